Background: an optimization exercise with open tools, aiming at small area. Do not read the settings as production practice. The RTL was checked by simulation tests, not by an equivalence proof against the original design. Runs are listed by start time; runs that overlapped did not see each other's results, and the first one shown may already differ from the original design. Some runs may be left out. An edit can pass the tests and still lose a function that they never use. In runs 5 to 10 the design's own scripts or RTL, not TritonCTS, make the clock network. The clock port is modelled as an ideal driver, which makes a skipped or thinned clock tree look cheaper than it is; a real chip needs a root buffer or a tree.

==> design.v <==
`timescale 1ns / 1ps
module digital_clock_clk_gen(
    input fpga_clk,
    input rstn,
    output sec_tick,   
    output min_tick,   
    output hour_tick,  
    output scan_tick   
    );
reg sec_clk;
reg min_clk;
reg hour_clk;
reg clk_5k;
reg [4:0] Dividing_to_1Hz_count;
reg [4:0] sec_count;
reg [4:0] min_count;
reg [2:0] count10k;
wire sec_toggle  = (Dividing_to_1Hz_count == 5'd24);
wire scan_toggle = (count10k == 3'd4);
assign sec_tick  = sec_toggle & ~sec_clk;
assign min_tick  = sec_tick & (sec_count == 5'd29) & ~min_clk;
assign hour_tick = min_tick & (min_count == 5'd29) & ~hour_clk;
assign scan_tick = scan_toggle & ~clk_5k;
always@(posedge fpga_clk, negedge rstn) begin
    if(!rstn) begin
        count10k<=3'd0;
        clk_5k<=1'b0;
    end
    else begin
        if(scan_toggle)begin
          count10k<=3'b0;
          clk_5k<=~clk_5k;
        end
        else begin
            count10k<=count10k+1;
        end
    end
end
always@(posedge fpga_clk, negedge rstn) begin  
    if(!rstn) begin
        Dividing_to_1Hz_count <= 0;
        sec_clk <= 1;
    end
    else if(sec_toggle) begin
        Dividing_to_1Hz_count <= 5'd0;
        sec_clk <= ~sec_clk;
    end
    else begin
        Dividing_to_1Hz_count <= Dividing_to_1Hz_count + 1;
    end
end
always@(posedge fpga_clk, negedge rstn) begin  
    if(!rstn) begin
        min_clk <= 1;
        sec_count <= 0;
    end
    else if(sec_tick) begin
        if(sec_count == 5'd29) begin
            min_clk <= ~min_clk;
            sec_count <= 0;
        end
        else begin
            sec_count <= sec_count + 5'd1;
        end
    end
end
always@(posedge fpga_clk, negedge rstn) begin  
    if(!rstn) begin
        hour_clk <= 1;
        min_count <= 0;
    end
    else if(min_tick) begin
        if(min_count == 5'd29) begin
            hour_clk <= ~hour_clk;
            min_count <= 0;
        end
        else begin
            min_count <= min_count + 5'd1;
        end
    end
end
endmodule
`timescale 1ns / 1ps
module Digital_Clock(
    input clk,
    input rstn,
    input sec_tick,  
    input min_tick,
    input hour_tick,
    input scan_tick,
    output reg [7:0] digit,
    output reg [6:0] seg
    );
    reg  [ 6:0] seg0, seg1, seg3, seg4, seg6, seg7;
    wire [ 6:0] seg2 = 7'b1111110;  
    wire [ 6:0] seg5 = 7'b1111110;  
    reg  [ 5:0] SEC;
    reg  [ 5:0] MIN;
    reg  [ 4:0] HOUR;   
    wire [ 3:0] SEC_ONES  = SEC%10;
    wire [ 3:0] SEC_TENS  = SEC/10;
    wire [ 3:0] MIN_ONES  = MIN%10;
    wire [ 3:0] MIN_TENS  = MIN/10;
    wire [ 3:0] HOUR_ONES = HOUR%10;
    wire [ 3:0] HOUR_TENS = HOUR/10;
    always @(posedge clk, negedge rstn) begin
        if(!rstn) begin
            SEC <= 0;
        end    
        else if(sec_tick && SEC == 6'd59) begin
            SEC <= 6'd0;
        end     
        else if(sec_tick) begin
            SEC <= SEC + 1;
        end
    end
    always @(posedge clk, negedge rstn) begin
        if(!rstn) begin
            MIN <= 0;
        end    
        else if(min_tick && MIN == 6'd59) begin
            MIN <= 6'd0;
        end     
        else if(min_tick) begin
            MIN <= MIN + 1;
        end
    end
    always @(posedge clk, negedge rstn) begin
        if(!rstn) begin
            HOUR <= 0;
        end    
        else if(hour_tick && HOUR == 5'd23) begin
            HOUR <= 5'd0;
        end     
        else if(hour_tick) begin
            HOUR <= HOUR + 1;
        end
    end
    always@(posedge clk, negedge rstn) begin  
        if(!rstn) begin
            digit <= 8'b11111110;
        end
        else if(scan_tick) begin
            digit <= {digit[6:0], digit[7]};
        end
    end
    always@(digit or seg0 or seg1 or seg2 or seg3 or seg4 or seg5 or seg6 or seg7) begin
        case(digit)
        8'b11111110 : seg = seg0;
        8'b11111101 : seg = seg1;
        8'b11111011 : seg = seg2; 
        8'b11110111 : seg = seg3;
        8'b11101111 : seg = seg4;
        8'b11011111 : seg = seg5; 
        8'b10111111 : seg = seg6;
        8'b01111111 : seg = seg7;
        default:seg = 7'b0;
        endcase 
    end
    always@(SEC_ONES) begin
        case(SEC_ONES)
        4'd0 : seg0 = 7'b0000001;
        4'd1 : seg0 = 7'b1001111;
        4'd2 : seg0 = 7'b0010010;
        4'd3 : seg0 = 7'b0000110;
        4'd4 : seg0 = 7'b1001100;
        4'd5 : seg0 = 7'b0100100;
        4'd6 : seg0 = 7'b0100000;
        4'd7 : seg0 = 7'b0001111;
        4'd8 : seg0 = 7'b0000000;
        4'd9 : seg0 = 7'b0000100;
        default:seg0 = 7'b0;
        endcase        
    end
    always@(SEC_TENS) begin
        case(SEC_TENS)
        4'd0 : seg1 = 7'b0000001;
        4'd1 : seg1 = 7'b1001111;
        4'd2 : seg1 = 7'b0010010;
        4'd3 : seg1 = 7'b0000110;
        4'd4 : seg1 = 7'b1001100;
        4'd5 : seg1 = 7'b0100100;
        default:seg1 = 7'b0;
        endcase        
    end
    always@(MIN_ONES) begin
        case(MIN_ONES)
        4'd0 : seg3 = 7'b0000001;
        4'd1 : seg3 = 7'b1001111;
        4'd2 : seg3 = 7'b0010010;
        4'd3 : seg3 = 7'b0000110;
        4'd4 : seg3 = 7'b1001100;
        4'd5 : seg3 = 7'b0100100;
        4'd6 : seg3 = 7'b0100000;
        4'd7 : seg3 = 7'b0001111;
        4'd8 : seg3 = 7'b0000000;
        4'd9 : seg3 = 7'b0000100;
        default:seg3 = 7'b0;
        endcase        
    end
    always@(MIN_TENS) begin
        case(MIN_TENS)
        4'd0 : seg4 = 7'b0000001;
        4'd1 : seg4 = 7'b1001111;
        4'd2 : seg4 = 7'b0010010;
        4'd3 : seg4 = 7'b0000110;
        4'd4 : seg4 = 7'b1001100;
        4'd5 : seg4 = 7'b0100100;
        default:seg4 = 7'b0;
        endcase        
    end
    always@(HOUR_ONES) begin
        case(HOUR_ONES)
        4'd0 : seg6 = 7'b0000001;
        4'd1 : seg6 = 7'b1001111;
        4'd2 : seg6 = 7'b0010010;
        4'd3 : seg6 = 7'b0000110;
        4'd4 : seg6 = 7'b1001100;
        4'd5 : seg6 = 7'b0100100;
        4'd6 : seg6 = 7'b0100000;
        4'd7 : seg6 = 7'b0001111;
        4'd8 : seg6 = 7'b0000000;
        4'd9 : seg6 = 7'b0000100;
        default:seg6 = 7'b0;
        endcase        
    end
    always@(HOUR_TENS) begin
        case(HOUR_TENS)
        4'd0 : seg7 = 7'b0000001;
        4'd1 : seg7 = 7'b1001111;
        4'd2 : seg7 = 7'b0010010;
        default:seg7 = 7'b0;
        endcase        
    end    
endmodule
`timescale 1ns / 1ps
module TOP_Digital_Clock(
    input fpga_clk,
    input rstn,
    output wire [7:0] digit,
    output wire [6:0] seg
);
wire sec_tick;
wire min_tick;
wire hour_tick;
wire scan_tick;
digital_clock_clk_gen inst_clk_gen(
    .fpga_clk(fpga_clk),
    .rstn(rstn),
    .sec_tick(sec_tick),
    .min_tick(min_tick),
    .hour_tick(hour_tick),
    .scan_tick(scan_tick)
);
Digital_Clock inst_Digital_Clock(
    .clk(fpga_clk),
    .rstn(rstn),
    .sec_tick(sec_tick),
    .min_tick(min_tick),
    .hour_tick(hour_tick),
    .scan_tick(scan_tick),
    .digit(digit),
    .seg(seg)
);
endmodule
==> run.sh <==
#!/bin/bash
# synth_recipe.tcl (not shown) runs the flow's synth.tcl, then flattens the netlist and writes it again
# the make line also repeats each setting of config.mk as NAME=value (left out here)
make -C /OpenROAD-flow-scripts/flow DESIGN_CONFIG=/design/flow/config.mk WORK_HOME=/design/flow/orfs CLKGATE_MAP_FILE= SYNTH_SCRIPT=/design/flow/synth_recipe.tcl finish
==> config.mk <==
export PLATFORM = sky130hd
export DESIGN_NAME = TOP_Digital_Clock
export DESIGN_NICKNAME = TOP_Digital_Clock
export VERILOG_FILES = /design/flow/design.v
export SDC_FILE = /design/flow/constraint.sdc
export NUM_CORES = 4
export LEC_CHECK = 0
export CAP_MARGIN = 20
export CORE_MARGIN = 2
export CORE_UTILIZATION = 40
export SLEW_MARGIN = 20
==> constraint.sdc <==
create_clock -name core_clock -period 10.0 [get_ports {fpga_clk}]
set_input_delay 2.0000 -clock core_clock [delete_from_list [all_inputs] [get_ports {fpga_clk}]]
set_output_delay 2.0000 -clock core_clock [all_outputs]
set_load 0.01 [all_outputs]
==> flow_summary.rst, run 1 <==
.. list-table::
   :header-rows: 1

   * - Metric
     - Value
   * - Seq cells post-synth
     - 47
   * - Max frequency
     - about 0.15 GHz
   * - Number of detailed-routing iterations run before antenna repair
     - 5
   * - Number of enable-type register cells in the synthesized netlist
     - 0
   * - Overall Global Routing Usage
     - 0.167
   * - Total number of yosys warnings
     - 2
   * - Area of the mapped netlist
     - around 4200 µm²
   * - CP max stage cell
     - sky130_fd_sc_hd__dfrtp_1
   * - Flip-flop cell with the highest count after synthesis
     - sky130_fd_sc_hd__dfrtp_1
   * - Hold slack
     - roughly 0.47 ns
   * - Combinational family with the most area after synthesis
     - simple AND/OR/NAND/NOR gates
   * - CTS Buffer Depth
     - 2
   * - CTS H-tree depth
     - 2
   * - Proportion of synthesized area in mux cells
     - 0.0539
   * - Number of port buffers
     - 16
   * - Gate Count Post-Synth
     - roughly 500
   * - Placed wire-length estimate after detailed placement
     - between 6000 and 7000 µm
   * - Required time at the endpoint of the critical path
     - about 8 ns
   * - Setup repair after global routing missed its margin
     - false
   * - Final weighted congestion of routability-driven global placement
     - 0.844
   * - Summed negative setup slack over all endpoints
     - 0 ns
   * - Average wire per standard cell
     - 13.8 µm
   * - Number of max-slew violations in the final report
     - 0
   * - Largest area contributor in the netlist
     - sky130_fd_sc_hd__dfrtp_1
   * - Sequential cell area fraction in the yosys report
     - 0.281
   * - Drt drc
     - 0
   * - Arithmetic-cell share of the synthesized area counting full adders, half adders and majority gates
     - 0.148
   * - Area overhead of the layout relative to synthesis
     - 7.79%
   * - Type of the worst min-delay path
     - reg -> reg
   * - Final-layout fill cell count
     - just over 1,000
   * - Count of buffers added by post-CTS timing repair for setup
     - 0
   * - Vias after detailed routing
     - between 3,000 and 4,000
   * - Relative slew slack
     - 0.511
   * - Most frequent cells after synthesis
     - sky130_fd_sc_hd__nand2_1 (54), sky130_fd_sc_hd__ha_1 (49), sky130_fd_sc_hd__o21ai_0 (49), sky130_fd_sc_hd__dfrtp_1 (37), sky130_fd_sc_hd__inv_1 (34)
   * - Area share of the largest cell type after synthesis
     - 0.219
   * - First-pass GRT wire length
     - around 16,000 µm
   * - Arrival time worst endpoint
     - approximately 4.6 ns
   * - Number of hold buffers added after CTS
     - 0
   * - Final critical delay including setup and external delays
     - between 6 and 7 ns
   * - Total Wirelength
     - 8870 µm
   * - Clock Root Buffer
     - sky130_fd_sc_hd__clkbuf_8
   * - Status
     - timing/DRC/antenna clean
   * - Pin count of the biggest net entering global routing
     - 48
   * - Setup Skew
     - 0.0112 ns
   * - I/O pin total
     - 17
   * - Post-synthesis xor/xnor area fraction
     - 0.0270
   * - Final global-route overflow total
     - 0
   * - Overall die height
     - about 110 µm
   * - Final hold violation count
     - 0
   * - Peak per-stage delay on the critical path
     - between 0.6 and 0.7 ns
   * - Origin of the worst setup path
     - inst_Digital_Clock.MIN[3]
   * - Final setup vio count
     - 0
   * - Source of the worst register-to-register timing path
     - inst_clk_gen.Dividing_to_1Hz_count[0]
   * - Basic-gate share of the synthesized area counting and, or, nand and nor cells
     - 0.218
   * - Core ar.
     - 10,300 µm²
   * - Launch point of the worst hold path
     - inst_clk_gen.sec_clk
   * - Final #Nets
     - roughly 560
   * - Biggest area contributors in the synthesized netlist
     - sky130_fd_sc_hd__dfrtp_1 (22%), sky130_fd_sc_hd__ha_1 (15%), sky130_fd_sc_hd__dfstp_2 (6.2%)
   * - Async S/R FF share, synth
     - 1.00
   * - Number of global-route vias before repair
     - roughly 3,400
   * - Most frequently used cell type in the post-synthesis netlist
     - sky130_fd_sc_hd__nand2_1
   * - Initial antenna violation count
     - 0
   * - Effective utilization at floorplan
     - 0.411
   * - Startpoint Class
     - flop
   * - Cells along the critical path
     - or2_2 > ha_1 > nor2b_1 > nand2_1 > a22oi_1 > xnor2_1 > ha_1 > inv_1 > o31ai_1 > xor2_1 > nand2_1 > o32a_1 > nand3_1 > clkdlybuf4s50_1
   * - Share of the core filled with cells in the final layout
     - 0.443
   * - Number of diodes
     - 0
   * - Post-Synthesis Mean Instance Area
     - roughly 8.4 µm²
   * - Source-to-sink clock delay at the later pin of the worst-skew pair
     - just over 0.3 ns
   * - Sink count of the clock tree
     - 47
   * - Final cycle utilization of the critical path
     - 0.658
   * - Total clock buffers created by CTS
     - 5
   * - CP max FO
     - 21
   * - Area used by sequential logic in the layout
     - 1190 µm²
   * - Ratio of cells with drive above 1 in the final layout
     - 0.0868
   * - Post-synth cell types
     - between 60 and 70
   * - Share of the synthesized area in compound gates (AO/OA/AOI/OAI)
     - 0.215
   * - CTS tree
     - done
   * - Transition time of the tightest slew-check pin
     - ~0.73 ns
   * - Category of the critical setup timing path
     - reg -> out
   * - Width of the die
     - approximately 110 µm
   * - CTS resizes
     - 0
   * - Number of violations of the max-capacitance limit
     - 0
   * - Via/cell ratio
     - about 5.5
   * - Type of element capturing the critical path
     - output pin
   * - Iteration-0 DRC Markers
     - around 170
   * - Total number of placement rows
     - 37
   * - Die Footprint
     - between 10,000 and 15,000 µm²
   * - Syn Nets
     - around 550
   * - Routed Antenna Nets
     - 0
   * - Multi-input logic area
     - 2800 µm²
   * - Clock transition at the register clock pins on the worst setup and hold paths after CTS
     - approximately 0.1 ns
area by class of cell:
| class | count | share of cell area |
|---|---|---|
| clock buffers | 5 | 0.0151 |
| clock inverters | 3 | 0.00605 |
| inverters | 36 | 0.0297 |
| multi-input cells | 399 | 0.614 |
| flip-flops and latches | 47 | 0.261 |
| well taps | 136 | 0.0374 |
| repair buffers | 17 | 0.0363 |
sequential cells by signal, summed over array words and instances, names as in the netlist:
register and flops:
inst_Digital_Clock.HOUR 5, inst_clk_gen.min_clk 1, inst_clk_gen.clk_5k 1, inst_Digital_Clock.SEC 6
inst_clk_gen.sec_count 5, inst_clk_gen.min_count 5, inst_clk_gen.count10k 3, inst_Digital_Clock.MIN 6
inst_clk_gen.sec_clk 1, inst_Digital_Clock.digit 8, inst_clk_gen.hour_clk 1, inst_clk_gen.Dividing_to_1Hz_count 5
path summary, 6_finish.rpt:
kind                                                    to  slack [ns]  cells after the start
worst max-delay path                                seg[2]        3.42                     14
worst min-delay path                  inst_clk_gen.sec_clk        0.47                      2
max in group asynchronous       inst_Digital_Clock.HOUR[0]        7.92                      1
worst min register to register        inst_clk_gen.sec_clk        0.47                      2
worst max register to register  inst_Digital_Clock.HOUR[3]        7.32                      9
min in group asynchronous         inst_clk_gen.count10k[2]        1.69                      1
critical path, delay by kind of cell (launching register included):
kind            cells  cell delay [ns]
compound gates      3             0.91
xor+xnor            2             0.53
fa+ha+maj           2             0.56
buf+inv             2             0.58
flops               1             0.61
simple gates        5             1.07
logic make-up (layout without fill, tap and decap cells):
family	after synthesis	after routing
xor+xnor	13	13
fa+ha+maj	50	50
simple gates	179	179
buf+inv	56	61
compound gates	137	137
mux	20	20
flops	47	47
cell usage in the layout, fill, tap and decap left out, types with 10 or more instances in the layout:
master and count:
sky130_fd_sc_hd__a21oi_1 22, sky130_fd_sc_hd__dfrtp_1 37, sky130_fd_sc_hd__o21ai_0 49, sky130_fd_sc_hd__ha_1 49
sky130_fd_sc_hd__clkdlybuf4s50_1 15, sky130_fd_sc_hd__nor2b_1 10, sky130_fd_sc_hd__nand3_1 18, sky130_fd_sc_hd__nand2_1 54
sky130_fd_sc_hd__dfstp_2 10, sky130_fd_sc_hd__nor2_1 32, sky130_fd_sc_hd__mux2_2 12, sky130_fd_sc_hd__nand4_1 11
sky130_fd_sc_hd__inv_1 34, sky130_fd_sc_hd__nand2b_1 10
metal layers:
metal / GRT usage / wire length (µm)
met1: 0.227 / 4420
met2: 0.276 / 4030
met3: 0.0225 / 263
met4: 0.0510 / 159
met5: 0 / 0
through the flow:
stage,instance area [µm²],instances,setup slack (ns)
3_5_place_dp,4450,635,3.80
3_3_place_gp,4450,635,3.88
6_report,4550,643,3.42
5_1_grt,4550,643,3.10
4_1_cts,4550,643,3.43
2_1_floorplan,4220,502,4.79
Power of run 1 is not shown: the default activity estimate is doubtful for this run.
==> run 2, diff against run 1 <==
==> design.v (replaced) <==
`timescale 1ns / 1ps
module digital_clock_clk_gen(
    input fpga_clk,
    input rstn,
    output sec_tick,
    output scan_tick
    );
reg [3:0] cyc;     
reg [2:0] tenth;   
wire cyc_last   = (cyc == 4'd9);
assign scan_tick = (cyc == 4'd4);
assign sec_tick  = cyc_last & (tenth == 3'd4);
always @(posedge fpga_clk, negedge rstn) begin
    if (!rstn) begin
        cyc   <= 4'd0;
        tenth <= 3'd0;
    end
    else begin
        cyc <= cyc_last ? 4'd0 : cyc + 4'd1;
        if (cyc_last)
            tenth <= (tenth == 3'd4) ? 3'd0 : tenth + 3'd1;
    end
end
endmodule
`timescale 1ns / 1ps
module Digital_Clock(
    input clk,
    input rstn,
    input sec_tick,
    input scan_tick,
    output wire [7:0] digit,
    output reg  [6:0] seg
    );
reg [3:0] sec_ones;
reg [2:0] sec_tens;
reg [3:0] min_ones;
reg [2:0] min_tens;
reg [3:0] hour_ones;
reg [1:0] hour_tens;
reg [2:0] pos;         
wire sec_ones_last  = (sec_ones == 4'd9);
wire sec_tens_last  = (sec_tens == 3'd5);
wire min_ones_last  = (min_ones == 4'd9);
wire min_tens_last  = (min_tens == 3'd5);
wire hour_ones_last = (hour_ones == 4'd9);
wire day_last       = (hour_tens == 2'd2) && (hour_ones == 4'd3);
wire t1 = sec_tick;
wire t2 = t1 & sec_ones_last;
wire t3 = t2 & sec_tens_last;
wire t4 = t3 & min_ones_last;
wire t5 = t4 & min_tens_last;
always @(posedge clk, negedge rstn) begin
    if (!rstn) begin
        sec_ones  <= 4'd0;
        sec_tens  <= 3'd0;
        min_ones  <= 4'd0;
        min_tens  <= 3'd0;
        hour_ones <= 4'd0;
        hour_tens <= 2'd0;
        pos       <= 3'd0;
    end
    else begin
        if (t1) sec_ones <= sec_ones_last ? 4'd0 : sec_ones + 4'd1;
        if (t2) sec_tens <= sec_tens_last ? 3'd0 : sec_tens + 3'd1;
        if (t3) min_ones <= min_ones_last ? 4'd0 : min_ones + 4'd1;
        if (t4) min_tens <= min_tens_last ? 3'd0 : min_tens + 3'd1;
        if (t5) begin
            if (day_last) begin
                hour_ones <= 4'd0;
                hour_tens <= 2'd0;
            end
            else if (hour_ones_last) begin
                hour_ones <= 4'd0;
                hour_tens <= hour_tens + 2'd1;
            end
            else begin
                hour_ones <= hour_ones + 4'd1;
            end
        end
        if (scan_tick) pos <= pos + 3'd1;
    end
end
assign digit = ~(8'd1 << pos);
reg [3:0] val;
always @(*) begin
    case (pos)
    3'd0: val = sec_ones;
    3'd1: val = {1'b0, sec_tens};
    3'd2: val = 4'd10;
    3'd3: val = min_ones;
    3'd4: val = {1'b0, min_tens};
    3'd5: val = 4'd10;
    3'd6: val = hour_ones;
    default: val = {2'b00, hour_tens};
    endcase
end
always @(*) begin
    case (val)
    4'd0: seg = 7'b0000001;
    4'd1: seg = 7'b1001111;
    4'd2: seg = 7'b0010010;
    4'd3: seg = 7'b0000110;
    4'd4: seg = 7'b1001100;
    4'd5: seg = 7'b0100100;
    4'd6: seg = 7'b0100000;
    4'd7: seg = 7'b0001111;
    4'd8: seg = 7'b0000000;
    4'd9: seg = 7'b0000100;
    default: seg = 7'b1111110;
    endcase
end
endmodule
`timescale 1ns / 1ps
module TOP_Digital_Clock(
    input fpga_clk,
    input rstn,
    output wire [7:0] digit,
    output wire [6:0] seg
);
wire sec_tick;
wire scan_tick;
digital_clock_clk_gen inst_clk_gen(
    .fpga_clk(fpga_clk),
    .rstn(rstn),
    .sec_tick(sec_tick),
    .scan_tick(scan_tick)
);
Digital_Clock inst_Digital_Clock(
    .clk(fpga_clk),
    .rstn(rstn),
    .sec_tick(sec_tick),
    .scan_tick(scan_tick),
    .digit(digit),
    .seg(seg)
);
endmodule
==> flow_summary.rst, run 2 <==
.. list-table::
   :header-rows: 1

   * - Metric
     - Value
   * - Status
     - timing/DRC/antenna clean
   * - Largest area contributor in the netlist
     - sky130_fd_sc_hd__dfrtp_1
   * - Area overhead of the layout relative to synthesis
     - 14.8%
   * - Share of the core filled with cells in the final layout
     - 0.467
   * - Type of the worst min-delay path
     - reg -> reg
   * - Category of the critical setup timing path
     - reg -> out
   * - Average wire per standard cell
     - about 13 µm
   * - CTS resizes
     - 0
   * - Pin count of the biggest net entering global routing
     - 31
   * - Drt drc
     - 0
   * - Summed negative setup slack over all endpoints
     - 0 ns
   * - CTS Buffer Depth
     - 2
   * - Clock Root Buffer
     - sky130_fd_sc_hd__clkbuf_8
   * - Peak per-stage delay on the critical path
     - about 0.7 ns
   * - Ratio of cells with drive above 1 in the final layout
     - 0.0844
   * - Setup repair after global routing missed its margin
     - false
   * - Most frequently used cell type in the post-synthesis netlist
     - sky130_fd_sc_hd__dfrtp_1
   * - Most frequent cells after synthesis
     - sky130_fd_sc_hd__dfrtp_1 (30), sky130_fd_sc_hd__nand2_1 (29), sky130_fd_sc_hd__inv_1 (21), sky130_fd_sc_hd__ha_1 (17), sky130_fd_sc_hd__o21ai_0 (17)
   * - Type of element capturing the critical path
     - output pin
   * - Final critical delay including setup and external delays
     - ~5.4 ns
   * - Sequential cell area fraction in the yosys report
     - 0.366
   * - Most common cell after layout, fill and taps aside
     - sky130_fd_sc_hd__dfrtp_1
   * - Post-Synthesis Mean Instance Area
     - 9.41 µm²
   * - Required time at the endpoint of the critical path
     - 8.00 ns
   * - Width of the die
     - around 76 µm
   * - Commonest non-fill, non-tap cells in the layout
     - sky130_fd_sc_hd__dfrtp_1 (30), sky130_fd_sc_hd__nand2_1 (29), sky130_fd_sc_hd__inv_1 (21)
   * - Total clock buffers created by CTS
     - 5
   * - First-pass GRT wire length
     - ~7000 µm
   * - Via/cell ratio
     - ~5.1
   * - Number of detailed-routing iterations run before antenna repair
     - 4
   * - Max frequency
     - between 0.15 and 0.2 GHz
   * - Startpoint Class
     - flop
   * - Number of global-route vias before repair
     - between 1,000 and 1,500
   * - Relative slew slack
     - 0.369
   * - Number of port buffers
     - 16
   * - Iteration-0 DRC Markers
     - 85
   * - Placed wire-length estimate after detailed placement
     - around 3000 µm
   * - Async S/R FF share, synth
     - 1.00
   * - Count of buffers added by post-CTS timing repair for setup
     - 0
   * - Number of violations of the max-capacitance limit
     - 0
   * - Number of max-slew violations in the final report
     - 0
   * - Final weighted congestion of routability-driven global placement
     - approximately 0.76
   * - Final #Nets
     - 256
   * - Routed Antenna Nets
     - 0
   * - Post-synth cell types
     - 51
   * - Final global-route overflow total
     - 0
   * - CTS H-tree depth
     - 2
   * - CP max stage cell
     - sky130_fd_sc_hd__dfrtp_1
   * - Core ar.
     - 5040 µm²
   * - Number of enable-type register cells in the synthesized netlist
     - 0
   * - Initial antenna violation count
     - 0
   * - Transition time of the tightest slew-check pin
     - 0.938 ns
   * - Total Wirelength
     - around 4100 µm
   * - Total number of yosys warnings
     - 2
   * - Final hold violation count
     - 0
   * - Number of diodes
     - 0
   * - CP max FO
     - 18
   * - Source-to-sink clock delay at the later pin of the worst-skew pair
     - between 0.2 and 0.3 ns
   * - Seq cells post-synth
     - 30
   * - Die Footprint
     - 5720 µm²
   * - Clock transition at the register clock pins on the worst setup and hold paths after CTS
     - approximately 0.060 ns
   * - I/O pin total
     - 17
   * - Setup Skew
     - ~0.0047 ns
   * - Overall Global Routing Usage
     - 0.162
   * - CTS tree
     - done
   * - Final cycle utilization of the critical path
     - 0.541
   * - Number of hold buffers added after CTS
     - 0
   * - Arrival time worst endpoint
     - 3.41 ns
   * - Syn Nets
     - 237
   * - Area share of the largest cell type after synthesis
     - 0.366
   * - Area of the mapped netlist
     - 2050 µm²
   * - Gate Count Post-Synth
     - approximately 220
   * - Biggest area contributors in the synthesized netlist
     - sky130_fd_sc_hd__dfrtp_1 (37%), sky130_fd_sc_hd__ha_1 (10%), sky130_fd_sc_hd__nand2_1 (5.3%)
   * - Total number of placement rows
     - 26
   * - Effective utilization at floorplan
     - 0.407
   * - Vias after detailed routing
     - roughly 1,600
   * - Sink count of the clock tree
     - 30
   * - Flip-flop cell with the highest count after synthesis
     - sky130_fd_sc_hd__dfrtp_1
   * - Worst-case setup margin in the final layout
     - approximately 4.6 ns
   * - Final setup vio count
     - 0
   * - Worst-case setup slack after placement
     - 4.90 ns
   * - Cells along the critical path
     - inv_1 > ha_1 > nor4b_2 > a21oi_2 > and4bb_2 > nor2_1 > inv_1 > ha_1 > nor2_1 > o22a_1 > clkdlybuf4s50_1
   * - Overall die height
     - ~76 µm
[run 2: cell types whose count changed after synthesis, moves of 7 or more]
cell / before / now
sky130_fd_sc_hd__mux2_2: 12 / 1
sky130_fd_sc_hd__nand4_1: 11 / 0
sky130_fd_sc_hd__dfrtp_1: 37 / 30
sky130_fd_sc_hd__ha_1: 49 / 17
sky130_fd_sc_hd__nor2_1: 32 / 9
sky130_fd_sc_hd__nand3_1: 18 / 9
sky130_fd_sc_hd__a21oi_1: 22 / 7
sky130_fd_sc_hd__dfstp_2: 10 / 0
sky130_fd_sc_hd__inv_1: 34 / 21
sky130_fd_sc_hd__o21ai_0: 49 / 17
sky130_fd_sc_hd__nor2b_1: 10 / 2
sky130_fd_sc_hd__clkbuf_1: 13 / 2
sky130_fd_sc_hd__nand2_1: 54 / 29
[run 2: cell families after synthesis]
| family | after synthesis | synth area share |
|---|---|---|
| AO/OA/AOI/OAI | 51 | 0.176 |
| XOR/XNOR | 9 | 0.0384 |
| adder cells (fa/ha/maj) | 17 | 0.104 |
| buffers and inverters | 26 | 0.0524 |
| flip-flops | 30 | 0.366 |
| multiplexers | 5 | 0.0250 |
| AND/OR/NAND/NOR | 80 | 0.238 |
[run 2: layout make-up]
| class | instances | area, µm² |
|---|---|---|
| Multi-Input combinational cell | 162 | 1190 |
| Inverter | 21 | 78.8 |
| Timing Repair Buffer | 17 | 168 |
| Sequential cell | 30 | 751 |
| Clock buffer | 7 | 76.3 |
| Tap cell | 70 | 87.6 |
| Fill cell | 501 | 2690 |
[run 2: worst max-delay path: cells and delay by family (launching register included)]
family                     cells  cell delay, ns
and+or+nand+nor                4            0.85
buffers and inverters          3            0.80
DFF                            1            0.70
adders and majority gates      2            0.53
AOI/OAI and AO/OA              2            0.25
[run 2: routing by layer]
metal	vias up	track usage	wire length, µm
met5	-	0	0
met4	0	0.0585	40
met3	4	0.0437	100
met2	15	0.250	1940
met1	760	0.219	2040
li1	795	-	-
[run 2: final timing paths]
check | start | endpoint | cells after the start | slack (ns)
worst max register to register | inst_clk_gen.tenth[0] | inst_Digital_Clock.hour_ones[2] | 7 | 7.84
worst min-delay path | inst_clk_gen.tenth[2] | inst_clk_gen.tenth[2] | 1 | 0.51
worst min register to register | inst_clk_gen.tenth[2] | inst_clk_gen.tenth[2] | 1 | 0.51
min in group asynchronous | rstn | inst_Digital_Clock.min_ones[0] | 2 | 2.10
max in group asynchronous | rstn | inst_Digital_Clock.sec_ones[1] | 2 | 7.60
worst max-delay path | inst_Digital_Clock.pos[2] | seg[1] | 11 | 4.59
[run 2: through the flow]
stage	cell area, µm²	instances	hold slack (ns)
floorplan	2050	218	0.451
global placement	2280	300	0.474
detailed placement	2280	300	0.496
CTS	2350	307	0.505
global route	2350	307	0.524
finish	2350	307	0.506
Power of run 2 is not shown: the default activity estimate is doubtful for this run.
==> run 3, diff against run 2 <==
==> design.v (replaced) <==
`timescale 1ns / 1ps
module digital_clock_clk_gen(
    input fpga_clk,
    input rstn,
    output sec_tick,
    output scan_tick
    );
reg [3:0] cyc;     
reg [2:0] tenth;   
wire cyc_last = cyc[3] & cyc[0];                 
assign scan_tick = cyc[2] & ~cyc[1] & ~cyc[0];   
assign sec_tick  = cyc_last & tenth[2];          
always @(posedge fpga_clk, negedge rstn) begin
    if (!rstn) begin
        cyc   <= 4'd0;
        tenth <= 3'd0;
    end
    else begin
        cyc[0] <= ~cyc[0];
        cyc[1] <= ~cyc[3] & (cyc[1] ^ cyc[0]);
        cyc[2] <= cyc[2] ^ (cyc[1] & cyc[0]);
        cyc[3] <= cyc[3] ? ~cyc[0] : (cyc[2] & cyc[1] & cyc[0]);
        if (cyc_last) begin
            tenth[0] <= ~tenth[0] & ~tenth[2];
            tenth[1] <= tenth[1] ^ tenth[0];
            tenth[2] <= tenth[1] & tenth[0];
        end
    end
end
endmodule
`timescale 1ns / 1ps
module Digital_Clock(
    input clk,
    input rstn,
    input sec_tick,
    input scan_tick,
    output wire [7:0] digit,
    output wire [6:0] seg
    );
reg [3:0] so;
reg [2:0] st;
reg [3:0] mo;
reg [2:0] mt;
reg [3:0] ho;
reg [1:0] ht;
reg [2:0] pos;
wire so_n0 = (~so[0]);
wire so_n1 = (so[0] & ~so[1] & ~so[3]) | (~so[0] & so[1]);
wire so_n2 = (so[0] & so[1] & ~so[2]) | (~so[1] & so[2]) | (~so[0] & so[2]);
wire so_n3 = (~so[0] & so[3]) | (so[0] & so[1] & so[2]);
wire so_last = (so[0] & so[3]);
wire t2 = sec_tick & so_last;
wire st_n0 = (~st[0]);
wire st_n1 = (st[0] & ~st[1] & ~st[2]) | (~st[0] & st[1]);
wire st_n2 = (st[0] & st[1]) | (~st[0] & st[2]);
wire st_last = (st[0] & st[2]);
wire t3 = t2 & st_last;
wire mo_n0 = (~mo[0]);
wire mo_n1 = (mo[0] & ~mo[1] & ~mo[3]) | (~mo[0] & mo[1]);
wire mo_n2 = (mo[0] & mo[1] & ~mo[2]) | (~mo[1] & mo[2]) | (~mo[0] & mo[2]);
wire mo_n3 = (~mo[0] & mo[3]) | (mo[0] & mo[1] & mo[2]);
wire mo_last = (mo[0] & mo[3]);
wire t4 = t3 & mo_last;
wire mt_n0 = (~mt[0]);
wire mt_n1 = (mt[0] & ~mt[1] & ~mt[2]) | (~mt[0] & mt[1]);
wire mt_n2 = (mt[0] & mt[1]) | (~mt[0] & mt[2]);
wire mt_last = (mt[0] & mt[2]);
wire t5 = t4 & mt_last;
wire h_n0 = (~ho[0]);
wire h_n1 = (ho[0] & ~ho[1] & ~ho[3]) | (~ho[0] & ho[1]);
wire h_n2 = (ho[0] & ho[1] & ~ho[2] & ~ht[1]) | (~ho[1] & ho[2]) | (~ho[0] & ho[2]);
wire h_n3 = (~ho[0] & ho[3]) | (ho[0] & ho[1] & ho[2]);
wire h_n4 = (ho[0] & ho[3] & ~ht[0]) | (~ho[3] & ht[0]) | (~ho[0] & ht[0]);
wire h_n5 = (ho[0] & ho[3] & ht[0]) | (~ho[0] & ht[1]) | (~ho[1] & ht[1]);
wire [7:0] sel = 8'd1 << pos;
assign digit = ~sel;
wire val0 = (sel[0] & so[0]) | (sel[1] & st[0]) | (sel[3] & mo[0]) | (sel[4] & mt[0]) | (sel[6] & ho[0]) | (sel[7] & ht[0]);
wire val1 = (sel[0] & so[1]) | (sel[1] & st[1]) | sel[2] | (sel[3] & mo[1]) | (sel[4] & mt[1]) | sel[5] | (sel[6] & ho[1]) | (sel[7] & ht[1]);
wire val2 = (sel[0] & so[2]) | (sel[1] & st[2]) | (sel[3] & mo[2]) | (sel[4] & mt[2]) | (sel[6] & ho[2]);
wire val3 = (sel[0] & so[3]) | sel[2] | (sel[3] & mo[3]) | sel[5] | (sel[6] & ho[3]);
assign seg[0] = (~val1 & ~val2 & ~val3) | (val0 & val1 & val2);
assign seg[1] = (val0 & ~val2 & ~val3) | (val1 & ~val2) | (val0 & val1);
assign seg[2] = (val0) | (~val1 & val2) | (val1 & val3);
assign seg[3] = (val0 & ~val1 & ~val2 & ~val3) | (val1 & val3) | (~val0 & ~val1 & val2) | (val0 & val1 & val2);
assign seg[4] = (~val0 & val1 & ~val2);
assign seg[5] = (val1 & val3) | (val0 & ~val1 & val2) | (~val0 & val1 & val2);
assign seg[6] = (val0 & ~val1 & ~val2 & ~val3) | (val1 & val3) | (~val0 & ~val1 & val2);
always @(posedge clk, negedge rstn) begin
    if (!rstn) begin
        so <= 4'd0;
        st <= 3'd0;
        mo <= 4'd0;
        mt <= 3'd0;
        ho <= 4'd0;
        ht <= 2'd0;
        pos <= 3'd0;
    end
    else begin
        if (sec_tick) so <= {so_n3, so_n2, so_n1, so_n0};
        if (t2) st <= {st_n2, st_n1, st_n0};
        if (t3) mo <= {mo_n3, mo_n2, mo_n1, mo_n0};
        if (t4) mt <= {mt_n2, mt_n1, mt_n0};
        if (t5) begin ho <= {h_n3, h_n2, h_n1, h_n0}; ht <= {h_n5, h_n4}; end
        if (scan_tick) pos <= pos + 3'd1;
    end
end
endmodule
`timescale 1ns / 1ps
module TOP_Digital_Clock(
    input fpga_clk,
    input rstn,
    output wire [7:0] digit,
    output wire [6:0] seg
);
wire sec_tick;
wire scan_tick;
digital_clock_clk_gen inst_clk_gen(
    .fpga_clk(fpga_clk),
    .rstn(rstn),
    .sec_tick(sec_tick),
    .scan_tick(scan_tick)
);
Digital_Clock inst_Digital_Clock(
    .clk(fpga_clk),
    .rstn(rstn),
    .sec_tick(sec_tick),
    .scan_tick(scan_tick),
    .digit(digit),
    .seg(seg)
);
endmodule
==> flow/run.sh (new file) <==
#!/bin/bash
# Own layout flow: the standard synthesis, then the combinational logic is
# re-mapped for area with ABC (flip-flops untouched), then the standard ORFS
# flow from floorplan to finish with smaller port buffers and a lighter clock tree.
set -euo pipefail
W=$(pwd)
F=$W/flow
R=$W/orfs/results/sky130hd/TOP_Digital_Clock/base
LIB=$FLOW_HOME/platforms/sky130hd/lib/sky130_fd_sc_hd__tt_025C_1v80.lib
YOSYS=$(command -v yosys || echo $FLOW_HOME/../tools/install/yosys/bin/yosys)

bash standard.sh synth > std_synth.log 2>&1
cp $R/1_2_yosys.v $W/std_netlist.v

best=""; bestarea=""
for s in $F/abc*.abc; do
  n=$(basename $s .abc)
  sed -e "s#@LIB@#$LIB#g" -e "s#@IN@#$W/std_netlist.v#" -e "s#@OUT@#$W/reopt_$n.v#" \
      -e "s#@ABC@#$s#" -e "s#@TOP@#$FLOW_TOP#" $F/reopt.ys.in > $W/reopt_$n.ys
  if $YOSYS -l $W/reopt_$n.log -q $W/reopt_$n.ys > /dev/null 2>&1; then
    a=$(grep "Chip area for module" $W/reopt_$n.log | tail -1 | awk '{print $NF}')
    if [[ -n "$a" ]] && { [[ -z "$bestarea" ]] || python3 -c "import sys; sys.exit(0 if $a < $bestarea else 1)"; }; then
      best=$n; bestarea=$a
    fi
  fi
done
echo "re-mapped netlist: $best ($bestarea um2)" | tee $W/reopt_choice.txt
if [[ -n "$best" ]]; then
  cp $W/reopt_$best.v $R/1_2_yosys.v
  touch $R/1_2_yosys.v
  rm -f $R/1_synth.odb $R/1_synth.sdc
fi

export BUFFER_PORTS_ARGS="-buffer_cell sky130_fd_sc_hd__buf_1"
export CTS_ARGS="-sink_clustering_enable -repair_clock_nets -dont_use_dummy_load -buf_list sky130_fd_sc_hd__clkbuf_4 -root_buf sky130_fd_sc_hd__clkbuf_4"
bash standard.sh finish > std_finish.log 2>&1
==> flow/abc1.abc (new file) <==
strash
dch -f
amap
==> flow/abc2.abc (new file) <==
strash
balance -l; resub -K 6 -l; rewrite -l; resub -K 6 -N 2 -l; refactor -l; resub -K 8 -l; balance -l; resub -K 8 -N 2 -l; rewrite -l; resub -K 10 -l; rewrite -z -l; resub -K 10 -N 2 -l; balance -l; resub -K 12 -l; refactor -z -l; resub -K 12 -N 2 -l; rewrite -z -l; balance -l
dch -f
amap
==> flow/abc3.abc (new file) <==
strash
dc2
dch -f
amap
==> flow/abc4.abc (new file) <==
strash
dch -f
&get -n
&nf -p -a -R 1000
&put
==> flow/reopt.ys.in (new file) <==
# Re-map the combinational logic of the standard synthesis netlist; the
# flip-flop instances (names, cell types, connections) are kept as they are.
read_liberty -ignore_miss_func @LIB@
blackbox sky130_fd_sc_hd__df*
read_verilog @IN@
hierarchy -top @TOP@
flatten
opt_clean -purge
abc -script @ABC@ -liberty @LIB@ -dont_use *probe* -dont_use *lpflow* -D 10000
opt_clean -purge
hilomap -singleton -hicell sky130_fd_sc_hd__conb_1 HI -locell sky130_fd_sc_hd__conb_1 LO
splitnets
opt_clean -purge
stat -liberty @LIB@
write_verilog -noattr -nohex -nodec @OUT@
==> standard.sh (new file) <==
#!/bin/bash
# synth_recipe.tcl (not shown) runs the flow's synth.tcl, then flattens the netlist and writes it again
# the make line also repeats each setting of config.mk as NAME=value (left out here)
make -C /OpenROAD-flow-scripts/flow DESIGN_CONFIG=/design/flow/config.mk WORK_HOME=/design/flow/orfs CLKGATE_MAP_FILE= SYNTH_SCRIPT=/design/flow/synth_recipe.tcl "${@:-finish}"
removed: run.sh
==> flow_summary.rst, run 3 <==
.. list-table::
   :header-rows: 1

   * - Metric
     - Value
   * - CTS resizes
     - 0
   * - Post-route insts no fill
     - 240
   * - Final global-route overflow total
     - 0
   * - Arrival time worst endpoint
     - a little under 3 ns
   * - Number of violations of the max-capacitance limit
     - 0
   * - Number of max-slew violations in the final report
     - 0
   * - Relative slew slack
     - 0.457
   * - Number of global-route vias before repair
     - ~1,200
   * - Width of the die
     - 63.3 µm
   * - Required time at the endpoint of the critical path
     - approximately 8.0 ns
   * - Initial antenna violation count
     - 0
   * - Vias after detailed routing
     - around 1,200
   * - Pin count of the biggest net entering global routing
     - 31
   * - Number of diodes
     - 0
   * - CTS tree
     - done
   * - Type of element capturing the critical path
     - output pin
   * - Final #Nets
     - 198
   * - Number of hold buffers added after CTS
     - 0
   * - CTS Buffer Depth
     - 2
   * - Total number of yosys warnings
     - 2
   * - Core ar.
     - 3360 µm²
   * - Drt drc
     - 0
   * - Transition time of the tightest slew-check pin
     - a little under 0.8 ns
   * - Startpoint Class
     - flop
   * - Number of port buffers
     - 16
   * - Setup Skew
     - 0.0225 ns
   * - Placed wire-length estimate after detailed placement
     - 2310 µm
   * - Iteration-0 DRC Markers
     - slightly below 50
   * - I/O pin total
     - 17
   * - Setup repair after global routing missed its margin
     - false
   * - Area of the mapped netlist
     - between 1000 and 1500 µm²
   * - Count of buffers added by post-CTS timing repair for setup
     - 0
   * - Sink count of the clock tree
     - 30
   * - Number of detailed-routing iterations run before antenna repair
     - 4
   * - Max frequency
     - around 0.2 GHz
   * - Commonest non-fill, non-tap cells in the layout
     - sky130_fd_sc_hd__clkinv_1 (42), sky130_fd_sc_hd__nor2_1 (35), sky130_fd_sc_hd__dfrtp_1 (30)
   * - Status
     - timing/DRC/antenna clean
   * - Clock Root Buffer
     - sky130_fd_sc_hd__clkbuf_4
   * - Area overhead of the layout relative to synthesis
     - 11.6%
   * - Ratio of cells with drive above 1 in the final layout
     - 0.0309
   * - Total number of placement rows
     - 21
   * - Post-Synthesis Mean Instance Area
     - around 8.2 µm²
   * - Total Wirelength
     - ~3000 µm
   * - Gate Count Post-Synth
     - around 170
   * - Average wire per standard cell
     - 12.4 µm
   * - Clock transition at the register clock pins on the worst setup and hold paths after CTS
     - 0.09 ns
   * - Source-to-sink clock delay at the later pin of the worst-skew pair
     - approximately 0.32 ns
   * - Syn Nets
     - about 170
   * - Final setup vio count
     - 0
   * - Most common cell after layout, fill and taps aside
     - sky130_fd_sc_hd__clkinv_1
   * - CTS H-tree depth
     - 2
   * - Final critical delay including setup and external delays
     - ~4.9 ns
   * - First-pass GRT wire length
     - slightly above 5000 µm
   * - Via/cell ratio
     - 5.14
   * - Type of the worst min-delay path
     - reg -> reg
   * - CP max FO
     - 6
   * - Effective utilization at floorplan
     - 0.419
   * - Total clock buffers created by CTS
     - 5
   * - Final cycle utilization of the critical path
     - 0.495
   * - Final weighted congestion of routability-driven global placement
     - between 0.8 and 0.9
   * - Summed negative setup slack over all endpoints
     - 0 ns
   * - Routed Antenna Nets
     - 0
   * - Die Footprint
     - 4010 µm²
   * - Placed instance count
     - about 240
   * - Category of the critical setup timing path
     - reg -> out
   * - Overall die height
     - around 63 µm
   * - Final hold violation count
     - 0
   * - Overall Global Routing Usage
     - 0.166
run 3: routing by layer:
metal	vias to the layer above	GRT usage	share of wire
met1	576	0.190	0.45
met4	0	0.0815	0.022
met5	-	0	0
met2	27	0.288	0.49
li1	623	-	-
met3	7	0.0393	0.030
run 3: worst max-delay path, cell delays in order (launching register included):
cell	delay, ns
sky130_fd_sc_hd__dfrtp_1	0.44
sky130_fd_sc_hd__clkinv_1	0.20
sky130_fd_sc_hd__nand3_1	0.27
sky130_fd_sc_hd__o22ai_1	0.12
sky130_fd_sc_hd__a2111oi_0	0.71
sky130_fd_sc_hd__clkinv_1	0.26
sky130_fd_sc_hd__nor2_1	0.24
sky130_fd_sc_hd__nor2_1	0.10
sky130_fd_sc_hd__o22ai_1	0.12
sky130_fd_sc_hd__buf_1	0.17
run 3: per-stage QoR:
stage	setup slack [ns]	area, µm²	hold WS (ns)	util
final	5.05	1570	0.473	0.467
after global routing	4.76	1570	0.488	0.467
after CTS	5.08	1570	0.478	0.467
after detailed placement	5.46	1530	0.467	0.456
after global placement	5.76	1530	0.453	0.456
after floorplan	5.90	1410	0.434	-
run 3: cell type report:
class / instances / area (µm²)
Inverter: 42 / 158
Tap cell: 46 / 57.6
Timing Repair Buffer: 17 / 67.6
Sequential cell: 30 / 751
Clock buffer: 5 / 37.5
Fill cell: 358 / 1790
Multi-Input combinational cell: 100 / 499
run 3: worst paths after layout:
path                                            from                        to  slack, ns  depth (start not counted)
max                        inst_Digital_Clock.pos[2]                    seg[3]       5.05                          9
min                         inst_Digital_Clock.ht[0]  inst_Digital_Clock.ht[0]       0.47                          1
max reg2reg                      inst_clk_gen.cyc[0]  inst_Digital_Clock.ho[2]       7.15                         16
min reg2reg                 inst_Digital_Clock.ht[0]  inst_Digital_Clock.ht[0]       0.47                          1
max in group asynchronous                       rstn  inst_Digital_Clock.so[1]       8.02                          2
min in group asynchronous                       rstn  inst_Digital_Clock.so[3]       1.68                          2
Power of run 3 is not shown: the default activity estimate is doubtful for this run.
==> run 4, diff against run 3 <==
--- a/design.v
+++ b/design.v
@@ -5,26 +5,20 @@
     output sec_tick,
     output scan_tick
     );
-reg [3:0] cyc;     
-reg [2:0] tenth;   
-wire cyc_last = cyc[3] & cyc[0];                 
-assign scan_tick = cyc[2] & ~cyc[1] & ~cyc[0];   
-assign sec_tick  = cyc_last & tenth[2];          
+reg [3:0] c;
+reg [2:0] tenth;
+wire c_fb = (c[0] & ~c[3]) | (c[0] & ~c[1]) | (~c[0] & c[1] & c[3]) | (~c[0] & ~c[2]);
+wire c_last = (~c[0] & ~c[2]);    
+assign scan_tick = (~c[0] & c[1] & c[3]);    
+assign sec_tick = c_last & ((~tenth[0] & tenth[1]));    
 always @(posedge fpga_clk, negedge rstn) begin
     if (!rstn) begin
-        cyc   <= 4'd0;
+        c <= 4'd1;
         tenth <= 3'd0;
     end
     else begin
-        cyc[0] <= ~cyc[0];
-        cyc[1] <= ~cyc[3] & (cyc[1] ^ cyc[0]);
-        cyc[2] <= cyc[2] ^ (cyc[1] & cyc[0]);
-        cyc[3] <= cyc[3] ? ~cyc[0] : (cyc[2] & cyc[1] & cyc[0]);
-        if (cyc_last) begin
-            tenth[0] <= ~tenth[0] & ~tenth[2];
-            tenth[1] <= tenth[1] ^ tenth[0];
-            tenth[2] <= tenth[1] & tenth[0];
-        end
+        c <= {c[2:0], c_fb};
+        if (c_last) tenth <= {(tenth[0] & tenth[1]), (tenth[0]), (~tenth[2])};
     end
 end
 endmodule
@@ -41,8 +35,7 @@
 reg [2:0] st;
 reg [3:0] mo;
 reg [2:0] mt;
-reg [3:0] ho;
-reg [1:0] ht;
+reg [4:0] hr;
 reg [2:0] pos;
 wire so_n0 = (~so[0]);
 wire so_n1 = (so[0] & ~so[1] & ~so[3]) | (~so[0] & so[1]);
@@ -66,18 +59,23 @@
 wire mt_n2 = (mt[0] & mt[1]) | (~mt[0] & mt[2]);
 wire mt_last = (mt[0] & mt[2]);
 wire t5 = t4 & mt_last;
-wire h_n0 = (~ho[0]);
-wire h_n1 = (ho[0] & ~ho[1] & ~ho[3]) | (~ho[0] & ho[1]);
-wire h_n2 = (ho[0] & ho[1] & ~ho[2] & ~ht[1]) | (~ho[1] & ho[2]) | (~ho[0] & ho[2]);
-wire h_n3 = (~ho[0] & ho[3]) | (ho[0] & ho[1] & ho[2]);
-wire h_n4 = (ho[0] & ho[3] & ~ht[0]) | (~ho[3] & ht[0]) | (~ho[0] & ht[0]);
-wire h_n5 = (ho[0] & ho[3] & ht[0]) | (~ho[0] & ht[1]) | (~ho[1] & ht[1]);
+wire h_n0 = (~hr[0]);
+wire h_n1 = (hr[0] & ~hr[1] & ~hr[3]) | (~hr[0] & hr[1]) | (hr[0] & ~hr[1] & hr[2]);
+wire h_n2 = (hr[0] & hr[1] & ~hr[2]) | (~hr[1] & hr[2]) | (~hr[0] & hr[2]) | (hr[0] & hr[3] & hr[4]);
+wire h_n3 = (hr[0] & hr[1] & hr[2] & ~hr[3]) | (~hr[0] & hr[3]) | (~hr[1] & hr[2] & hr[3]) | (hr[3] & hr[4]);
+wire h_n4 = (hr[0] & ~hr[2] & hr[3] & ~hr[4]) | (~hr[3] & hr[4]) | (~hr[0] & hr[4]);
+wire hod0 = (hr[0]);
+wire htd0 = (hr[4]);
+wire hod1 = (hr[1]);
+wire htd1 = (hr[2] & hr[3]);
+wire hod2 = (hr[2] & ~hr[3]);
+wire hod3 = (~hr[2] & hr[3]);
 wire [7:0] sel = 8'd1 << pos;
 assign digit = ~sel;
-wire val0 = (sel[0] & so[0]) | (sel[1] & st[0]) | (sel[3] & mo[0]) | (sel[4] & mt[0]) | (sel[6] & ho[0]) | (sel[7] & ht[0]);
-wire val1 = (sel[0] & so[1]) | (sel[1] & st[1]) | sel[2] | (sel[3] & mo[1]) | (sel[4] & mt[1]) | sel[5] | (sel[6] & ho[1]) | (sel[7] & ht[1]);
-wire val2 = (sel[0] & so[2]) | (sel[1] & st[2]) | (sel[3] & mo[2]) | (sel[4] & mt[2]) | (sel[6] & ho[2]);
-wire val3 = (sel[0] & so[3]) | sel[2] | (sel[3] & mo[3]) | sel[5] | (sel[6] & ho[3]);
+wire val0 = (sel[0] & so[0]) | (sel[1] & st[0]) | (sel[3] & mo[0]) | (sel[4] & mt[0]) | (sel[6] & hod0) | (sel[7] & htd0);
+wire val1 = (sel[0] & so[1]) | (sel[1] & st[1]) | sel[2] | (sel[3] & mo[1]) | (sel[4] & mt[1]) | sel[5] | (sel[6] & hod1) | (sel[7] & htd1);
+wire val2 = (sel[0] & so[2]) | (sel[1] & st[2]) | (sel[3] & mo[2]) | (sel[4] & mt[2]) | (sel[6] & hod2);
+wire val3 = (sel[0] & so[3]) | sel[2] | (sel[3] & mo[3]) | sel[5] | (sel[6] & hod3);
 assign seg[0] = (~val1 & ~val2 & ~val3) | (val0 & val1 & val2);
 assign seg[1] = (val0 & ~val2 & ~val3) | (val1 & ~val2) | (val0 & val1);
 assign seg[2] = (val0) | (~val1 & val2) | (val1 & val3);
@@ -91,8 +89,7 @@
         st <= 3'd0;
         mo <= 4'd0;
         mt <= 3'd0;
-        ho <= 4'd0;
-        ht <= 2'd0;
+        hr <= 5'd0;
         pos <= 3'd0;
     end
     else begin
@@ -100,7 +97,7 @@
         if (t2) st <= {st_n2, st_n1, st_n0};
         if (t3) mo <= {mo_n3, mo_n2, mo_n1, mo_n0};
         if (t4) mt <= {mt_n2, mt_n1, mt_n0};
-        if (t5) begin ho <= {h_n3, h_n2, h_n1, h_n0}; ht <= {h_n5, h_n4}; end
+        if (t5) hr <= {h_n4, h_n3, h_n2, h_n1, h_n0};
         if (scan_tick) pos <= pos + 3'd1;
     end
 end
==> flow_summary.rst, run 4 <==
.. list-table::
   :header-rows: 1

   * - Metric
     - Value
   * - Commonest non-fill, non-tap cells in the layout
     - sky130_fd_sc_hd__clkinv_1 (36), sky130_fd_sc_hd__nor2_1 (29), sky130_fd_sc_hd__dfrtp_1 (28)
   * - Relative slew slack
     - 0.470
   * - Arrival time worst endpoint
     - 2.86 ns
   * - Sink count of the clock tree
     - 29
   * - Initial antenna violation count
     - 0
   * - Number of port buffers
     - 16
   * - Final hold violation count
     - 0
   * - Critical path's top delay family
     - compound AO/OA/AOI/OAI gates
   * - Total number of placement rows
     - 21
   * - Core ar.
     - 3310 µm²
   * - CTS resizes
     - 0
   * - Type of element capturing the critical path
     - output pin
   * - Final cycle utilization of the critical path
     - 0.486
   * - Max frequency
     - ~0.21 GHz
   * - Final #Nets
     - 185
   * - Number of violations of the max-capacitance limit
     - 0
   * - Die Footprint
     - between 3000 and 4000 µm²
   * - Count of buffers added by post-CTS timing repair for setup
     - 0
   * - Number of global-route vias before repair
     - between 1,000 and 1,500
   * - Peak per-stage delay on the critical path
     - between 0.6 and 0.7 ns
   * - Gate Count Post-Synth
     - 159
   * - Final weighted congestion of routability-driven global placement
     - between 0.8 and 0.9
   * - Overall Global Routing Usage
     - 0.158
   * - Bufs and invs on worst path
     - 3
   * - Ratio of cells with drive above 1 in the final layout
     - 0.0387
   * - Worst-case setup margin in the final layout
     - between 5 and 6 ns
   * - Number of flip-flops under the largest register name
     - 5
   * - Final critical delay including setup and external delays
     - slightly below 5 ns
   * - Summed negative setup slack over all endpoints
     - 0 ns
   * - CTS H-tree depth
     - 2
   * - I/O pin total
     - 17
   * - Setup Skew
     - roughly 0.017 ns
   * - Clock Root Buffer
     - sky130_fd_sc_hd__clkbuf_4
   * - Routed Antenna Nets
     - 0
   * - Worst-case setup slack after placement
     - ~5.6 ns
   * - Number of diodes
     - 0
   * - Area of the mapped netlist
     - roughly 1400 µm²
   * - CP max stage cell
     - sky130_fd_sc_hd__a2111oi_0
   * - Source-to-sink clock delay at the later pin of the worst-skew pair
     - approximately 0.33 ns
   * - Type of the worst min-delay path
     - reg -> reg
   * - Required time at the endpoint of the critical path
     - 8.00 ns
   * - Overall die height
     - 62.3 µm
   * - Clock transition at the register clock pins on the worst setup and hold paths after CTS
     - ~0.09 ns
   * - Total number of yosys warnings
     - 2
   * - Transition time of the tightest slew-check pin
     - slightly below 0.8 ns
   * - Total clock buffers created by CTS
     - 5
   * - First-pass GRT wire length
     - 4730 µm
   * - Startpoint Class
     - flop
   * - Drt drc
     - 0
   * - Syn Nets
     - 161
   * - Number of hold buffers added after CTS
     - 0
   * - Number of max-slew violations in the final report
     - 0
   * - CTS tree
     - done
   * - Average wire per standard cell
     - roughly 12 µm
   * - Placed wire-length estimate after detailed placement
     - between 2000 and 2500 µm
   * - Final global-route overflow total
     - 0
   * - Width of the die
     - ~62 µm
   * - Iteration-0 DRC Markers
     - 78
   * - Number of detailed-routing iterations run before antenna repair
     - 4
   * - Setup repair after global routing missed its margin
     - false
   * - CP max FO
     - 7
   * - Status
     - timing/DRC/antenna clean
   * - CTS Buffer Depth
     - 2
   * - Area overhead of the layout relative to synthesis
     - 12.0%
   * - Category of the critical setup timing path
     - reg -> out
   * - Biggest register
     - inst_Digital_Clock.hr
   * - Most common cell after layout, fill and taps aside
     - sky130_fd_sc_hd__clkinv_1
   * - Vias after detailed routing
     - ~1,200
   * - Final standard cell area without fillers
     - ~1500 µm²
   * - Post-Synthesis Mean Instance Area
     - about 8.6 µm²
   * - Final setup vio count
     - 0
   * - DP Area
     - 1490 µm²
   * - Cells along the critical path
     - clkinv_1 > nand3_1 > nor2b_1 > a2111oi_0 > clkinv_1 > nor2_1 > nor2_1 > o22ai_1 > buf_1
   * - Total Wirelength
     - ~2700 µm
   * - Via/cell ratio
     - 5.24
   * - Pin count of the biggest net entering global routing
     - 30
   * - Effective utilization at floorplan
     - 0.411
-- run 4: cell count changes in the layout (fill, tap and decap cells not counted), sizes merged, moves of 2 or more --
| cell | previous run | this run |
|---|---|---|
| nor2 | 35 | 29 |
| o32ai | 0 | 2 |
| a211oi | 3 | 5 |
| a21oi | 8 | 5 |
| clkinv | 42 | 36 |
| nand2 | 14 | 10 |
| nand3 | 4 | 7 |
| dfrtp | 30 | 28 |
| o22ai | 16 | 12 |
-- run 4: worst paths after layout --
| kind | from | to | slack, ns | cells after the start |
|---|---|---|---|---|
| max | inst_Digital_Clock.pos[2] | seg[3] | 5.14 | 9 |
| min | inst_clk_gen.c[2] | inst_clk_gen.c[3] | 0.39 | 0 |
| max reg2reg | inst_clk_gen.c[0] | inst_Digital_Clock.hr[2] | 6.77 | 16 |
| min reg2reg | inst_clk_gen.c[2] | inst_clk_gen.c[3] | 0.39 | 0 |
| max in group asynchronous | rstn | inst_clk_gen.c[0] | 8.04 | 2 |
| min in group asynchronous | rstn | inst_Digital_Clock.so[2] | 1.66 | 2 |
-- run 4: layout make-up --
cell class | instances | area (µm²)
fill | 343 | 1790
tap | 46 | 57.6
inverter | 36 | 135
multi-input combinational | 94 | 498
clock buffer | 5 | 37.5
sequential | 29 | 727
timing repair buffer | 17 | 67.6
-- run 4: stage by stage --
| stage | instances | hold slack [ns] | utilization |
|---|---|---|---|
| 2_1_floorplan | 159 | 0.354 | - |
| 3_3_place_gp | 222 | 0.363 | 0.449 |
| 3_5_place_dp | 222 | 0.370 | 0.449 |
| 4_1_cts | 227 | 0.398 | 0.460 |
| 5_1_grt | 227 | 0.410 | 0.460 |
| 6_report | 227 | 0.392 | 0.460 |
-- run 4: metal layers --
metal  wire length, µm  track usage
met1              1200        0.182
met2              1330        0.270
met4                51       0.0667
met3               133       0.0507
met5                 0            0
-- run 4: worst reg2reg max path: cells and delay by family (launching register included) --
family	cells	cell delay, ns
AOI/OAI and AO/OA	2	0.22
and+or+nand+nor	12	2.16
buffers and inverters	2	0.31
DFF	1	0.39
Power of run 4 is not shown: the default activity estimate is doubtful for this run.
==> run 5, diff against run 4 <==
--- a/flow/run.sh
+++ b/flow/run.sh
@@ -33,4 +33,5 @@
 
 export BUFFER_PORTS_ARGS="-buffer_cell sky130_fd_sc_hd__buf_1"
 export CTS_ARGS="-sink_clustering_enable -repair_clock_nets -dont_use_dummy_load -buf_list sky130_fd_sc_hd__clkbuf_4 -root_buf sky130_fd_sc_hd__clkbuf_4"
+export POST_CTS_TCL=$F/post_cts.tcl
 bash standard.sh finish > std_finish.log 2>&1
==> flow/post_cts.tcl (new file) <==
# Replace the clock tree that CTS built by NBUF clock buffers, each driving a
# cluster of nearby flip-flops; the clock port drives the buffers directly.
set nbuf [expr {[info exists ::env(MY_CLK_NBUF)] ? $::env(MY_CLK_NBUF) : 3}]
set bufm [expr {[info exists ::env(MY_CLK_BUF)] ? $::env(MY_CLK_BUF) : "sky130_fd_sc_hd__clkbuf_4"}]
set block [ord::get_db_block]
set port_net [[$block findBTerm fpga_clk] getNet]
# collect sinks (register clock pins) reachable through the CTS tree
set ::pc_sinks {}
set ::pc_old_insts {}
set ::pc_old_nets {}
proc walk {net} {
  upvar #0 pc_sinks sinks pc_old_insts old_insts pc_old_nets old_nets
  foreach it [$net getITerms] {
    if {[$it getIoType] ne "INPUT"} { continue }
    set inst [$it getInst]
    set m [[$inst getMaster] getName]
    if {[string match "*clkbuf*" $m] || [string match "*clkinv*" $m] || [string match "clkload*" [$inst getName]]} {
      lappend old_insts $inst
      foreach o [$inst getITerms] {
        if {[$o getIoType] eq "OUTPUT" && [$o getNet] ne "NULL"} { lappend old_nets [$o getNet]; walk [$o getNet] }
      }
    } else {
      lappend sinks $it
    }
  }
}
walk $port_net
set sinks $::pc_sinks
set old_insts $::pc_old_insts
set old_nets $::pc_old_nets
puts "post_cts: [llength $sinks] sinks, [llength $old_insts] old clock cells"
# disconnect sinks and remove the old tree
foreach s $sinks { $s disconnect }
foreach inst $old_insts { odb::dbInst_destroy $inst }
foreach n $old_nets { if {[llength [$n getITerms]] == 0} { odb::dbNet_destroy $n } }
# k-means clustering of sink locations
set pts {}
foreach s $sinks { set b [[$s getInst] getBBox]; lappend pts [list [expr {([$b xMin]+[$b xMax])/2}] [expr {([$b yMin]+[$b yMax])/2}]] }
set n [llength $pts]
set sorted [lsort -integer -index 0 [lmap p $pts {lindex $p 0}]]
set cent {}
for {set k 0} {$k < $nbuf} {incr k} {
  set p [lindex [lsort -integer -index 0 $pts] [expr {int(($k + 0.5) * $n / $nbuf)}]]
  lappend cent $p
}
for {set iter 0} {$iter < 30} {incr iter} {
  set assign {}
  foreach p $pts {
    set best 0; set bd 1e18
    for {set k 0} {$k < $nbuf} {incr k} {
      set c [lindex $cent $k]
      set d [expr {pow([lindex $p 0]-[lindex $c 0],2)+pow([lindex $p 1]-[lindex $c 1],2)}]
      if {$d < $bd} { set bd $d; set best $k }
    }
    lappend assign $best
  }
  set newcent {}
  for {set k 0} {$k < $nbuf} {incr k} {
    set sx 0; set sy 0; set c 0
    foreach p $pts a $assign { if {$a == $k} { set sx [expr {$sx+[lindex $p 0]}]; set sy [expr {$sy+[lindex $p 1]}]; incr c } }
    if {$c > 0} { lappend newcent [list [expr {int($sx/$c)}] [expr {int($sy/$c)}]] } else { lappend newcent [lindex $cent $k] }
  }
  set cent $newcent
}
set master [[ord::get_db] findMaster $bufm]
for {set k 0} {$k < $nbuf} {incr k} {
  set net [odb::dbNet_create $block "clknet_my_$k"]
  $net setSigType CLOCK
  set inst [odb::dbInst_create $block $master "clkbuf_my_$k"]
  set c [lindex $cent $k]
  $inst setLocation [expr {[lindex $c 0] - [$master getWidth]/2}] [expr {[lindex $c 1]}]
  $inst setPlacementStatus PLACED
  [$inst findITerm A] connect $port_net
  [$inst findITerm X] connect $net
  set cnt 0
  foreach s $sinks a $assign { if {$a == $k} { $s connect $net; incr cnt } }
  puts "post_cts: clkbuf_my_$k drives $cnt sinks"
}
detailed_placement
check_placement -verbose
estimate_parasitics -placement
report_clock_skew
==> flow_summary.rst, run 5 <==
.. list-table::
   :header-rows: 1

   * - Metric
     - Value
   * - Status
     - timing/DRC/antenna clean
   * - Arrival time worst endpoint
     - approximately 2.7 ns
   * - Drt drc
     - 0
   * - Vias after detailed routing
     - about 1,200
   * - Worst R2R End
     - inst_Digital_Clock.hr[2]
   * - Source-to-sink clock delay at the later pin of the worst-skew pair
     - 0.18 ns
   * - Final global-route overflow total
     - 0
   * - Hold slack
     - roughly 0.40 ns
   * - Source of the worst register-to-register timing path
     - inst_clk_gen.c[0]
   * - Number of diodes
     - 0
   * - Total Wirelength
     - approximately 2700 µm
   * - Routed Antenna Nets
     - 0
   * - Max frequency
     - around 0.21 GHz
   * - R2r setup slk
     - 6.70 ns
   * - Total number of yosys warnings
     - 2
   * - Final critical delay including setup and external delays
     - 4.72 ns
   * - Area of the mapped netlist
     - 1360 µm²
   * - I/O pin total
     - 17
   * - Number of flip-flops under the largest register name
     - 5
   * - Via/cell ratio
     - 5.24
   * - Syn Nets
     - 161
   * - Overall Global Routing Usage
     - 0.155
   * - Launch point of the worst hold path
     - inst_clk_gen.c[2]
   * - Total number of placement rows
     - 21
   * - Final #Nets
     - roughly 180
   * - Type of the worst min-delay path
     - reg -> reg
   * - Post-Synthesis Mean Instance Area
     - 8.55 µm²
   * - Effective utilization at floorplan
     - 0.411
   * - Setup repair after global routing missed its margin
     - false
   * - Final cycle utilization of the critical path
     - 0.472
   * - Summed negative setup slack over all endpoints
     - 0 ns
   * - Transition time of the tightest slew-check pin
     - around 0.78 ns
   * - Width of the die
     - approximately 62 µm
   * - Origin of the worst setup path
     - inst_Digital_Clock.pos[2]
   * - Placed wire-length estimate after detailed placement
     - ~2100 µm
   * - Core ar.
     - roughly 3300 µm²
   * - Final setup vio count
     - 0
   * - Clock transition at the register clock pins on the worst setup and hold paths after CTS
     - roughly 0.12 ns
   * - Biggest register
     - inst_Digital_Clock.hr
   * - Final hold violation count
     - 0
   * - Pin count of the biggest net entering global routing
     - 30
   * - Number of max-slew violations in the final report
     - 0
   * - Iteration-0 DRC Markers
     - slightly above 60
   * - Commonest non-fill, non-tap cells in the layout
     - sky130_fd_sc_hd__clkinv_1 (36), sky130_fd_sc_hd__nor2_1 (29), sky130_fd_sc_hd__dfrtp_1 (28)
   * - Number of port buffers
     - 16
   * - Area overhead of the layout relative to synthesis
     - 10.9%
   * - Category of the critical setup timing path
     - reg -> out
   * - Number of global-route vias before repair
     - roughly 1,100
   * - Relative slew slack
     - 0.463
   * - Most common cell after layout, fill and taps aside
     - sky130_fd_sc_hd__clkinv_1
   * - Sink count of the clock tree
     - 29
   * - Average wire per standard cell
     - 12.0 µm
   * - Setup Skew
     - between 0.05 and 0.06 ns
   * - Final weighted congestion of routability-driven global placement
     - around 0.8
   * - Type of element capturing the critical path
     - output pin
   * - CP Capture Point
     - seg[3]
   * - First-pass GRT wire length
     - about 4700 µm
   * - Gate Count Post-Synth
     - 159
   * - Overall die height
     - between 60 and 70 µm
   * - Share of the core filled with cells in the final layout
     - 0.455
   * - Logic depth of the worst register-to-register path
     - 16
   * - Startpoint Class
     - flop
   * - Ratio of cells with drive above 1 in the final layout
     - 0.0279
   * - CP max FO
     - 7
   * - Required time at the endpoint of the critical path
     - ~8 ns
   * - Number of detailed-routing iterations run before antenna repair
     - 4
   * - Die Footprint
     - about 3900 µm²
   * - Number of violations of the max-capacitance limit
     - 0
   * - Initial antenna violation count
     - 0
## run 5: worst min-delay path by stage
stage,to,depth (start not counted),slack (ns)
floorplan,inst_clk_gen.c[2],0,0.35
global placement,inst_clk_gen.c[2],0,0.36
detailed placement,inst_clk_gen.c[2],0,0.37
global route,inst_clk_gen.c[2],0,0.42
finish,inst_clk_gen.c[3],0,0.40
## run 5: metrics by stage
| step | cells | instance area [µm²] | worst slack (ns) |
|---|---|---|---|
| 6_report | 225 | 1510 | 5.28 |
| 3_5_place_dp | 222 | 1490 | 5.57 |
| 2_1_floorplan | 159 | 1360 | 5.96 |
| 3_3_place_gp | 222 | 1490 | 5.78 |
| 5_1_grt | 225 | 1510 | 4.99 |
## run 5: area by class of cell
| type | count | area, µm² |
|---|---|---|
| well taps | 46 | 57.6 |
| flip-flops and latches | 29 | 727 |
| repair buffers | 17 | 67.6 |
| multi-input cells | 94 | 498 |
| fillers | 341 | 1800 |
| inverters | 36 | 135 |
| plain buffers | 3 | 22.5 |
## run 5: worst max-delay path: stages (launching register included)
cell and delay [ns]:
sky130_fd_sc_hd__dfrtp_1 0.47, sky130_fd_sc_hd__clkinv_1 0.16, sky130_fd_sc_hd__nand3_1 0.22, sky130_fd_sc_hd__nor2b_1 0.07
sky130_fd_sc_hd__a2111oi_0 0.70, sky130_fd_sc_hd__clkinv_1 0.28, sky130_fd_sc_hd__nor2_1 0.25, sky130_fd_sc_hd__nor2_1 0.10
sky130_fd_sc_hd__o22ai_1 0.12, sky130_fd_sc_hd__buf_1 0.17
## run 5: per-layer routing
layer	GRT usage	vias to the layer above	wire (µm)
met5	0	-	0
met1	0.185	563	1220
met3	0.0507	3	130
met4	0.0417	0	14
met2	0.269	27	1350
li1	-	586	-
Power of run 5 is not shown: the default activity estimate is doubtful for this run.
==> run 6, diff against run 5 <==
==> design.v (replaced) <==
`timescale 1ns / 1ps
module digital_clock_clk_gen(
    input fpga_clk,
    input rstn,
    output sec_tick,
    output scan_tick
    );
reg  [3:0] c_q;
wire [3:0] c = c_q;
reg  [2:0] tenth_q;
wire [2:0] tenth = tenth_q ^ 3'd1;
wire c_n0 = (c[0] & ~c[3]) | (c[0] & ~c[1]) | (~c[0] & c[1] & c[3]) | (~c[0] & ~c[2]);
wire c_n1 = (c[0]);
wire c_n2 = (c[1]);
wire c_n3 = (c[2]);
wire c_last = (~c[0] & ~c[2]);    
assign scan_tick = (~c[0] & c[1] & c[3]);    
wire tenth_n0 = (~tenth[0] & ~tenth[2]);
wire tenth_n1 = (~tenth[0]) | (tenth[2]);
wire tenth_n2 = (~tenth[1]) | (tenth[0] & tenth[2]);
assign sec_tick = c_last & ((tenth[0] & ~tenth[2]));
always @(posedge fpga_clk, negedge rstn) begin
    if (!rstn) begin
        c_q <= 4'd1;
        tenth_q <= 3'd1;
    end
    else begin
        c_q <= {c_n3, c_n2, c_n1, c_n0} ^ 4'd0;
        if (c_last) tenth_q <= {tenth_n2, tenth_n1, tenth_n0} ^ 3'd1;
    end
end
endmodule
`timescale 1ns / 1ps
module Digital_Clock(
    input clk,
    input rstn,
    input sec_tick,
    input scan_tick,
    output wire [7:0] digit,
    output wire [6:0] seg
    );
reg  [3:0] so_q;
wire [3:0] so = so_q ^ 4'd10;
reg  [2:0] st_q;
wire [2:0] st = st_q ^ 3'd7;
reg  [3:0] mo_q;
wire [3:0] mo = mo_q ^ 4'd11;
reg  [2:0] mt_q;
wire [2:0] mt = mt_q ^ 3'd3;
reg  [4:0] hr_q;
wire [4:0] hr = hr_q ^ 5'd3;
reg  [2:0] pos_q;
wire [2:0] pos = pos_q ^ 3'd4;
wire so_n0 = (~so[0]);
wire so_n1 = (so[0] & ~so[1] & ~so[3]) | (~so[0] & so[1]);
wire so_n2 = (so[0] & so[1] & ~so[2]) | (~so[1] & so[2]) | (~so[0] & so[2]);
wire so_n3 = (~so[0] & so[3]) | (so[0] & so[1] & so[2]);
wire so_last = (so[0] & so[3]);
wire t2 = sec_tick & so_last;
wire st_n0 = (~st[0]);
wire st_n1 = (st[0] & ~st[1] & ~st[2]) | (~st[0] & st[1]);
wire st_n2 = (st[0] & st[1]) | (~st[0] & st[2]);
wire st_last = (st[0] & st[2]);
wire t3 = t2 & st_last;
wire mo_n0 = (~mo[0]);
wire mo_n1 = (mo[0] & ~mo[1] & ~mo[3]) | (~mo[0] & mo[1]);
wire mo_n2 = (mo[0] & mo[1] & ~mo[2]) | (~mo[1] & mo[2]) | (~mo[0] & mo[2]);
wire mo_n3 = (~mo[0] & mo[3]) | (mo[0] & mo[1] & mo[2]);
wire mo_last = (mo[0] & mo[3]);
wire t4 = t3 & mo_last;
wire mt_n0 = (~mt[0]);
wire mt_n1 = (mt[0] & ~mt[1] & ~mt[2]) | (~mt[0] & mt[1]);
wire mt_n2 = (mt[0] & mt[1]) | (~mt[0] & mt[2]);
wire mt_last = (mt[0] & mt[2]);
wire t5 = t4 & mt_last;
wire hr_n0 = (~hr[0]);
wire hr_n1 = (hr[0] & ~hr[1] & ~hr[3]) | (~hr[0] & hr[1]) | (hr[0] & ~hr[1] & hr[2]);
wire hr_n2 = (hr[0] & hr[1] & ~hr[2]) | (~hr[1] & hr[2]) | (~hr[0] & hr[2]) | (hr[0] & hr[3] & hr[4]);
wire hr_n3 = (hr[0] & hr[1] & hr[2] & ~hr[3]) | (~hr[0] & hr[3]) | (~hr[1] & hr[2] & hr[3]) | (hr[3] & hr[4]);
wire hr_n4 = (hr[0] & ~hr[2] & hr[3] & ~hr[4]) | (~hr[3] & hr[4]) | (~hr[0] & hr[4]);
wire h6d0 = (hr[0]);
wire h7d0 = (hr[4]);
wire h6d1 = (hr[1]);
wire h7d1 = (hr[2] & hr[3]);
wire h6d2 = (hr[2] & ~hr[3]);
wire h6d3 = (~hr[2] & hr[3]);
wire pos_n0 = (~pos[0]);
wire pos_n1 = (~pos[0] & ~pos[1] & ~pos[2]) | (pos[0] & pos[2]) | (pos[1] & pos[2]);
wire pos_n2 = (~pos[1]);
wire sel0 = (~pos[0] & ~pos[1] & pos[2]);
wire sel1 = (pos[0] & ~pos[1] & pos[2]);
wire sel2 = (~pos[0] & pos[1] & pos[2]);
wire sel3 = (pos[0] & pos[1] & ~pos[2]);
wire sel4 = (~pos[0] & ~pos[1] & ~pos[2]);
wire sel5 = (pos[0] & pos[1] & pos[2]);
wire sel6 = (~pos[0] & pos[1] & ~pos[2]);
wire sel7 = (pos[0] & ~pos[1] & ~pos[2]);
assign digit = ~{sel7, sel6, sel5, sel4, sel3, sel2, sel1, sel0};
wire val0 = (sel0 & so[0]) | (sel1 & st[0]) | (sel3 & mo[0]) | (sel4 & mt[0]) | (sel6 & h6d0) | (sel7 & h7d0);
wire val1 = (sel0 & so[1]) | (sel1 & st[1]) | sel2 | (sel3 & mo[1]) | (sel4 & mt[1]) | sel5 | (sel6 & h6d1) | (sel7 & h7d1);
wire val2 = (sel0 & so[2]) | (sel1 & st[2]) | (sel3 & mo[2]) | (sel4 & mt[2]) | (sel6 & h6d2);
wire val3 = (sel0 & so[3]) | sel2 | (sel3 & mo[3]) | sel5 | (sel6 & h6d3);
assign seg[0] = (~val1 & ~val2 & ~val3) | (val0 & val1 & val2);
assign seg[1] = (val0 & ~val2 & ~val3) | (val1 & ~val2) | (val0 & val1);
assign seg[2] = (val0) | (~val1 & val2) | (val1 & val3);
assign seg[3] = (val0 & ~val1 & ~val2 & ~val3) | (val1 & val3) | (~val0 & ~val1 & val2) | (val0 & val1 & val2);
assign seg[4] = (~val0 & val1 & ~val2);
assign seg[5] = (val1 & val3) | (val0 & ~val1 & val2) | (~val0 & val1 & val2);
assign seg[6] = (val0 & ~val1 & ~val2 & ~val3) | (val1 & val3) | (~val0 & ~val1 & val2);
always @(posedge clk, negedge rstn) begin
    if (!rstn) begin
        so_q <= 4'd10;
        st_q <= 3'd7;
        mo_q <= 4'd11;
        mt_q <= 3'd3;
        hr_q <= 5'd3;
        pos_q <= 3'd0;
    end
    else begin
        if (sec_tick) so_q <= {so_n3, so_n2, so_n1, so_n0} ^ 4'd10;
        if (t2) st_q <= {st_n2, st_n1, st_n0} ^ 3'd7;
        if (t3) mo_q <= {mo_n3, mo_n2, mo_n1, mo_n0} ^ 4'd11;
        if (t4) mt_q <= {mt_n2, mt_n1, mt_n0} ^ 3'd3;
        if (t5) hr_q <= {hr_n4, hr_n3, hr_n2, hr_n1, hr_n0} ^ 5'd3;
        if (scan_tick) pos_q <= {pos_n2, pos_n1, pos_n0} ^ 3'd4;
    end
end
endmodule
`timescale 1ns / 1ps
module TOP_Digital_Clock(
    input fpga_clk,
    input rstn,
    output wire [7:0] digit,
    output wire [6:0] seg
);
wire sec_tick;
wire scan_tick;
digital_clock_clk_gen inst_clk_gen(
    .fpga_clk(fpga_clk),
    .rstn(rstn),
    .sec_tick(sec_tick),
    .scan_tick(scan_tick)
);
Digital_Clock inst_Digital_Clock(
    .clk(fpga_clk),
    .rstn(rstn),
    .sec_tick(sec_tick),
    .scan_tick(scan_tick),
    .digit(digit),
    .seg(seg)
);
endmodule
==> flow/run.sh (replaced) <==
#!/bin/bash
# Own layout flow: the standard synthesis; its combinational logic re-mapped
# for area, or an own synthesis with the standard registers (names, cells),
# whichever is smaller; then the standard ORFS flow from floorplan to finish
# with small port buffers and a one-level clock tree of four buffers.
set -euo pipefail
W=$(pwd)
F=$W/flow
R=$W/orfs/results/sky130hd/TOP_Digital_Clock/base
LIB=$FLOW_HOME/platforms/sky130hd/lib/sky130_fd_sc_hd__tt_025C_1v80.lib
YOSYS=$(command -v yosys || echo $FLOW_HOME/../tools/install/yosys/bin/yosys)

bash standard.sh synth > std_synth.log 2>&1
cp $R/1_2_yosys.v $W/std_netlist.v

# candidates: (a) the standard netlist with its combinational logic re-mapped,
# (b) an own synthesis of the design whose registers are then given the
# standard synthesis's names and cell types. The smallest is laid out.
best=""; bestarea=""
consider() {  # consider NAME LOG NETLIST
  local a
  a=$(grep "Chip area for module" $2 | tail -1 | awk '{print $NF}')
  if [[ -n "$a" ]] && { [[ -z "$bestarea" ]] || python3 -c "import sys; sys.exit(0 if $a < $bestarea else 1)"; }; then
    best=$3; bestarea=$a
  fi
  echo "$1: ${a:-failed}" >> $W/reopt_choice.txt
}
: > $W/reopt_choice.txt
for s in $F/abc*.abc; do
  n=$(basename $s .abc)
  sed -e "s#@LIB@#$LIB#g" -e "s#@IN@#$W/std_netlist.v#" -e "s#@OUT@#$W/reopt_$n.v#" \
      -e "s#@ABC@#$s#" -e "s#@TOP@#$FLOW_TOP#" $F/reopt.ys.in > $W/reopt_$n.ys
  if $YOSYS -l $W/reopt_$n.log -q $W/reopt_$n.ys > /dev/null 2>&1; then
    consider reopt_$n $W/reopt_$n.log $W/reopt_$n.v
  fi
  sed -e "s#@LIB@#$LIB#g" -e "s#@DESIGN@#$FLOW_DESIGN#" -e "s#@OUT@#$W/own_$n.raw.v#" \
      -e "s#@ABC@#$s#" -e "s#@TOP@#$FLOW_TOP#" $F/synth_own.ys.in > $W/own_$n.ys
  if $YOSYS -l $W/own_$n.log -q $W/own_$n.ys > /dev/null 2>&1 && \
     python3 $F/match_regs.py $W/std_netlist.v $W/own_$n.raw.v $W/own_$n.v > $W/own_$n.match.log 2>&1; then
    consider own_$n $W/own_$n.log $W/own_$n.v
  fi
done
echo "chosen: $best ($bestarea um2)" | tee -a $W/reopt_choice.txt
if [[ -n "$best" ]]; then
  cp $best $R/1_2_yosys.v
  touch $R/1_2_yosys.v
  rm -f $R/1_synth.odb $R/1_synth.sdc
fi

export BUFFER_PORTS_ARGS="-buffer_cell sky130_fd_sc_hd__buf_1"
export CTS_ARGS="-sink_clustering_enable -repair_clock_nets -dont_use_dummy_load -buf_list sky130_fd_sc_hd__clkbuf_4 -root_buf sky130_fd_sc_hd__clkbuf_4"
export POST_CTS_TCL=$F/post_cts.tcl
export MY_CLK_NBUF=${MY_CLK_NBUF:-4} MY_CLK_BUF=${MY_CLK_BUF:-sky130_fd_sc_hd__clkbuf_4}
bash standard.sh finish > std_finish.log 2>&1
==> flow/match_regs.py (new file) <==
"""Give the flip-flops of an own-synthesis netlist the names and cell types
that the standard synthesis gave them, matching them by the register net on
their Q pin.  Exits non-zero if the registers do not pair one to one."""
import re, sys
def flops(text):
    res = {}
    for m in re.finditer(r'(sky130_fd_sc_hd__df\w+)\s+(\\\S+|\S+)\s*\((.*?)\);', text, re.S):
        cell, name, body = m.group(1), m.group(2), m.group(3)
        q = re.search(r'\.Q\(\s*(\\\S+\s|[^\s)]+)\s*\)', body)
        if not q:
            sys.exit(f"flop {name} without Q")
        res[q.group(1).strip()] = (cell, name, m.start(), m.end())
    return res
std_text = open(sys.argv[1]).read()
own_text = open(sys.argv[2]).read()
std = flops(std_text)
own = flops(own_text)
if set(std) != set(own):
    sys.exit(f"registers differ: std-only {sorted(set(std)-set(own))[:5]} own-only {sorted(set(own)-set(std))[:5]}")
out = []
pos = 0
for q, (cell, name, s, e) in sorted(own.items(), key=lambda kv: kv[1][2]):
    scell, sname = std[q][0], std[q][1]
    inst = own_text[s:e]
    inst = inst.replace(cell, scell, 1)
    inst = inst.replace(name, sname, 1)
    out.append(own_text[pos:s]); out.append(inst); pos = e
out.append(own_text[pos:])
new = "".join(out)
# no other instance may already carry one of the standard names
for q, (scell, sname, s, e) in std.items():
    if len(re.findall(r'\s' + re.escape(sname) + r'\s*\(', new)) != 1:
        sys.exit(f"name clash for {sname}")
open(sys.argv[3], "w").write(new)
print(f"matched {len(std)} registers")
==> flow/synth_own.ys.in (new file) <==
# Own synthesis of the design: Yosys's generic synthesis (without the fsm and
# share passes, flattened, as the standard synthesis), then ABC maps the
# combinational logic for area. Flip-flops are renamed to the standard
# synthesis's names and cell types afterwards (match_regs.py).
read_verilog @DESIGN@
synth -flatten -top @TOP@ -nofsm -noshare
rename -hide w:*$func$*
dfflibmap -liberty @LIB@ -dont_use *dfxtp* -dont_use *dfrbp* -dont_use *dfbbp* -dont_use *dfsbp*
opt
abc -script @ABC@ -liberty @LIB@ -dont_use *probe* -dont_use *lpflow* -D 10000
opt_clean -purge
hilomap -singleton -hicell sky130_fd_sc_hd__conb_1 HI -locell sky130_fd_sc_hd__conb_1 LO
splitnets
opt_clean -purge
stat -liberty @LIB@
write_verilog -noattr -nohex -nodec @OUT@
removed: flow/abc4.abc
==> flow_summary.rst, run 6 <==
.. list-table::
   :header-rows: 1

   * - Metric
     - Value
   * - R2r setup slk
     - between 6 and 7 ns
   * - Setup repair after global routing missed its margin
     - false
   * - Via/cell ratio
     - 5.19
   * - Bufs and invs on worst path
     - 3
   * - Final global-route overflow total
     - 0
   * - Sink count of the clock tree
     - 29
   * - Total Wirelength
     - between 2000 and 3000 µm
   * - Syn Nets
     - around 150
   * - Iteration-0 DRC Markers
     - 50
   * - Number of max-slew violations in the final report
     - 0
   * - Type of the worst min-delay path
     - reg -> reg
   * - Width of the die
     - ~62 µm
   * - Arrival time worst endpoint
     - 2.84 ns
   * - Biggest register
     - inst_Digital_Clock.hr_q
   * - Pin count of the biggest net entering global routing
     - 30
   * - Clock transition at the register clock pins on the worst setup and hold paths after CTS
     - 0.10 ns
   * - Initial antenna violation count
     - 0
   * - Final #Nets
     - 172
   * - Cells along the critical path
     - clkinv_1 > nand3_1 > o22ai_1 > nor4_1 > clkinv_1 > o221ai_1 > o31a_1 > or2_0 > buf_1
   * - Drt drc
     - 0
   * - Final weighted congestion of routability-driven global placement
     - between 0.7 and 0.8
   * - Final setup vio count
     - 0
   * - Most common cell after layout, fill and taps aside
     - sky130_fd_sc_hd__nor2_1
   * - Critical path's top delay family
     - simple AND/OR/NAND/NOR gates
   * - Gate Count Post-Synth
     - ~150
   * - CP max stage cell
     - sky130_fd_sc_hd__nor4_1
   * - Ratio of cells with drive above 1 in the final layout
     - 0.113
   * - Effective utilization at floorplan
     - 0.427
   * - Peak per-stage delay on the critical path
     - around 0.78 ns
   * - Final-layout fill cell count
     - 314
   * - Number of detailed-routing iterations run before antenna repair
     - 4
   * - Final cycle utilization of the critical path
     - 0.484
   * - Area overhead of the layout relative to synthesis
     - 11.5%
   * - I/O pin total
     - 17
   * - Setup Skew
     - ~0.042 ns
   * - Post-Synthesis Mean Instance Area
     - between 9 and 10 µm²
   * - Most frequent cell on the critical path
     - sky130_fd_sc_hd__clkinv_1
   * - Overall die height
     - between 60 and 70 µm
   * - Number of global-route vias before repair
     - 1,060
   * - Number of diodes
     - 0
   * - Relative slew slack
     - 0.394
   * - Summed negative setup slack over all endpoints
     - 0 ns
   * - Total number of placement rows
     - 20
   * - CP max FO
     - 7
   * - Source-to-sink clock delay at the later pin of the worst-skew pair
     - roughly 0.16 ns
   * - Die Footprint
     - 3790 µm²
   * - Category of the critical setup timing path
     - reg -> out
   * - Required time at the endpoint of the critical path
     - roughly 8 ns
   * - First-pass GRT wire length
     - 4490 µm
   * - Type of element capturing the critical path
     - output pin
   * - Core ar.
     - about 3100 µm²
   * - Placed wire-length estimate after detailed placement
     - 2130 µm
   * - Startpoint Class
     - flop
   * - Status
     - timing/DRC/antenna clean
   * - Transition time of the tightest slew-check pin
     - approximately 0.90 ns
   * - Final critical delay including setup and external delays
     - approximately 4.8 ns
   * - Max frequency
     - between 0.2 and 0.25 GHz
   * - Routed Antenna Nets
     - 0
   * - Final hold violation count
     - 0
   * - Commonest non-fill, non-tap cells in the layout
     - sky130_fd_sc_hd__nor2_1 (23), sky130_fd_sc_hd__clkinv_1 (22), sky130_fd_sc_hd__buf_1 (16)
   * - Total number of yosys warnings
     - 2
   * - Number of flip-flops under the largest register name
     - 5
   * - Average wire per standard cell
     - between 10 and 15 µm
   * - Number of port buffers
     - 16
   * - Number of violations of the max-capacitance limit
     - 0
   * - Overall Global Routing Usage
     - 0.165
   * - Vias after detailed routing
     - ~1,100
   * - Area of the mapped netlist
     - 1330 µm²
[run 6: cell type report]
type / instances / area [µm²] / area share
Sequential cell: 29 / 743 / 0.503
Multi-Input combinational cell: 96 / 499 / 0.338
Buffer: 4 / 30.0 / 0.0203
Tap cell: 44 / 55.1 / 0.0373
Timing Repair Buffer: 17 / 67.6 / 0.0457
Inverter: 22 / 82.6 / 0.0559
[run 6: path summary, 6_finish.rpt]
kind                                                  start                         end  cells after the start
worst max-delay path            inst_Digital_Clock.pos_q[0]                      seg[3]                      9
worst min-delay path                    inst_clk_gen.c_q[1]         inst_clk_gen.c_q[2]                      0
worst max register to register          inst_clk_gen.c_q[2]  inst_Digital_Clock.hr_q[2]                     18
worst min register to register          inst_clk_gen.c_q[1]         inst_clk_gen.c_q[2]                      0
max in group asynchronous                              rstn  inst_Digital_Clock.mt_q[1]                      2
min in group asynchronous                              rstn  inst_Digital_Clock.hr_q[2]                      2
[run 6: metal layers]
metal  vias to the layer above  GRT usage  part of all wire
met5                         -          0                 0
met4                         0     0.0547             0.017
met3                         6     0.0672             0.049
met2                        19      0.286              0.49
met1                       517      0.185              0.44
li1                        559          -                 -
[run 6: stage by stage]
step / util / setup WS, ns / hold slack (ns) / instance area, µm² / std cells
global placement: 0.467 / 5.56 / 0.357 / 1450 / 208
finish: 0.476 / 5.16 / 0.382 / 1480 / 212
floorplan: - / 5.51 / 0.354 / 1330 / 147
detailed placement: 0.467 / 5.35 / 0.361 / 1450 / 208
global route: 0.476 / 4.83 / 0.398 / 1480 / 212
Power of run 6 is not shown: the default activity estimate is doubtful for this run.
==> run 7, diff against run 6 <==
--- a/design.v
+++ b/design.v
@@ -5,28 +5,22 @@
     output sec_tick,
     output scan_tick
     );
-reg  [3:0] c_q;
-wire [3:0] c = c_q;
-reg  [2:0] tenth_q;
-wire [2:0] tenth = tenth_q ^ 3'd1;
-wire c_n0 = (c[0] & ~c[3]) | (c[0] & ~c[1]) | (~c[0] & c[1] & c[3]) | (~c[0] & ~c[2]);
+reg  [5:0] c_q;
+wire [5:0] c = c_q;
+wire c_n0 = (~c[4] & ~c[5]) | (c[3] & ~c[5]) | (c[0] & ~c[3] & c[4] & c[5]) | (~c[0] & ~c[1] & ~c[3] & c[5]) | (c[1] & ~c[2] & ~c[5]);
 wire c_n1 = (c[0]);
 wire c_n2 = (c[1]);
 wire c_n3 = (c[2]);
-wire c_last = (~c[0] & ~c[2]);    
-assign scan_tick = (~c[0] & c[1] & c[3]);    
-wire tenth_n0 = (~tenth[0] & ~tenth[2]);
-wire tenth_n1 = (~tenth[0]) | (tenth[2]);
-wire tenth_n2 = (~tenth[1]) | (tenth[0] & tenth[2]);
-assign sec_tick = c_last & ((tenth[0] & ~tenth[2]));
+wire c_n4 = (c[3]);
+wire c_n5 = (c[4]);
+assign scan_tick = (~c[0] & c[1] & c[2] & c[4]) | (~c[0] & c[2] & c[4] & ~c[5]);    
+assign sec_tick = (~c[0] & c[1] & ~c[2] & c[4] & ~c[5]);    
 always @(posedge fpga_clk, negedge rstn) begin
     if (!rstn) begin
-        c_q <= 4'd1;
-        tenth_q <= 3'd1;
+        c_q <= 6'd37;
     end
     else begin
-        c_q <= {c_n3, c_n2, c_n1, c_n0} ^ 4'd0;
-        if (c_last) tenth_q <= {tenth_n2, tenth_n1, tenth_n0} ^ 3'd1;
+        c_q <= {c_n5, c_n4, c_n3, c_n2, c_n1, c_n0} ^ 6'd0;
     end
 end
 endmodule
@@ -40,17 +34,17 @@
     output wire [6:0] seg
     );
 reg  [3:0] so_q;
-wire [3:0] so = so_q ^ 4'd10;
+wire [3:0] so = so_q ^ 4'd6;
 reg  [2:0] st_q;
-wire [2:0] st = st_q ^ 3'd7;
+wire [2:0] st = st_q ^ 3'd5;
 reg  [3:0] mo_q;
 wire [3:0] mo = mo_q ^ 4'd11;
 reg  [2:0] mt_q;
-wire [2:0] mt = mt_q ^ 3'd3;
+wire [2:0] mt = mt_q ^ 3'd7;
 reg  [4:0] hr_q;
-wire [4:0] hr = hr_q ^ 5'd3;
+wire [4:0] hr = hr_q ^ 5'd15;
 reg  [2:0] pos_q;
-wire [2:0] pos = pos_q ^ 3'd4;
+wire [2:0] pos = pos_q ^ 3'd5;
 wire so_n0 = (~so[0]);
 wire so_n1 = (so[0] & ~so[1] & ~so[3]) | (~so[0] & so[1]);
 wire so_n2 = (so[0] & so[1] & ~so[2]) | (~so[1] & so[2]) | (~so[0] & so[2]);
@@ -97,32 +91,32 @@
 wire sel7 = (pos[0] & ~pos[1] & ~pos[2]);
 assign digit = ~{sel7, sel6, sel5, sel4, sel3, sel2, sel1, sel0};
 wire val0 = (sel0 & so[0]) | (sel1 & st[0]) | (sel3 & mo[0]) | (sel4 & mt[0]) | (sel6 & h6d0) | (sel7 & h7d0);
-wire val1 = (sel0 & so[1]) | (sel1 & st[1]) | sel2 | (sel3 & mo[1]) | (sel4 & mt[1]) | sel5 | (sel6 & h6d1) | (sel7 & h7d1);
-wire val2 = (sel0 & so[2]) | (sel1 & st[2]) | (sel3 & mo[2]) | (sel4 & mt[2]) | (sel6 & h6d2);
+wire val1 = (sel0 & so[1]) | (sel1 & st[1]) | (sel3 & mo[1]) | (sel4 & mt[1]) | (sel6 & h6d1) | (sel7 & h7d1);
+wire val2 = (sel0 & so[2]) | (sel1 & st[2]) | sel2 | (sel3 & mo[2]) | (sel4 & mt[2]) | sel5 | (sel6 & h6d2);
 wire val3 = (sel0 & so[3]) | sel2 | (sel3 & mo[3]) | sel5 | (sel6 & h6d3);
 assign seg[0] = (~val1 & ~val2 & ~val3) | (val0 & val1 & val2);
-assign seg[1] = (val0 & ~val2 & ~val3) | (val1 & ~val2) | (val0 & val1);
-assign seg[2] = (val0) | (~val1 & val2) | (val1 & val3);
-assign seg[3] = (val0 & ~val1 & ~val2 & ~val3) | (val1 & val3) | (~val0 & ~val1 & val2) | (val0 & val1 & val2);
-assign seg[4] = (~val0 & val1 & ~val2);
-assign seg[5] = (val1 & val3) | (val0 & ~val1 & val2) | (~val0 & val1 & val2);
-assign seg[6] = (val0 & ~val1 & ~val2 & ~val3) | (val1 & val3) | (~val0 & ~val1 & val2);
+assign seg[1] = (val0 & ~val2 & ~val3) | (val1 & ~val2) | (val0 & val1) | (val2 & val3);
+assign seg[2] = (val0) | (~val1 & val2);
+assign seg[3] = (val0 & ~val1 & ~val2 & ~val3) | (~val0 & ~val1 & val2) | (val0 & val1 & val2);
+assign seg[4] = (~val0 & val1 & ~val2) | (val2 & val3);
+assign seg[5] = (val2 & val3) | (val0 & ~val1 & val2) | (~val0 & val1 & val2);
+assign seg[6] = (val0 & ~val1 & ~val2 & ~val3) | (~val0 & ~val1 & val2);
 always @(posedge clk, negedge rstn) begin
     if (!rstn) begin
-        so_q <= 4'd10;
-        st_q <= 3'd7;
+        so_q <= 4'd6;
+        st_q <= 3'd5;
         mo_q <= 4'd11;
-        mt_q <= 3'd3;
-        hr_q <= 5'd3;
-        pos_q <= 3'd0;
+        mt_q <= 3'd7;
+        hr_q <= 5'd15;
+        pos_q <= 3'd1;
     end
     else begin
-        if (sec_tick) so_q <= {so_n3, so_n2, so_n1, so_n0} ^ 4'd10;
-        if (t2) st_q <= {st_n2, st_n1, st_n0} ^ 3'd7;
+        if (sec_tick) so_q <= {so_n3, so_n2, so_n1, so_n0} ^ 4'd6;
+        if (t2) st_q <= {st_n2, st_n1, st_n0} ^ 3'd5;
         if (t3) mo_q <= {mo_n3, mo_n2, mo_n1, mo_n0} ^ 4'd11;
-        if (t4) mt_q <= {mt_n2, mt_n1, mt_n0} ^ 3'd3;
-        if (t5) hr_q <= {hr_n4, hr_n3, hr_n2, hr_n1, hr_n0} ^ 5'd3;
-        if (scan_tick) pos_q <= {pos_n2, pos_n1, pos_n0} ^ 3'd4;
+        if (t4) mt_q <= {mt_n2, mt_n1, mt_n0} ^ 3'd7;
+        if (t5) hr_q <= {hr_n4, hr_n3, hr_n2, hr_n1, hr_n0} ^ 5'd15;
+        if (scan_tick) pos_q <= {pos_n2, pos_n1, pos_n0} ^ 3'd5;
     end
 end
 endmodule
==> flow/abc_x10.abc (new file) <==
strash
dc2
dch
amap
==> flow/abc_x13.abc (new file) <==
strash
drw
drf
dc2
dch -f
amap
==> flow/abc_x4.abc (new file) <==
strash
dc2
dch -f
amap -m
==> flow_summary.rst, run 7 <==
.. list-table::
   :header-rows: 1

   * - Metric
     - Value
   * - Final cycle utilization of the critical path
     - 0.468
   * - Status
     - timing/DRC/antenna clean
   * - Source-to-sink clock delay at the later pin of the worst-skew pair
     - roughly 0.17 ns
   * - Worst R2R End
     - inst_Digital_Clock.hr_q[2]
   * - Clock transition at the register clock pins on the worst setup and hold paths after CTS
     - 0.06 ns
   * - Setup Skew
     - about 0.047 ns
   * - Total Wirelength
     - 2740 µm
   * - Summed negative setup slack over all endpoints
     - 0 ns
   * - Overall die height
     - a little over 60 µm
   * - Cells along the critical path
     - clkinv_1 > nand3_1 > clkinv_1 > a32o_1 > nor3_1 > o21ai_0 > o21a_1 > or2_0 > a21oi_1 > buf_1
   * - I/O pin total
     - 17
   * - Final critical delay including setup and external delays
     - between 4 and 5 ns
   * - Placed wire-length estimate after detailed placement
     - approximately 2100 µm
   * - Number of max-slew violations in the final report
     - 0
   * - Peak per-stage delay on the critical path
     - between 0.5 and 0.6 ns
   * - CP max FO
     - 6
   * - Hold-critical path depth
     - 0
   * - Number of detailed-routing iterations run before antenna repair
     - 4
   * - Biggest register
     - inst_clk_gen.c_q
   * - Arrival time worst endpoint
     - 2.68 ns
   * - Die Footprint
     - around 3700 µm²
   * - Hold slack
     - 0.413 ns
   * - Effective utilization at floorplan
     - 0.421
   * - Gate Count Post-Synth
     - 142
   * - CP max stage cell
     - sky130_fd_sc_hd__dfstp_2
   * - Final standard cell area without fillers
     - roughly 1500 µm²
   * - Number of global-route vias before repair
     - 1,019
   * - Final hold violation count
     - 0
   * - Transition time of the tightest slew-check pin
     - a little under 0.6 ns
   * - Setup repair after global routing missed its margin
     - false
   * - Vias after detailed routing
     - around 1,100
   * - Regs by FF count
     - inst_clk_gen.c_q: 6 flops, inst_Digital_Clock.hr_q: 5 flops
   * - Core ar.
     - ~3000 µm²
   * - Width of the die
     - 60.9 µm
   * - Iteration-0 DRC Markers
     - 64
   * - Type of the worst min-delay path
     - reg -> reg
   * - First-pass GRT wire length
     - roughly 4500 µm
   * - Routed Antenna Nets
     - 0
   * - Commonest non-fill, non-tap cells in the layout
     - sky130_fd_sc_hd__clkinv_1 (21), sky130_fd_sc_hd__nand2_1 (18), sky130_fd_sc_hd__dfstp_2 (18)
   * - Worst-case setup slack after placement
     - approximately 5.5 ns
   * - Startpoint Class
     - flop
   * - DP Area
     - 1430 µm²
   * - Average wire per standard cell
     - 13.2 µm
   * - Category of the critical setup timing path
     - reg -> out
   * - Final global-route overflow total
     - 0
   * - Type of element capturing the critical path
     - output pin
   * - R2r setup slk
     - about 7.4 ns
   * - Pin count of the biggest net entering global routing
     - 29
   * - Sink count of the clock tree
     - 28
   * - Area of the mapped netlist
     - ~1300 µm²
   * - Capture endpoint of the worst hold path
     - inst_clk_gen.c_q[5]
   * - Total number of yosys warnings
     - 2
   * - Launch point of the worst hold path
     - inst_clk_gen.c_q[4]
   * - Most common cell after layout, fill and taps aside
     - sky130_fd_sc_hd__clkinv_1
   * - Relative slew slack
     - 0.599
   * - Worst-case setup margin in the final layout
     - approximately 5.3 ns
   * - Final #Nets
     - 168
   * - Max frequency
     - 0.213 GHz
   * - Source of the worst register-to-register timing path
     - inst_clk_gen.c_q[2]
   * - Number of flip-flops under the largest register name
     - 6
   * - Total number of placement rows
     - 20
   * - Post-Synthesis Mean Instance Area
     - 9.12 µm²
   * - Required time at the endpoint of the critical path
     - around 8.0 ns
   * - Final setup vio count
     - 0
   * - Number of violations of the max-capacitance limit
     - 0
   * - Syn Nets
     - between 100 and 150
   * - Most frequent cell on the critical path
     - sky130_fd_sc_hd__clkinv_1
   * - Logic depth of the worst register-to-register path
     - 15
   * - Final weighted congestion of routability-driven global placement
     - between 0.8 and 0.9
   * - Number of diodes
     - 0
   * - Via/cell ratio
     - 5.31
   * - Area overhead of the layout relative to synthesis
     - 12.4%
   * - Drt drc
     - 0
   * - Initial antenna violation count
     - 0
   * - Overall Global Routing Usage
     - 0.172
   * - Number of port buffers
     - 16
   * - Ratio of cells with drive above 1 in the final layout
     - 0.146
[run 7: changes by cell type in the layout (fill, tap and decap cells not counted), moves of 3 or more]
cell,before,now
sky130_fd_sc_hd__dfstp_2,14,18
sky130_fd_sc_hd__nand2_1,12,18
sky130_fd_sc_hd__nor2_1,23,15
sky130_fd_sc_hd__o21ai_0,8,11
sky130_fd_sc_hd__a21oi_1,10,6
sky130_fd_sc_hd__dfrtp_1,15,10
[run 7: worst max-delay path: cells and delay by family, from the launching register on]
kind            cells  cell delay [ns]
flops               1             0.55
buf+inv             3             0.40
compound gates      4             0.74
simple gates        3             0.86
[run 7: layout make-up]
cell class,instances,area (µm²)
inverter,21,78.8
timing repair buffer,18,75.1
tap,44,55.1
buffer,4,30.0
multi-input combinational,93,493
sequential,28,723
fill,320,1620
[run 7: worst max-delay path by stage]
stage / startpoint / to / cells past startpoint
2_1_floorplan: inst_Digital_Clock.pos_q[0] / seg[5] / 8
3_3_place_gp: inst_Digital_Clock.pos_q[0] / seg[5] / 11
3_5_place_dp: inst_Digital_Clock.pos_q[0] / seg[5] / 10
5_1_grt: inst_Digital_Clock.pos_q[0] / seg[5] / 10
6_report: inst_Digital_Clock.pos_q[0] / seg[5] / 10
[run 7: layer usage]
metal | track usage | routed length, µm | vias up
li1 | - | - | 547
met3 | 0.0704 | 136 | 5
met5 | 0 | 0 | -
met2 | 0.278 | 1280 | 24
met4 | 0.0776 | 46 | 0
met1 | 0.201 | 1280 | 529
[run 7: stage by stage]
step / instances / util
after floorplan: 142 / -
after global placement: 204 / 0.463
after detailed placement: 204 / 0.463
final: 208 / 0.473
after global routing: 208 / 0.473
Power of run 7 is not shown: the default activity estimate is doubtful for this run.
==> run 8, diff against run 7 <==
--- a/config.mk
+++ b/config.mk
@@ -8,4 +8,5 @@
 export CAP_MARGIN = 20
 export CORE_MARGIN = 2
 export CORE_UTILIZATION = 40
+export GPL_TIMING_DRIVEN = 0
 export SLEW_MARGIN = 20
==> flow_summary.rst, run 8 <==
.. list-table::
   :header-rows: 1

   * - Metric
     - Value
   * - Setup Skew
     - 0.0315 ns
   * - Overall die height
     - roughly 61 µm
   * - Core ar.
     - 3080 µm²
   * - Vias after detailed routing
     - ~1,100
   * - Ratio of cells with drive above 1 in the final layout
     - 0.148
   * - Setup repair after global routing missed its margin
     - false
   * - Width of the die
     - between 60 and 70 µm
   * - Relative slew slack
     - 0.567
   * - Type of the worst min-delay path
     - reg -> reg
   * - Number of flip-flops under the largest register name
     - 6
   * - Number of max-slew violations in the final report
     - 0
   * - Status
     - timing/DRC/antenna clean
   * - Area of the mapped netlist
     - 1290 µm²
   * - Iteration-0 DRC Markers
     - between 60 and 70
   * - Detail Route met3 WL
     - around 110 µm
   * - Die Footprint
     - around 3700 µm²
   * - Total Wirelength
     - around 2700 µm
   * - Post-Route M1 WL
     - 1300 µm
   * - Pin count of the biggest net entering global routing
     - 29
   * - Final hold violation count
     - 0
   * - Final-layout fill cell count
     - 326
   * - Peak per-stage delay on the critical path
     - 0.56 ns
   * - Critical path's top delay family
     - simple AND/OR/NAND/NOR gates
   * - Placed instance count
     - 202
   * - Gate Count Post-Synth
     - between 100 and 150
   * - Overall Global Routing Usage
     - 0.171
   * - Post-Synthesis Mean Instance Area
     - a little over 9 µm²
   * - Via/cell ratio
     - 5.20
   * - CP max FO
     - 6
   * - Max frequency
     - between 0.2 and 0.25 GHz
   * - Number of diodes
     - 0
   * - Drt drc
     - 0
   * - Required time at the endpoint of the critical path
     - about 8.0 ns
   * - Total number of placement rows
     - 20
   * - Most frequent cell on the critical path
     - sky130_fd_sc_hd__clkinv_1
   * - CP max stage cell
     - sky130_fd_sc_hd__dfstp_2
   * - Initial antenna violation count
     - 0
   * - Final cycle utilization of the critical path
     - 0.479
   * - Bufs and invs on worst path
     - 3
   * - Final global-route overflow total
     - 0
   * - Wire length on met2
     - between 1000 and 1500 µm
   * - Total number of yosys warnings
     - 2
   * - Effective utilization at floorplan
     - 0.421
   * - Number of violations of the max-capacitance limit
     - 0
   * - Number of port buffers
     - 16
   * - Routed Antenna Nets
     - 0
   * - Sink count of the clock tree
     - 28
   * - Number of detailed-routing iterations run before antenna repair
     - 4
   * - Post-route insts no fill
     - around 210
   * - Area overhead of the layout relative to synthesis
     - 11.8%
   * - Startpoint Class
     - flop
   * - Summed negative setup slack over all endpoints
     - 0 ns
   * - Placed wire-length estimate after detailed placement
     - between 2000 and 2500 µm
   * - Syn Nets
     - 144
   * - Clock transition at the register clock pins on the worst setup and hold paths after CTS
     - ~0.060 ns
   * - Commonest non-fill, non-tap cells in the layout
     - sky130_fd_sc_hd__clkinv_1 (21), sky130_fd_sc_hd__nand2_1 (18), sky130_fd_sc_hd__dfstp_2 (18)
   * - Final weighted congestion of routability-driven global placement
     - 0.842
   * - Type of element capturing the critical path
     - output pin
   * - Biggest register
     - inst_clk_gen.c_q
   * - Final critical delay including setup and external delays
     - ~4.8 ns
   * - Source-to-sink clock delay at the later pin of the worst-skew pair
     - between 0.15 and 0.2 ns
   * - First-pass GRT wire length
     - 4490 µm
   * - Final setup vio count
     - 0
   * - Cells along the critical path
     - clkinv_1 > nand3_1 > clkinv_1 > a32o_1 > nor3_1 > o21ai_0 > o21a_1 > or2_0 > a21oi_1 > buf_1
   * - Top routing layer used
     - met4
   * - Transition time of the tightest slew-check pin
     - between 0.6 and 0.7 ns
   * - Number of global-route vias before repair
     - between 1,000 and 1,500
   * - Most common cell after layout, fill and taps aside
     - sky130_fd_sc_hd__clkinv_1
   * - I/O pin total
     - 17
   * - Regs by FF count
     - inst_clk_gen.c_q: 6 flops, inst_Digital_Clock.hr_q: 5 flops
   * - Category of the critical setup timing path
     - reg -> out
   * - Average wire per standard cell
     - 13.0 µm
   * - Arrival time worst endpoint
     - 2.79 ns
   * - Final #Nets
     - 166
==> run 8: area by class of cell <==
class                      count  area, µm²  area share
inverter                      21       78.8      0.0545
tap                           44       55.1      0.0380
sequential                    28        723       0.500
multi-input combinational     93        499       0.345
timing repair buffer          16       61.3      0.0424
buffer                         4       30.0      0.0207
==> run 8: path summary, 6_finish.rpt <==
path / to / startpoint / slack, ns / cells after the start
setup / recovery: seg[5] / inst_Digital_Clock.pos_q[0] / 5.21 / 10
hold / removal: inst_clk_gen.c_q[5] / inst_clk_gen.c_q[4] / 0.41 / 0
setup reg to reg: inst_Digital_Clock.hr_q[2] / inst_clk_gen.c_q[2] / 7.19 / 15
hold reg to reg: inst_clk_gen.c_q[5] / inst_clk_gen.c_q[4] / 0.41 / 0
max in group asynchronous: inst_clk_gen.c_q[3] / rstn / 7.73 / 1
min in group asynchronous: inst_Digital_Clock.hr_q[4] / rstn / 1.83 / 1
==> run 8: per-layer routing <==
layer  GRT usage  vias up
met1       0.210      500
met4      0.0621        0
met5           0        -
li1            -      546
met3      0.0512        4
met2       0.284       22
==> run 8: stage by stage <==
stage | util | hold WS (ns) | area (µm²) | worst slack, ns
detailed placement | 0.459 | 0.397 | 1410 | 5.10
finish | 0.470 | 0.410 | 1450 | 5.21
global placement | 0.458 | 0.385 | 1410 | 4.94
floorplan | - | 0.375 | 1290 | 4.95
global route | 0.470 | 0.417 | 1450 | 4.91
Power of run 8 is not shown: the default activity estimate is doubtful for this run.
==> run 9, diff against run 8 <==
--- a/design.v
+++ b/design.v
@@ -13,11 +13,11 @@
 wire c_n3 = (c[2]);
 wire c_n4 = (c[3]);
 wire c_n5 = (c[4]);
-assign scan_tick = (~c[0] & c[1] & c[2] & c[4]) | (~c[0] & c[2] & c[4] & ~c[5]);    
-assign sec_tick = (~c[0] & c[1] & ~c[2] & c[4] & ~c[5]);    
+assign scan_tick = (c[1] & c[3] & ~c[4] & ~c[5]) | (c[1] & ~c[2] & c[3] & ~c[5]);    
+assign sec_tick = (~c[0] & c[1] & ~c[2] & c[3] & c[4]);    
 always @(posedge fpga_clk, negedge rstn) begin
     if (!rstn) begin
-        c_q <= 6'd37;
+        c_q <= 6'd52;
     end
     else begin
         c_q <= {c_n5, c_n4, c_n3, c_n2, c_n1, c_n0} ^ 6'd0;
@@ -34,17 +34,17 @@
     output wire [6:0] seg
     );
 reg  [3:0] so_q;
-wire [3:0] so = so_q ^ 4'd6;
+wire [3:0] so = so_q ^ 4'd3;
 reg  [2:0] st_q;
-wire [2:0] st = st_q ^ 3'd5;
+wire [2:0] st = st_q ^ 3'd3;
 reg  [3:0] mo_q;
 wire [3:0] mo = mo_q ^ 4'd11;
 reg  [2:0] mt_q;
-wire [2:0] mt = mt_q ^ 3'd7;
+wire [2:0] mt = mt_q ^ 3'd5;
 reg  [4:0] hr_q;
 wire [4:0] hr = hr_q ^ 5'd15;
 reg  [2:0] pos_q;
-wire [2:0] pos = pos_q ^ 3'd5;
+wire [2:0] pos = pos_q ^ 3'd3;
 wire so_n0 = (~so[0]);
 wire so_n1 = (so[0] & ~so[1] & ~so[3]) | (~so[0] & so[1]);
 wire so_n2 = (so[0] & so[1] & ~so[2]) | (~so[1] & so[2]) | (~so[0] & so[2]);
@@ -103,20 +103,20 @@
 assign seg[6] = (val0 & ~val1 & ~val2 & ~val3) | (~val0 & ~val1 & val2);
 always @(posedge clk, negedge rstn) begin
     if (!rstn) begin
-        so_q <= 4'd6;
-        st_q <= 3'd5;
+        so_q <= 4'd3;
+        st_q <= 3'd3;
         mo_q <= 4'd11;
-        mt_q <= 3'd7;
+        mt_q <= 3'd5;
         hr_q <= 5'd15;
-        pos_q <= 3'd1;
+        pos_q <= 3'd7;
     end
     else begin
-        if (sec_tick) so_q <= {so_n3, so_n2, so_n1, so_n0} ^ 4'd6;
-        if (t2) st_q <= {st_n2, st_n1, st_n0} ^ 3'd5;
+        if (sec_tick) so_q <= {so_n3, so_n2, so_n1, so_n0} ^ 4'd3;
+        if (t2) st_q <= {st_n2, st_n1, st_n0} ^ 3'd3;
         if (t3) mo_q <= {mo_n3, mo_n2, mo_n1, mo_n0} ^ 4'd11;
-        if (t4) mt_q <= {mt_n2, mt_n1, mt_n0} ^ 3'd7;
+        if (t4) mt_q <= {mt_n2, mt_n1, mt_n0} ^ 3'd5;
         if (t5) hr_q <= {hr_n4, hr_n3, hr_n2, hr_n1, hr_n0} ^ 5'd15;
-        if (scan_tick) pos_q <= {pos_n2, pos_n1, pos_n0} ^ 3'd5;
+        if (scan_tick) pos_q <= {pos_n2, pos_n1, pos_n0} ^ 3'd3;
     end
 end
 endmodule
--- a/flow/run.sh
+++ b/flow/run.sh
@@ -2,7 +2,7 @@
 # Own layout flow: the standard synthesis; its combinational logic re-mapped
 # for area, or an own synthesis with the standard registers (names, cells),
 # whichever is smaller; then the standard ORFS flow from floorplan to finish
-# with small port buffers and a one-level clock tree of four buffers.
+# with small port buffers and the clock through a single clkbuf_16.
 set -euo pipefail
 W=$(pwd)
 F=$W/flow
@@ -50,5 +50,5 @@
 export BUFFER_PORTS_ARGS="-buffer_cell sky130_fd_sc_hd__buf_1"
 export CTS_ARGS="-sink_clustering_enable -repair_clock_nets -dont_use_dummy_load -buf_list sky130_fd_sc_hd__clkbuf_4 -root_buf sky130_fd_sc_hd__clkbuf_4"
 export POST_CTS_TCL=$F/post_cts.tcl
-export MY_CLK_NBUF=${MY_CLK_NBUF:-4} MY_CLK_BUF=${MY_CLK_BUF:-sky130_fd_sc_hd__clkbuf_4}
+export MY_CLK_NBUF=${MY_CLK_NBUF:-1} MY_CLK_BUF=${MY_CLK_BUF:-sky130_fd_sc_hd__clkbuf_16}
 bash standard.sh finish > std_finish.log 2>&1
--- a/flow/post_cts.tcl
+++ b/flow/post_cts.tcl
@@ -1,7 +1,8 @@
-# Replace the clock tree that CTS built by NBUF clock buffers, each driving a
-# cluster of nearby flip-flops; the clock port drives the buffers directly.
-set nbuf [expr {[info exists ::env(MY_CLK_NBUF)] ? $::env(MY_CLK_NBUF) : 3}]
-set bufm [expr {[info exists ::env(MY_CLK_BUF)] ? $::env(MY_CLK_BUF) : "sky130_fd_sc_hd__clkbuf_4"}]
+# Replace the clock tree that CTS built by NBUF clock buffers (one clkbuf_16
+# by default), each driving a cluster of nearby flip-flops; the clock port
+# drives the buffers directly.
+set nbuf [expr {[info exists ::env(MY_CLK_NBUF)] ? $::env(MY_CLK_NBUF) : 1}]
+set bufm [expr {[info exists ::env(MY_CLK_BUF)] ? $::env(MY_CLK_BUF) : "sky130_fd_sc_hd__clkbuf_16"}]
 set block [ord::get_db_block]
 set port_net [[$block findBTerm fpga_clk] getNet]
 # collect sinks (register clock pins) reachable through the CTS tree
==> flow_summary.rst, run 9 <==
.. list-table::
   :header-rows: 1

   * - Metric
     - Value
   * - Clock transition at the register clock pins on the worst setup and hold paths after CTS
     - ~0.10 ns
   * - R2r setup slk
     - a little over 7 ns
   * - Startpoint Class
     - flop
   * - Final-layout fill cell count
     - ~310
   * - Iteration-0 DRC Markers
     - just under 100
   * - Commonest non-fill, non-tap cells in the layout
     - sky130_fd_sc_hd__clkinv_1 (22), sky130_fd_sc_hd__dfstp_2 (19), sky130_fd_sc_hd__nor2_1 (17)
   * - CP max FO
     - 7
   * - I/O pin total
     - 17
   * - Bufs and invs on worst path
     - 2
   * - Pin count of the biggest net entering global routing
     - 29
   * - Syn Nets
     - around 140
   * - Number of global-route vias before repair
     - 1,012
   * - Number of flip-flops under the largest register name
     - 6
   * - Initial antenna violation count
     - 0
   * - Sink count of the clock tree
     - 28
   * - Die Footprint
     - 3690 µm²
   * - Final weighted congestion of routability-driven global placement
     - about 0.8
   * - Regs by FF count
     - inst_clk_gen.c_q: 6 flops, inst_Digital_Clock.hr_q: 5 flops
   * - First-pass GRT wire length
     - about 4600 µm
   * - Final critical delay including setup and external delays
     - between 5 and 6 ns
   * - Final setup vio count
     - 0
   * - Number of detailed-routing iterations run before antenna repair
     - 4
   * - Final hold violation count
     - 0
   * - Cells along the critical path
     - clkinv_1 > nand3_1 > o22ai_1 > a2111oi_1 > o21ai_0 > o21a_1 > or2_0 > a21oi_1 > buf_1
   * - Biggest register
     - inst_clk_gen.c_q
   * - Summed negative setup slack over all endpoints
     - 0 ns
   * - Area overhead of the layout relative to synthesis
     - 11.1%
   * - Number of diodes
     - 0
   * - Required time at the endpoint of the critical path
     - 8.00 ns
   * - Post-Synthesis Mean Instance Area
     - roughly 9.1 µm²
   * - Number of violations of the max-capacitance limit
     - 0
   * - Total number of placement rows
     - 20
   * - Category of the critical setup timing path
     - reg -> out
   * - Source-to-sink clock delay at the later pin of the worst-skew pair
     - around 0.16 ns
   * - Average wire per standard cell
     - 12.9 µm
   * - Total number of yosys warnings
     - 2
   * - Setup repair after global routing missed its margin
     - false
   * - Final global-route overflow total
     - 0
   * - Number of port buffers
     - 16
   * - Type of the worst min-delay path
     - reg -> reg
   * - Core ar.
     - around 3000 µm²
   * - CP max stage cell
     - sky130_fd_sc_hd__a2111oi_1
   * - Transition time of the tightest slew-check pin
     - between 0.9 and 1 ns
   * - Via/cell ratio
     - 5.15
   * - Area of the mapped netlist
     - about 1300 µm²
   * - Area used by sequential logic in the layout
     - approximately 720 µm²
   * - Width of the die
     - 60.8 µm
   * - Critical path's top delay family
     - compound AO/OA/AOI/OAI gates
   * - Placed wire-length estimate after detailed placement
     - 2060 µm
   * - Overall Global Routing Usage
     - 0.165
   * - Total Wirelength
     - approximately 2600 µm
   * - Effective utilization at floorplan
     - 0.422
   * - Peak per-stage delay on the critical path
     - about 0.85 ns
   * - Ratio of cells with drive above 1 in the final layout
     - 0.133
   * - Max frequency
     - between 0.15 and 0.2 GHz
   * - Arrival time worst endpoint
     - 3.11 ns
   * - Relative slew slack
     - 0.343
   * - Type of element capturing the critical path
     - output pin
   * - Final #Nets
     - approximately 160
   * - Overall die height
     - just over 60 µm
   * - Gate Count Post-Synth
     - approximately 140
   * - Multi-input logic area
     - between 400 and 500 µm²
   * - Status
     - timing/DRC/antenna clean
   * - Most common cell after layout, fill and taps aside
     - sky130_fd_sc_hd__clkinv_1
   * - Vias after detailed routing
     - roughly 1,000
   * - Drt drc
     - 0
   * - Routed Antenna Nets
     - 0
   * - Number of max-slew violations in the final report
     - 0
   * - Final cycle utilization of the critical path
     - 0.511
   * - Setup Skew
     - roughly 0.0034 ns
-- run 9: cell type report --
type	instances	area share
sequential	28	0.506
multi-input combinational	91	0.337
inverter	22	0.0577
timing repair buffer	16	0.0428
tap	44	0.0385
buffer	1	0.0175
-- run 9: stage by stage --
step / instance area [µm²] / worst slack, ns / hold WS [ns] / instances / util
2_1_floorplan: 1290 / 4.97 / 0.362 / 141 / -
3_3_place_gp: 1400 / 4.93 / 0.368 / 201 / 0.460
3_5_place_dp: 1410 / 5.11 / 0.369 / 201 / 0.461
5_1_grt: 1430 / 4.60 / 0.395 / 202 / 0.469
6_report: 1430 / 4.89 / 0.384 / 202 / 0.469
-- run 9: path summary, 6_finish.rpt --
path / cells after the start / endpoint / from
setup reg to reg: 17 / inst_Digital_Clock.hr_q[2] / inst_clk_gen.c_q[1]
max in group asynchronous: 1 / inst_Digital_Clock.hr_q[4] / rstn
min in group asynchronous: 1 / inst_clk_gen.c_q[0] / rstn
hold / removal: 0 / inst_clk_gen.c_q[5] / inst_clk_gen.c_q[4]
setup / recovery: 9 / seg[5] / inst_Digital_Clock.pos_q[2]
hold reg to reg: 0 / inst_clk_gen.c_q[5] / inst_clk_gen.c_q[4]
-- run 9: per-layer routing --
layer	global-route usage	vias to the layer above	share of wire
li1	-	531	-
met5	0	-	0
met3	0.0192	4	0.024
met1	0.221	488	0.48
met4	0.0528	0	0.018
met2	0.281	18	0.48
Power of run 9 is not shown: the default activity estimate is doubtful for this run.
==> run 10, diff against run 9 <==
--- a/design.v
+++ b/design.v
@@ -6,21 +6,21 @@
     output scan_tick
     );
 reg  [5:0] c_q;
-wire [5:0] c = c_q;
+wire [5:0] c = c_q ^ 6'd30;
 wire c_n0 = (~c[4] & ~c[5]) | (c[3] & ~c[5]) | (c[0] & ~c[3] & c[4] & c[5]) | (~c[0] & ~c[1] & ~c[3] & c[5]) | (c[1] & ~c[2] & ~c[5]);
 wire c_n1 = (c[0]);
 wire c_n2 = (c[1]);
 wire c_n3 = (c[2]);
 wire c_n4 = (c[3]);
 wire c_n5 = (c[4]);
-assign scan_tick = (c[1] & c[3] & ~c[4] & ~c[5]) | (c[1] & ~c[2] & c[3] & ~c[5]);    
-assign sec_tick = (~c[0] & c[1] & ~c[2] & c[3] & c[4]);    
+assign scan_tick = (~c[0] & ~c[1] & ~c[3] & c[5]) | (~c[1] & ~c[3] & c[4] & c[5]);    
+assign sec_tick = (c[1] & c[2] & ~c[3] & c[4] & ~c[5]);    
 always @(posedge fpga_clk, negedge rstn) begin
     if (!rstn) begin
-        c_q <= 6'd52;
+        c_q <= 6'd48;
     end
     else begin
-        c_q <= {c_n5, c_n4, c_n3, c_n2, c_n1, c_n0} ^ 6'd0;
+        c_q <= {c_n5, c_n4, c_n3, c_n2, c_n1, c_n0} ^ 6'd30;
     end
 end
 endmodule
@@ -38,13 +38,13 @@
 reg  [2:0] st_q;
 wire [2:0] st = st_q ^ 3'd3;
 reg  [3:0] mo_q;
-wire [3:0] mo = mo_q ^ 4'd11;
+wire [3:0] mo = mo_q ^ 4'd10;
 reg  [2:0] mt_q;
-wire [2:0] mt = mt_q ^ 3'd5;
+wire [2:0] mt = mt_q ^ 3'd2;
 reg  [4:0] hr_q;
-wire [4:0] hr = hr_q ^ 5'd15;
+wire [4:0] hr = hr_q ^ 5'd31;
 reg  [2:0] pos_q;
-wire [2:0] pos = pos_q ^ 3'd3;
+wire [2:0] pos = pos_q ^ 3'd4;
 wire so_n0 = (~so[0]);
 wire so_n1 = (so[0] & ~so[1] & ~so[3]) | (~so[0] & so[1]);
 wire so_n2 = (so[0] & so[1] & ~so[2]) | (~so[1] & so[2]) | (~so[0] & so[2]);
@@ -70,10 +70,10 @@
 wire hr_n0 = (~hr[0]);
 wire hr_n1 = (hr[0] & ~hr[1] & ~hr[3]) | (~hr[0] & hr[1]) | (hr[0] & ~hr[1] & hr[2]);
 wire hr_n2 = (hr[0] & hr[1] & ~hr[2]) | (~hr[1] & hr[2]) | (~hr[0] & hr[2]) | (hr[0] & hr[3] & hr[4]);
-wire hr_n3 = (hr[0] & hr[1] & hr[2] & ~hr[3]) | (~hr[0] & hr[3]) | (~hr[1] & hr[2] & hr[3]) | (hr[3] & hr[4]);
-wire hr_n4 = (hr[0] & ~hr[2] & hr[3] & ~hr[4]) | (~hr[3] & hr[4]) | (~hr[0] & hr[4]);
+wire hr_n3 = (hr[0] & hr[1] & hr[2] & ~hr[3]) | (~hr[0] & hr[3]) | (hr[3] & hr[4]);
+wire hr_n4 = (~hr[3] & hr[4]) | (~hr[0] & hr[4]) | (hr[0] & ~hr[2] & hr[3]);
 wire h6d0 = (hr[0]);
-wire h7d0 = (hr[4]);
+wire h7d0 = (~hr[3] & hr[4]) | (~hr[2] & hr[4]);
 wire h6d1 = (hr[1]);
 wire h7d1 = (hr[2] & hr[3]);
 wire h6d2 = (hr[2] & ~hr[3]);
@@ -105,18 +105,18 @@
     if (!rstn) begin
         so_q <= 4'd3;
         st_q <= 3'd3;
-        mo_q <= 4'd11;
-        mt_q <= 3'd5;
-        hr_q <= 5'd15;
-        pos_q <= 3'd7;
+        mo_q <= 4'd10;
+        mt_q <= 3'd2;
+        hr_q <= 5'd31;
+        pos_q <= 3'd0;
     end
     else begin
         if (sec_tick) so_q <= {so_n3, so_n2, so_n1, so_n0} ^ 4'd3;
         if (t2) st_q <= {st_n2, st_n1, st_n0} ^ 3'd3;
-        if (t3) mo_q <= {mo_n3, mo_n2, mo_n1, mo_n0} ^ 4'd11;
-        if (t4) mt_q <= {mt_n2, mt_n1, mt_n0} ^ 3'd5;
-        if (t5) hr_q <= {hr_n4, hr_n3, hr_n2, hr_n1, hr_n0} ^ 5'd15;
-        if (scan_tick) pos_q <= {pos_n2, pos_n1, pos_n0} ^ 3'd3;
+        if (t3) mo_q <= {mo_n3, mo_n2, mo_n1, mo_n0} ^ 4'd10;
+        if (t4) mt_q <= {mt_n2, mt_n1, mt_n0} ^ 3'd2;
+        if (t5) hr_q <= {hr_n4, hr_n3, hr_n2, hr_n1, hr_n0} ^ 5'd31;
+        if (scan_tick) pos_q <= {pos_n2, pos_n1, pos_n0} ^ 3'd4;
     end
 end
 endmodule
--- a/flow/run.sh
+++ b/flow/run.sh
@@ -2,7 +2,7 @@
 # Own layout flow: the standard synthesis; its combinational logic re-mapped
 # for area, or an own synthesis with the standard registers (names, cells),
 # whichever is smaller; then the standard ORFS flow from floorplan to finish
-# with small port buffers and the clock through a single clkbuf_16.
+# with small port buffers and the clock through a single buf_12.
 set -euo pipefail
 W=$(pwd)
 F=$W/flow
@@ -50,5 +50,5 @@
 export BUFFER_PORTS_ARGS="-buffer_cell sky130_fd_sc_hd__buf_1"
 export CTS_ARGS="-sink_clustering_enable -repair_clock_nets -dont_use_dummy_load -buf_list sky130_fd_sc_hd__clkbuf_4 -root_buf sky130_fd_sc_hd__clkbuf_4"
 export POST_CTS_TCL=$F/post_cts.tcl
-export MY_CLK_NBUF=${MY_CLK_NBUF:-1} MY_CLK_BUF=${MY_CLK_BUF:-sky130_fd_sc_hd__clkbuf_16}
+export MY_CLK_NBUF=${MY_CLK_NBUF:-1} MY_CLK_BUF=${MY_CLK_BUF:-sky130_fd_sc_hd__buf_12}
 bash standard.sh finish > std_finish.log 2>&1
--- a/flow/post_cts.tcl
+++ b/flow/post_cts.tcl
@@ -1,8 +1,8 @@
-# Replace the clock tree that CTS built by NBUF clock buffers (one clkbuf_16
+# Replace the clock tree that CTS built by NBUF buffers (one buf_12
 # by default), each driving a cluster of nearby flip-flops; the clock port
 # drives the buffers directly.
 set nbuf [expr {[info exists ::env(MY_CLK_NBUF)] ? $::env(MY_CLK_NBUF) : 1}]
-set bufm [expr {[info exists ::env(MY_CLK_BUF)] ? $::env(MY_CLK_BUF) : "sky130_fd_sc_hd__clkbuf_16"}]
+set bufm [expr {[info exists ::env(MY_CLK_BUF)] ? $::env(MY_CLK_BUF) : "sky130_fd_sc_hd__buf_12"}]
 set block [ord::get_db_block]
 set port_net [[$block findBTerm fpga_clk] getNet]
 # collect sinks (register clock pins) reachable through the CTS tree
==> flow_summary.rst, run 10 <==
.. list-table::
   :header-rows: 1

   * - Metric
     - Value
   * - Biggest register
     - inst_clk_gen.c_q
   * - Setup repair after global routing missed its margin
     - false
   * - Overall Global Routing Usage
     - 0.147
   * - Final critical delay including setup and external delays
     - 4.90 ns
   * - Total number of placement rows
     - 20
   * - Final standard cell area without fillers
     - around 1400 µm²
   * - Via/cell ratio
     - just under 5
   * - Required time at the endpoint of the critical path
     - roughly 8 ns
   * - Area overhead of the layout relative to synthesis
     - 10.9%
   * - Effective utilization at floorplan
     - 0.419
   * - Total number of yosys warnings
     - 2
   * - Final cycle utilization of the critical path
     - 0.490
   * - Commonest non-fill, non-tap cells in the layout
     - sky130_fd_sc_hd__clkinv_1 (25), sky130_fd_sc_hd__nor2_1 (22), sky130_fd_sc_hd__buf_1 (15)
   * - R2r setup slk
     - around 7.1 ns
   * - Category of the critical setup timing path
     - reg -> out
   * - Source-to-sink clock delay at the later pin of the worst-skew pair
     - between 0.1 and 0.15 ns
   * - Relative slew slack
     - 0.312
   * - Source of the worst register-to-register timing path
     - inst_clk_gen.c_q[1]
   * - Die Footprint
     - between 3000 and 4000 µm²
   * - Gate Count Post-Synth
     - 143
   * - Routed Antenna Nets
     - 0
   * - Status
     - timing/DRC/antenna clean
   * - Core ar.
     - around 3100 µm²
   * - Drt drc
     - 0
   * - Number of violations of the max-capacitance limit
     - 0
   * - Worst R2R End
     - inst_Digital_Clock.hr_q[3]
   * - Most common cell after layout, fill and taps aside
     - sky130_fd_sc_hd__clkinv_1
   * - Transition time of the tightest slew-check pin
     - 1.03 ns
   * - Average wire per standard cell
     - 11.9 µm
   * - Number of detailed-routing iterations run before antenna repair
     - 4
   * - Final #Nets
     - 164
   * - Final hold violation count
     - 0
   * - Vias after detailed routing
     - 1,010
   * - Setup Skew
     - roughly 0.0029 ns
   * - Iteration-0 DRC Markers
     - 88
   * - I/O pin total
     - 17
   * - Type of element capturing the critical path
     - output pin
   * - CP max FO
     - 7
   * - DP Area
     - between 1000 and 1500 µm²
   * - Clock transition at the register clock pins on the worst setup and hold paths after CTS
     - approximately 0.1 ns
   * - Final setup vio count
     - 0
   * - Share of the core filled with cells in the final layout
     - 0.465
   * - Regs by FF count
     - inst_clk_gen.c_q: 6 flops, inst_Digital_Clock.hr_q: 5 flops
   * - Sink count of the clock tree
     - 28
   * - Origin of the worst setup path
     - inst_Digital_Clock.pos_q[2]
   * - Summed negative setup slack over all endpoints
     - 0 ns
   * - Post-Synthesis Mean Instance Area
     - about 9 µm²
   * - Ratio of cells with drive above 1 in the final layout
     - 0.100
   * - Overall die height
     - 60.6 µm
   * - Final global-route overflow total
     - 0
   * - Number of global-route vias before repair
     - 931
   * - Placed wire-length estimate after detailed placement
     - roughly 2000 µm
   * - Arrival time worst endpoint
     - 2.90 ns
   * - Width of the die
     - about 61 µm
   * - Startpoint Class
     - flop
   * - Number of max-slew violations in the final report
     - 0
   * - Type of the worst min-delay path
     - reg -> reg
   * - Initial antenna violation count
     - 0
   * - Syn Nets
     - ~150
   * - Logic depth of the worst register-to-register path
     - 16
   * - Pin count of the biggest net entering global routing
     - 29
   * - Final-layout fill cell count
     - 307
   * - Max frequency
     - between 0.2 and 0.25 GHz
   * - Area of the mapped netlist
     - about 1300 µm²
   * - Total Wirelength
     - about 2400 µm
   * - Final weighted congestion of routability-driven global placement
     - approximately 0.8
   * - Number of port buffers
     - 16
   * - CP Capture Point
     - seg[5]
   * - Number of diodes
     - 0
   * - First-pass GRT wire length
     - 4130 µm
   * - Number of flip-flops under the largest register name
     - 6
[run 10: worst min-delay path by stage]
stage / start / to / cells after the start
2_1_floorplan: inst_clk_gen.c_q[2] / inst_clk_gen.c_q[3] / 0
3_3_place_gp: inst_clk_gen.c_q[2] / inst_clk_gen.c_q[3] / 0
3_5_place_dp: inst_clk_gen.c_q[2] / inst_clk_gen.c_q[3] / 0
5_1_grt: inst_clk_gen.c_q[2] / inst_clk_gen.c_q[3] / 0
6_report: inst_clk_gen.c_q[2] / inst_clk_gen.c_q[3] / 0
[run 10: critical path: stages, from the launching register on]
cell and delay [ns]:
sky130_fd_sc_hd__dfrtp_1 0.42, sky130_fd_sc_hd__clkinv_1 0.15, sky130_fd_sc_hd__nand3_1 0.20, sky130_fd_sc_hd__o22ai_1 0.10
sky130_fd_sc_hd__a2111oi_1 0.88, sky130_fd_sc_hd__o21ai_0 0.28, sky130_fd_sc_hd__o21a_1 0.19, sky130_fd_sc_hd__or2_0 0.22
sky130_fd_sc_hd__a21oi_1 0.16, sky130_fd_sc_hd__buf_1 0.17
[run 10: cell type report]
type	instances	area [µm²]	area share
multi-input combinational	90	470	0.332
timing repair buffer	16	61.3	0.0432
tap	44	55.1	0.0388
buffer	1	20.0	0.0141
sequential	28	718	0.506
inverter	25	93.8	0.0661
[run 10: per-stage QoR]
step | std cells | hold slack [ns] | setup WS [ns]
floorplan | 143 | 0.354 | 5.16
global placement | 203 | 0.377 | 5.15
detailed placement | 203 | 0.372 | 5.17
global route | 204 | 0.426 | 4.82
finish | 204 | 0.394 | 5.10
[run 10: metal layers]
metal | wire [µm] | up-vias | GRT usage
met1 | 1240 | 459 | 0.224
met4 | 0 | 0 | 0.00932
li1 | - | 537 | -
met5 | 0 | - | 0
met3 | 83 | 0 | 0.0192
met2 | 1090 | 14 | 0.238
Power of run 10 is not shown: the default activity estimate is doubtful for this run.

afterwards: timing with drivers on the ports:
The results above use ideal ports. As a check the final layouts listed here were re-extracted and re-timed, cells and wires unchanged.
Step 1, drivers: a clkbuf_16 drives fpga_clk and a buf_2 each remaining input, both assumed.
Step 2 adds t to the input delays and takes it off the output delays; t is the mean of the earliest and latest rising clock arrival at the registers after step 1. Input paths then give back, and output paths get back, about the clock's delay inside the block.
a / b / c = no drivers / after step 1 / after step 2; a / b = the first two.
| run | t (ns) | setup WS [ns] | slew at the worst register clock pin (ns) |
|---|---|---|---|
| run 1 | 0.329 | 3.422 / 3.393 / 3.722 | 0.10 / 0.10 |
| run 2 | 0.306 | 4.592 / 4.567 / 4.874 | 0.06 / 0.06 |
| run 3 | 0.336 | 5.051 / 5.028 / 5.364 | 0.10 / 0.10 |
| run 4 | 0.340 | 5.138 / 5.117 / 5.456 | 0.09 / 0.09 |
| run 5 | 0.186 | 5.284 / 5.247 / 5.433 | 0.12 / 0.12 |
| run 6 | 0.182 | 5.155 / 5.112 / 5.294 | 0.10 / 0.10 |
| run 7 | 0.188 | 5.316 / 5.273 / 5.461 | 0.11 / 0.11 |
| run 8 | 0.185 | 5.213 / 5.171 / 5.356 | 0.10 / 0.10 |
| run 9 | 0.190 | 4.888 / 4.861 / 5.050 | 0.10 / 0.10 |
| run 10 | 0.160 | 5.100 / 5.073 / 5.232 | 0.10 / 0.10 |
After both steps every run listed still meets setup and hold.
